This design comes from an exercise in tuning for small area on the open sky130 flow, not from production work. Only simulation tests tie the RTL to the original design; equivalence was not proved. The runs stand in the order in which they began. Some may have run side by side, so a run need not build on the results above it, and the first need not be the original design. The series may have gaps, and a smaller design here may also do less where the tests do not look. Power is estimated from default activity; no workload was simulated.

[design/flow/design.v]
`timescale 1ns / 1ps
module aiso(clk, rst, rst_s);
   input  clk, rst;
	output rst_s;
   reg    qMeta, qOk;
   always @ (posedge clk or posedge rst)
      if (rst)	{qMeta, qOk} <= {1'b0, 1'b0};
         else	{qMeta, qOk} <= {1'b1, qMeta};
	assign rst_s = ~qOk;
endmodule
`timescale 1ns / 1ps
module vga(clk_100MHz, rst, hsync, vsync, video, pixel_tick, pixel_x, pixel_y);
    input        clk_100MHz, rst;
   output        hsync, vsync, video, pixel_tick;
   output  [9:0] pixel_x, pixel_y;
     wire        clk_100MHz, rst, hsync, vsync, video, pixel_tick;
     wire  [9:0] pixel_x, pixel_y;
   localparam HD = 640,  
              HF = 48,   
              HB = 16,   
              HR = 96,   
              VD = 480,  
              VF = 10,   
              VB = 33,   
              VR = 2;    
   reg [9:0] h_count_reg, h_count_next;
   reg [9:0] v_count_reg, v_count_next;
   reg       v_sync_reg, h_sync_reg;
   reg       v_sync_next, h_sync_next;
   wire      h_end, v_end, tick;
   always @ (posedge clk_100MHz or posedge rst)
      if (rst) 
         begin
            v_count_reg <= 0;
            h_count_reg <= 0;
            v_sync_reg <= 1'b0;
            h_sync_reg <= 1'b0;
         end
      else 
         begin
            v_count_reg <= v_count_next;
            h_count_reg <= h_count_next;
            v_sync_reg <= ~v_sync_next;
            h_sync_reg <= ~h_sync_next;
         end
   reg    [1:0] count, n_count;
   always @ (posedge clk_100MHz or posedge rst)
      if (rst) count <= 2'b0;
         else count <= n_count;
   assign tick = (count == 3);
   always @ (*)
      n_count = (tick) ? 2'b0 : count + 2'b1;
   assign h_end = (h_count_reg == (HD + HF + HB + HR - 1));
   assign v_end = (v_count_reg == (VD + VF + VB + VR - 1));
   always @ (*)
      if (tick)
         if (h_end)
            h_count_next = 0;
         else
            h_count_next = h_count_reg + 10'b1;
      else
         h_count_next = h_count_reg;   
   always @ (*)
      if (tick & h_end)
         if (v_end)
            v_count_next = 0;
         else
            v_count_next = v_count_reg + 10'b1;
      else
         v_count_next = v_count_reg;
   always @ (*)
      h_sync_next = (h_count_reg >= (HD + HB) && 
                     h_count_reg <= (HD + HB + HR - 1));
   always @ (*)
      v_sync_next = (v_count_reg >= (VD + VF) && 
                     v_count_reg <= (VD + VF + VR - 1));    
   assign video = (h_count_reg < HD) && (v_count_reg < VD);
   assign hsync = h_sync_reg;
   assign vsync = v_sync_reg;
   assign pixel_x = h_count_reg;
   assign pixel_y = v_count_reg;
   assign pixel_tick = tick;
endmodule
`timescale 1ns / 1ps
module vga_animate(clk, rst, video, sw, pixel_x, pixel_y, rgb);
	input        clk, rst, video;
   input  [1:0] sw;
	input  [9:0] pixel_x, pixel_y;
	output [11:0] rgb;
   wire   [9:0] pixel_x, pixel_y;
   reg    [11:0] rgb;
	wire         ball, paddle, wall;
	wire   [11:0] c_ball, c_paddle, c_wall;
   wire refr_tick;
   assign refr_tick = (pixel_y == 481) && (pixel_x == 0);
   wire   [9:0] ball_left, ball_right, ball_top, ball_bottom, ball_default;
   assign ball_left = ball_x_reg;
   assign ball_top = ball_y_reg;
   assign ball_right = ball_left + 3'b111;
   assign ball_bottom = ball_top + 3'b111;
   reg    [9:0] ball_x_reg, ball_y_reg;
   wire         gameover;
   assign gameover = (ball_right >= 639);
   wire   [9:0] ball_x_next, ball_y_next;
	assign ball = (pixel_x >= ball_left) && (pixel_x <= ball_right) &&
					  (pixel_y >= ball_top) && (pixel_y <= ball_bottom);
   assign ball_x_next = (refr_tick) ? ball_x_reg + x_delta_reg : ball_x_reg;
   assign ball_y_next = (refr_tick) ? ball_y_reg + y_delta_reg : ball_y_reg;
   always @ (*)
   begin
      x_delta_next = x_delta_reg;
      y_delta_next = y_delta_reg;
      if(ball_top < 1)
         y_delta_next = 2;
      else if(ball_bottom > (480 - 1))
         y_delta_next = -2;
      else if((32 <= ball_right) && (ball_right <= 35) &&
              (wall_top <= ball_bottom) && (ball_top <= wall_bottom))
         x_delta_next = 2;
      else if((600 <= ball_right) && (ball_right <= 603) &&
              (paddle_top <= ball_bottom) && (ball_top <= paddle_bottom))
         x_delta_next = -2;
   end
   reg    [9:0] x_delta_reg, x_delta_next;
   reg    [9:0] y_delta_reg, y_delta_next;
   assign c_ball = 12'b1000_1000_1000;
   wire   [9:0] paddle_top, paddle_bottom;
   assign paddle_top = paddle_reg;
   assign paddle_bottom = paddle_top + 7'b1000111;
   reg    [9:0] paddle_reg, paddle_next;   
	assign paddle = (pixel_x >= 600) && (pixel_x <= 603) &&
						 (pixel_y >= paddle_top) && (pixel_y <= paddle_bottom);
   always @ (*)
   begin
      paddle_next = paddle_reg;
      if(refr_tick)
         if(sw[1] & (paddle_bottom < 475))
            paddle_next = paddle_reg + 3'b100;
         else if(sw[0] & (paddle_top > 3'b100))
            paddle_next = paddle_reg - 3'b100;
   end
	assign c_paddle = 12'b0000_1001_0011; 
   wire   [9:0] wall_top, wall_bottom;
   assign wall_top = wall_reg;
   assign wall_bottom = wall_top + 7'b1000111;
   reg   [9:0] wall_reg, wall_next;
	assign wall = (pixel_x >= 32) && (pixel_x <= 35) &&
                 (pixel_y >= wall_top) && (pixel_y <= wall_bottom);
   always @ (*)
   begin
      wall_next = wall_reg;
      if(refr_tick)
         if((ball_bottom >= wall_bottom) &  (wall_bottom < 475))
            wall_next = wall_reg + 3'b100;
         else if((ball_top <= wall_top) & (wall_top > 3'b100))
            wall_next = wall_reg - 3'b100;
   end
	assign c_wall   = 12'b1111_1000_1100;   
   always @ (posedge clk or posedge rst)
      if(rst)
         begin
            paddle_reg <= 0;
            wall_reg <= 0;
            ball_x_reg <= 36;
            ball_y_reg <= 0;
            x_delta_reg <= 10'h004;
            y_delta_reg <= 10'h004;
         end
      else if(gameover)
         begin
            paddle_reg <= paddle_next;
            wall_reg <= wall_next;
            ball_x_reg <= 36;
            ball_y_reg <= 0;
            x_delta_reg <= x_delta_next;
            y_delta_reg <= y_delta_next;
         end      
      else
         begin
            paddle_reg <= paddle_next;
            wall_reg <= wall_next;
            ball_x_reg <= ball_x_next;
            ball_y_reg <= ball_y_next;
            x_delta_reg <= x_delta_next;
            y_delta_reg <= y_delta_next;
         end
	always @ (*)
      if (~video)
         rgb = 12'b0000_0000_0000;  
      else
         if (ball)
            rgb = c_ball;
         else if (paddle)
            rgb = c_paddle;
         else if (wall)
            rgb = c_wall;
         else
            rgb = 12'b1111_0111_0111;  
endmodule
`timescale 1ns / 1ps
module top_level(clk_100MHz, rst, sw, hsync, vsync, rgb);
    input         clk_100MHz, rst;
    input  [1:0]  sw;
   output         hsync, vsync;
   output  [11:0] rgb;
     wire         pixel_tick, rst_s, video;
     wire  [9:0]  pixel_x, pixel_y;
     wire  [11:0]  rgb_next;
     reg   [11:0]  rgb_reg;
   aiso
      AISO(.clk(clk_100MHz),  
           .rst(rst),         
           .rst_s(rst_s));    
   vga
      VGA(.clk_100MHz(clk_100MHz),  
          .rst(rst_s),              
          .hsync(hsync),            
          .vsync(vsync),            
          .video(video),            
          .pixel_tick(pixel_tick),  
          .pixel_x(pixel_x),        
          .pixel_y(pixel_y));       
   vga_animate
      PX_ANIMATE(.clk(clk_100MHz),   
                 .rst(rst_s),        
                 .video(video),      
                 .sw(sw),            
                 .pixel_x(pixel_x),  
                 .pixel_y(pixel_y),  
                 .rgb(rgb_next));    
   always@(posedge clk_100MHz)
      if (rst_s)
         rgb_reg <= 12'b0; 
      else if (pixel_tick)
         rgb_reg <= rgb_next;
   assign rgb = rgb_reg;
endmodule
[design/flow/run.sh]
#!/bin/bash
# synth_recipe.tcl (not shown) runs the flow's synth.tcl, then flattens the netlist and writes it again
# the make line also repeats each setting of config.mk as NAME=value (left out here)
make -C /OpenROAD-flow-scripts/flow DESIGN_CONFIG=/design/flow/config.mk WORK_HOME=/design/flow/orfs CLKGATE_MAP_FILE= SYNTH_SCRIPT=/design/flow/synth_recipe.tcl finish
[design/flow/config.mk]
export PLATFORM = sky130hd
export DESIGN_NAME = top_level
export DESIGN_NICKNAME = top_level
export VERILOG_FILES = /design/flow/design.v
export SDC_FILE = /design/flow/constraint.sdc
export NUM_CORES = 4
export LEC_CHECK = 0
export CAP_MARGIN = 20
export CORE_MARGIN = 2
export CORE_UTILIZATION = 40
export SLEW_MARGIN = 20
[design/flow/constraint.sdc]
create_clock -name core_clock -period 10.0 [get_ports {clk_100MHz}]
set_input_delay 2.0000 -clock core_clock [delete_from_list [all_inputs] [get_ports {clk_100MHz}]]
set_output_delay 2.0000 -clock core_clock [all_outputs]
set_load 0.01 [all_outputs]
==> flow_metrics.tcl, run 1 <==
set metrics [dict create \
    die_h_um 141 \
    cpPeakStageDelay_ns 0.55 \
    fin_cells 1121 \
    min_to "AISO.qOk" \
    htree_num_levels 3 \
    final_cell_area_sq_mm 0.00813 \
    dieArea_sq_mm 0.0198 \
    dp_hpwl_mm 15.1 \
    ys_seq_elements 72 \
    ys_top_cells_by_area "dfrtp_1, ha_1, xnor2_1" \
    holdCritPathClass "flop to flop" \
    io_buffers 17 \
    grt_pass1_wl_mm 33.1 \
    reg2reg_to "PX_ANIMATE.wall_reg[6]" \
    nets 1011 \
    r2r_cells 14 \
    clk_pin_slew_ns 0.06 \
    synthCells 889 \
    outcome "complete, no violations" \
    place_inst 1105 \
    yosysWarnings 4 \
    avgSynthCellArea_sq_um 8.42 \
    critPathArrivalTime_ns 4.59 \
    drive_gt1_share_pct 4.74 \
    netlist_top_cells_count "ha_1, nand2_1, a21oi_1" \
    coreArea_sq_mm 0.0185 \
    worst_ir_drop_vdd_v 0.0000615 \
    drt-initial-drc-count 542 \
    grt_setup_unrepaired "false" \
    synth_edf_count 0 \
    hp-start "AISO.qMeta" \
    synth_seq_area_share_pct 23.7 \
    gp_congestion 0.979 \
    tns_ns 0 \
    cts_sinks 72 \
    fin_crit_sh_pct 43.6 \
    drtPass1Iterations 5 \
    cts_tree "built" \
    diodes 0 \
    slew_viol_final 0 \
    drv_cap 0 \
    power_density_mw_per_mm2 84.1 \
    synth_ff_type "dfrtp_1" \
    hold_depth 0 \
    routed-via-count 6462 \
    crit_start "PX_ANIMATE.ball_y_reg[2]" \
    crit_fanout 10 \
    grt_max_degree 74 \
    grt_antenna_before_repair 0 \
    fmax_ghz 0.229 \
    root_buffer "clkbuf_16" \
    cts_resized 0 \
    crit_type "flop to flop" \
    netlist.area_leader.share_pct 20.7 \
    ant_nets 0 \
    synth_top_area_cell "dfrtp_1" \
    cp.required_ns 10.23 \
    r2r_start "PX_ANIMATE.ball_y_reg[2]" \
    drt-total-wl_mm 20.4 \
    startpoint_type "flop" \
    period_minus_slack_ns 4.36 \
    die_x_um 141 \
    leakagePower_nw 3.53 \
    endpoint_kind "flop" \
    worst_pin_slew_ns 1.00 \
    relSlewSlack_pct 32.9 \
    synthesis.nets 1018 \
    via_per_inst 5.76 \
    skew_ns 0.00769 \
    cts.path.max_buffers 2 \
    place_area_sq_mm 0.00781 \
    ios 18 \
    path_delay_family "simple AND/OR/NAND/NOR gates" \
    crit_chain "inv_1 -> ha_1 -> nand3b_1 -> nor3_1 -> xnor2_1 -> ha_1 -> nor2_1 -> or4_1 -> o311ai_0 -> a221oi_1 -> a211oi_1 -> nand2_1 -> a221oi_1 -> mux2i_1" \
    cts_hold_buf 0 \
    routedWlPerCell_um 18.2 \
    numCtsBuffers 9 \
    r2r_slack_ns 5.64 \
    grt_usage_pct 21.1 \
    grt_pass1_vias 6100 \
    path_buf_inv 1 \
    initial_utilization_pct 40.4 \
    grt_overflow 0 \
    num_rows 50 \
    slowest_stage "a211oi_1" \
    nFillCells 1846 \
    synth-async-reset-ratio_pct 91.7 \
    cts_setup_buffers 0 \
    yosysUniqueCellTypes 74 \
    drc 0 \
    area_delta_synth_final_pct 8.59 \
    finalHoldViolCount 0 \
    setup_violations 0 \
    insertion_delay_ns 0.35 \
    yosysMostFrequentCell "ha_1" \
    syn_area_sq_mm 0.00749 \
]
==> worst reg2reg max path: cells and delay by family (launching register included) <==
kind	cells	cell delay (ns)
xor+xnor	1	0.15
compound gates	4	1.13
mux	1	0.11
buf+inv	1	0.16
simple gates	5	1.53
fa+ha+maj	2	0.64
flops	1	0.53
==> through the flow <==
step	util, %	hold slack (ns)	setup slack (ns)	power (mW)
final	43.9	0.359	5.64	0.684
after global routing	43.9	0.373	5.31	0.707
after CTS	43.9	0.368	5.72	0.692
after detailed placement	42.2	0.353	5.78	0.331
after global placement	42.2	0.334	5.84	0.331
after floorplan	-	0.331	6.23	0.321
==> layout by cell type (no fill, tap or decap), drive strengths merged, types with 5 or more instances in the layout <==
master / synthesis / final
maj3: 8 / 8
nor3b: 5 / 5
ha: 123 / 123
a21oi: 68 / 68
o2111ai: 5 / 5
or4: 9 / 9
o21a: 10 / 10
a2111oi: 5 / 5
a21o: 12 / 12
nand2b: 10 / 10
nand4: 16 / 16
a211oi: 8 / 8
nand3b: 5 / 5
xor2: 11 / 11
xnor2: 63 / 63
nor2b: 19 / 19
clkbuf: 25 / 10
nor2: 47 / 47
or3: 6 / 6
nand3: 35 / 35
o211ai: 8 / 8
mux2i: 7 / 7
nand2: 71 / 71
inv: 64 / 65
nor3: 27 / 27
nor4: 12 / 12
o41ai: 5 / 5
dfrtp: 62 / 62
o31ai: 7 / 7
clkdlybuf4s50: 0 / 17
o21ai: 54 / 54
dfxtp: 6 / 6
==> cell type report <==
cell class,count,area (sq um),share of cell area [%]
sequential,72,1780,21.9
clock inverter,6,91.3,1.12
inverter,65,244,3.00
clock buffer,10,229,2.82
timing repair buffer,19,185,2.28
multi-input combinational,715,5310,65.3
tap,234,293,3.60
==> power breakdown <==
part | internal [mW] | switching [mW]
Clock | 0.220 | 0.139
Combinational | 0.0114 | 0.0120
Sequential | 0.293 | 0.00870
Total | 0.524 | 0.159
==> layer usage <==
| metal | GRT usage [%] | vias to the layer above | wire length (um) |
|---|---|---|---|
| met5 | 0 | - | 0 |
| met4 | 5.32 | 0 | 303 |
| met3 | 4.96 | 25 | 1200 |
| met2 | 32.3 | 202 | 8980 |
| met1 | 30.2 | 3029 | 9910 |
| li1 | - | 3206 | - |
==> cell families (layout without fill, tap and decap cells) <==
group / Yosys count / count (layout) / synth area share (%)
buffers and inverters: 102 / 100 / 5.51
adders and majority gates: 133 / 133 / 22.2
AOI/OAI and AO/OA: 220 / 220 / 18.9
DFF: 72 / 72 / 23.7
muxes: 8 / 8 / 1.09
and+or+nand+nor: 276 / 276 / 18.9
xor gates and xnor gates: 77 / 77 / 9.56
other: 1 / 1 / 0.0501
==> worst max-delay path by stage <==
| stage | endpoint | slack [ns] | cells past startpoint |
|---|---|---|---|
| 6_report | PX_ANIMATE.wall_reg[6] | 5.64 | 14 |
| 5_1_grt | PX_ANIMATE.wall_reg[6] | 5.31 | 14 |
| 4_1_cts | PX_ANIMATE.wall_reg[6] | 5.72 | 14 |
| 3_5_place_dp | PX_ANIMATE.wall_reg[6] | 5.78 | 14 |
| 3_3_place_gp | PX_ANIMATE.wall_reg[6] | 5.84 | 14 |
| 2_1_floorplan | PX_ANIMATE.wall_reg[6] | 6.23 | 15 |
==> inputs of run 2 (changes only) <==
==> design/flow/design.v (replaced) <==
`timescale 1ns / 1ps
module aiso(clk, rst, rst_s);
   input  clk, rst;
	output rst_s;
   reg    qMeta, qOk;
   always @ (posedge clk or posedge rst)
      if (rst)	{qMeta, qOk} <= {1'b0, 1'b0};
         else	{qMeta, qOk} <= {1'b1, qMeta};
	assign rst_s = ~qOk;
endmodule
`timescale 1ns / 1ps
module vga(clk_100MHz, rst, hsync, vsync, hc, vc, h_cell, v_cell);
   input        clk_100MHz, rst;
   output       hsync, vsync;
   output [9:0] hc, vc;
   output       h_cell, v_cell;
   reg [1:0] count;
   reg [9:0] hc, vc;
   reg       hsync, vsync;
   function [9:0] inc10(input [9:0] x, input cin);
      integer i; reg c;
      begin
         c = cin;
         for (i = 0; i < 10; i = i + 1) begin
            inc10[i] = x[i] ^ c;
            c = c & x[i];
         end
      end
   endfunction
   wire tick = count[1] & count[0];
   wire h_end = hc[9] & hc[8] & hc[4] & hc[3] & hc[2] & hc[1] & hc[0];    
   wire v_end = vc[9] & vc[3] & vc[2];                                    
   wire h_wrap = tick & h_end;
   wire v_wrap = h_wrap & v_end;
   wire [9:0] hc_inc = inc10(hc, tick);
   wire [9:0] vc_inc = inc10(vc, h_wrap);
   always @(posedge clk_100MHz) begin
      count <= rst ? 2'd0 : {count[1] ^ count[0], ~count[0]};
      hc <= (rst | h_wrap) ? 10'd0 : hc_inc;
      vc <= (rst | v_wrap) ? 10'd0 : vc_inc;
   end
   wire h_sync = hc[9] & ~hc[8] & hc[7] & (hc[6] | hc[5] | hc[4]) &
                 ~(hc[6] & hc[5] & hc[4]);
   wire v_sync = ~vc[9] & vc[8] & vc[7] & vc[6] & vc[5] & ~vc[4] & vc[3] &
                 ~vc[2] & vc[1];
   always @(posedge clk_100MHz or posedge rst)
      if (rst) begin
         hsync <= 1'b0;
         vsync <= 1'b0;
      end else begin
         hsync <= ~h_sync;
         vsync <= ~v_sync;
      end
   assign h_cell = tick & hc[2] & hc[1] & hc[0];
   assign v_cell = h_wrap & vc[2] & vc[1] & vc[0];
endmodule
`timescale 1ns / 1ps
module vga_animate(clk, rst, sw, hc, vc, h_cell, v_cell, rgb);
   input         clk, rst;
   input  [1:0]  sw;
   input  [9:0]  hc, vc;
   input         h_cell, v_cell;
   output [11:0] rgb;
   reg [8:0] X, Y;
   reg [6:0] P, W;
   reg       xfast, xneg, yneg;
   reg       mx, my;
   function [7:0] sub7(input [6:0] x, input [6:0] y);
      integer i; reg c;
      begin
         c = 1'b0;
         for (i = 0; i < 7; i = i + 1) begin
            sub7[i] = x[i] ^ y[i] ^ c;
            c = (~x[i] & y[i]) | (~(x[i] ^ y[i]) & c);
         end
         sub7[7] = c;
      end
   endfunction
   function [8:0] step9(input [8:0] x, input en, input down);
      integer i; reg c;
      begin
         c = en;
         for (i = 0; i < 9; i = i + 1) begin
            step9[i] = x[i] ^ c;
            c = c & (x[i] ^ down);
         end
      end
   endfunction
   function [6:0] step7(input [6:0] x, input en, input down);
      integer i; reg c;
      begin
         c = en;
         for (i = 0; i < 7; i = i + 1) begin
            step7[i] = x[i] ^ c;
            c = c & (x[i] ^ down);
         end
      end
   endfunction
   function in18(input [7:0] d);
      in18 = ~d[7] & ~d[6] & ~d[5] & ~(d[4] & (d[3] | d[2] | d[1]));
   endfunction
   wire h_zero = ~|hc;
   wire refr = h_zero & vc[8] & vc[7] & vc[6] & vc[5] & ~vc[4] & ~vc[3] &
               ~vc[2] & ~vc[1] & vc[0];
   wire video = ~h_zero & (~hc[9] | (~hc[8] & (~hc[7] | ~|hc[6:0]))) &
                ~vc[9] & ~(vc[8] & vc[7] & vc[6] & vc[5]);
   wire gameover = X[8] & X[5] & X[4] & X[3] & X[2] & ~X[1] & ~X[0];
   wire ywrap = Y[8];                  
   wire at_top = ~|Y[7:0];
   wire at_bottom = ~ywrap & Y[7] & Y[6] & Y[5] & ~Y[4] & Y[3] & Y[2] &
                    (Y[1] | Y[0]);
   wire [6:0] qa = video ? vc[8:2] : Y[7:1];
   wire [6:0] qb = (video & ~hc[9]) ? W : P;
   wire [7:0] qo = sub7(qa, qb);
   wire in_q = in18(qo);
   wire [7:0] kw = sub7(Y[7:1], W);
   wire kw_ov = (kw[7] & (&kw[6:1]) & (kw[0] | Y[0])) | in18(kw);
   wire kp_ov = (qo[7] & (&qo[6:1]) & (qo[0] | Y[0])) | in_q;
   wire x_wall = ~X[8] & ~X[7] & ~X[6] & ~X[5] & ~X[4] & X[3] & X[2] & (X[1] ^ X[0]);  
   wire x_pad  = X[8] & ~X[7] & ~X[6] & X[5] & ~X[4] & X[3] & ~X[2] & (X[1] ^ X[0]);   
   wire hit_wall = ~ywrap & x_wall & kw_ov;
   wire hit_pad  = ~video & ~ywrap & x_pad & kp_ov;
   wire w_bot = W[6] & W[5] & ~W[4] & ~W[3] & W[2] & ~W[1] & W[0];        
   wire p_bot = P[6] & P[5] & ~P[4] & ~P[3] & P[2] & ~P[1] & P[0];
   wire w_down = refr & ~ywrap & ~kw[7] & (kw[6] | kw[5] | kw[4]) & ~w_bot;
   wire w_up   = refr & ~ywrap & (kw[7] | (~Y[0] & ~|kw[6:0])) & |W[6:1];
   wire p_down = refr & sw[1] & ~p_bot;
   wire p_up   = refr & sw[0] & |P[6:1];
   reg [8:0] x_nxt;
   reg       xc;
   integer   i;
   always @(*) begin
      x_nxt[0] = X[0] ^ (refr & ~xfast);
      xc = refr & (xfast | (X[0] ^ xneg));
      for (i = 1; i < 9; i = i + 1) begin
         x_nxt[i] = X[i] ^ xc;
         xc = xc & (X[i] ^ xneg);
      end
   end
   wire [8:0] y_nxt = step9(Y, refr, yneg);
   wire [6:0] p_nxt = step7(P, p_down | p_up, ~p_down);
   wire [6:0] w_nxt = step7(W, w_down | w_up, ~w_down);
   always @(posedge clk) begin
      X <= (rst | gameover) ? 9'd18 : x_nxt;
      Y <= (rst | gameover) ? 9'd0 : y_nxt;
      P <= rst ? 7'd0 : p_nxt;
      W <= rst ? 7'd0 : w_nxt;
   end
   always @(posedge clk)
      if (rst) begin
         xfast <= 1'b1;
         xneg <= 1'b0;
         yneg <= 1'b0;
      end else begin
         if (at_top) yneg <= 1'b0;
         else if (at_bottom) yneg <= 1'b1;
         else if (hit_wall) begin xfast <= 1'b0; xneg <= 1'b0; end
         else if (hit_pad) begin xfast <= 1'b0; xneg <= 1'b1; end
      end
   wire ex = ~|(hc[9:3] ^ X[8:2]);
   wire ey = ~|(vc[9:3] ^ {1'b0, Y[7:2]});
   always @(posedge clk) begin
      if (rst) mx <= 1'b0; else if (h_cell) mx <= ex;
      if (rst) my <= 1'b0; else if (v_cell) my <= ey;
   end
   wire ltx = (~hc[2] & X[1]) | (~(hc[2] ^ X[1]) & ((~hc[1] & X[0]) | (~(hc[1] ^ X[0]) & ~hc[0])));
   wire lty = (~vc[2] & Y[1]) | (~(vc[2] ^ Y[1]) & ~vc[1] & Y[0]);
   wire bx_on = ltx ? mx : ex;
   wire by_on = lty ? my : ey;
   wire ball = bx_on & by_on;
   wire h_lo = |hc[2:0] & (~hc[2] | ~|hc[1:0]);
   wire paddle = hc[9] & ~hc[8] & ~hc[7] & hc[6] & ~hc[5] & hc[4] & hc[3] & h_lo & in_q;
   wire wall = ~hc[9] & ~hc[8] & ~hc[7] & ~hc[6] & hc[5] & ~hc[4] & ~hc[3] & h_lo & in_q;
   assign rgb = ~video ? 12'h000 :
                ball   ? 12'h888 :
                paddle ? 12'h093 :
                wall   ? 12'hF8C : 12'hF77;
endmodule
`timescale 1ns / 1ps
module top_level(clk_100MHz, rst, sw, hsync, vsync, rgb);
   input         clk_100MHz, rst;
   input  [1:0]  sw;
   output        hsync, vsync;
   output [11:0] rgb;
   wire          rst_s, h_cell, v_cell;
   wire   [9:0]  hc, vc;
   aiso AISO(.clk(clk_100MHz), .rst(rst), .rst_s(rst_s));
   vga VGA(.clk_100MHz(clk_100MHz), .rst(rst_s), .hsync(hsync),
           .vsync(vsync), .hc(hc), .vc(vc), .h_cell(h_cell), .v_cell(v_cell));
   vga_animate PX_ANIMATE(.clk(clk_100MHz), .rst(rst_s), .sw(sw),
                          .hc(hc), .vc(vc), .h_cell(h_cell),
                          .v_cell(v_cell), .rgb(rgb));
endmodule
--- a/design/flow/config.mk
+++ b/design/flow/config.mk
@@ -5,7 +5,9 @@
 export SDC_FILE = /design/flow/constraint.sdc
 export NUM_CORES = 4
 export LEC_CHECK = 0
+export ABC_AREA = 1
+export ABC_CLOCK_PERIOD_IN_PS = 10000
 export CAP_MARGIN = 20
 export CORE_MARGIN = 2
-export CORE_UTILIZATION = 40
+export CORE_UTILIZATION = 55
 export SLEW_MARGIN = 20
==> run 2 against run 1 <==
  * Clock power is 39% lower
  * Clock skew is 0.0036 ns higher
  * Die area is 57% lower
  * Cell count is 35% lower
  * Hold slack worse by 0.051 ns
  * Combinational power is 69% higher
  * Total power is 25% lower
  * Register-to-register slack worse by 0.74 ns
  * Non-clock buffer count is 2 lower
  * Sequential power is 16% lower
  * Final area is 42% lower
  * Clock-buffer cell count stayed put
  * Critical path type is now flop to primary output
  * Highest routed layer unchanged
==> flow_metrics.tcl, run 2 <==
set metrics [dict create \
    grt_setup_unrepaired "false" \
    critPathArrivalTime_ns 5.81 \
    finalHoldViolCount 0 \
    final_common_cell "nand2_1" \
    coreArea_sq_mm 0.00765 \
    cp.required_ns 8.00 \
    cts_setup_buffers 0 \
    yosysMostFrequentCell "nand2_1" \
    routedWlPerCell_um 13.5 \
    initial_utilization_pct 56.2 \
    drtPass1Iterations 7 \
    outcome "complete, no violations" \
    fmax_ghz 0.128 \
    syn_area_sq_mm 0.00430 \
    endpoint_kind "primary output" \
    htree_num_levels 3 \
    ios 18 \
    drt-total-wl_mm 9.91 \
    drv_cap 0 \
    avgSynthCellArea_sq_um 7.02 \
    cts.path.max_buffers 2 \
    cpPeakStageDelay_ns 0.56 \
    drc 0 \
    dp_hpwl_mm 7.85 \
    die_x_um 92.4 \
    final_core_util_pct 61.4 \
    grt_overflow 0 \
    insertion_delay_ns 0.34 \
    skew_ns 0.0113 \
    grt_usage_pct 24.2 \
    synth_edf_count 0 \
    synthMuxAreaShare_pct 0 \
    synth_ff_type "dfxtp_1" \
    critPathMostFrequentCell "inv_1" \
    worst_ir_drop_vdd_v 0.0000887 \
    setup_violations 0 \
    gp_congestion 0.909 \
    fin_crit_sh_pct 78.1 \
    drt-initial-drc-count 190 \
    power_density_mw_per_mm2 109 \
    synth_top_area_cell "dfxtp_1" \
    crit_fanout 21 \
    relSlewSlack_pct 50.7 \
    worst_pin_slew_ns 0.739 \
    path_buf_inv 8 \
    grt_max_degree 22 \
    synth_xor_area_share_pct 3.67 \
    num_rows 32 \
    ant_nets 0 \
    synth_top_family_by_area "simple AND/OR/NAND/NOR gates" \
    synth_simple_gate_area_share_pct 32.0 \
    synthCells 613 \
    synth-async-reset-ratio_pct 6.35 \
    grt_pass1_vias 3512 \
    slew_viol_final 0 \
    synthesis.nets 653 \
    routed-via-count 3834 \
    diodes 0 \
    cts_resized 0 \
    die_h_um 92.4 \
    synth_seq_area_share_pct 29.8 \
    ys_top_cells_by_area "dfxtp_1, nand2_1, inv_1" \
    holdCritPathClass "flop to asynchronous set/reset pin" \
    netlist_top_cells_count "nand2_1, inv_1, nor2_1" \
    grt_pass1_wl_mm 16.4 \
    netlist.area_leader.share_pct 27.5 \
    numCtsBuffers 9 \
    dieArea_sq_mm 0.00854 \
    via_per_inst 5.22 \
    grt_antenna_before_repair 0 \
    period_minus_slack_ns 7.81 \
    nets 667 \
    yosysWarnings 3 \
    cts_hold_buf 0 \
    cts_tree "built" \
    root_buffer "clkbuf_8" \
    ys_seq_elements 63 \
    synth_compound_area_share_pct 11.2 \
    clk_pin_slew_ns 0.08 \
    synth-adder-area-share_pct 12.6 \
    startpoint_type "flop" \
    drive_gt1_share_pct 8.54 \
    path_delay_family "adder cells" \
    layout_common_cells "nand2_1, inv_1, nor2_1" \
    yosysUniqueCellTypes 43 \
    io_buffers 17 \
    slowest_stage "clkdlybuf4s50_1" \
    area_delta_synth_final_pct 9.25 \
    cts_sinks 63 \
    leakagePower_nw 2.09 \
    tns_ns 0 \
    crit_type "flop to primary output" \
]
run 2: cell count changes in the layout (fill, tap and decap cells not counted), sizes merged, moves of 29 or more:
cell and change:
dfrtp -58, ha -99, nand2 +48, dfxtp +53
inv +31, a21oi -29, nor2 +38, xnor2 -57
run 2: worst register-to-register path, delay by kind of cell (launching register included):
family                   cells  cell delay (ns)
adder cells (fa/ha/maj)      7             2.18
AND/OR/NAND/NOR             10             1.40
AO/OA/AOI/OAI                4             0.63
buffers and inverters        6             0.39
flip-flops                   1             0.37
run 2: routing by layer:
layer	part of all wire, %	global-route usage, %
met2	49	42.5
met1	48	31.8
met5	0	0
met4	0.71	5.97
met3	2.4	2.77
run 2: layout make-up:
cell class,count,area [sq um]
clock buffer,10,128
clock inverter,6,61.3
fill,724,2950
inverter,98,370
multi-input combinational,438,2560
sequential,63,1280
tap,102,128
timing repair buffer,17,170
run 2: cells by family (layout without fill, tap and decap cells):
family	Yosys count	after routing
simple gates	294	294
xor+xnor	18	18
flops	63	63
fa+ha+maj	36	36
buf+inv	112	131
other cells	1	1
compound gates	89	89
run 2: path summary, 6_finish.rpt:
kind	from	endpoint	slack [ns]	cells after the start
max in group asynchronous	rst	AISO.qOk	8.09	2
min in group core_clock	AISO.qMeta	AISO.qOk	0.37	0
setup / recovery	VGA.hc[4]	rgb[7]	2.19	25
setup reg to reg	VGA.hc[4]	PX_ANIMATE.xneg	4.90	27
hold / removal	AISO.qOk	VGA.vsync	0.31	0
hold reg to reg	AISO.qOk	VGA.vsync	0.31	0
run 2: stage by stage:
step                cells  hold WS [ns]  setup WS [ns]  total power, mW  instance area [sq um]
floorplan             613        0.0194           3.48            0.289                   4300
global placement      718         0.334           2.72            0.299                   4510
detailed placement    718         0.315           2.58            0.300                   4510
CTS                   734         0.325           2.21            0.514                   4700
global route          734         0.360           1.68            0.533                   4700
finish                734         0.308           2.19            0.511                   4700
run 2: power by group:
part,internal (mW),total [mW],switching (mW)
combinational,0.0160,0.0395,0.0235
clock,0.114,0.217,0.102
sequential,0.252,0.254,0.00210
==> inputs of run 3 (changes only) <==
--- a/design/flow/config.mk
+++ b/design/flow/config.mk
@@ -10,4 +10,6 @@
 export CAP_MARGIN = 20
 export CORE_MARGIN = 2
 export CORE_UTILIZATION = 55
+export CTS_BUF_LIST = sky130_fd_sc_hd__clkbuf_4
+export CTS_CLUSTER_SIZE = 30
 export SLEW_MARGIN = 20
==> run 3 against run 2 <==
  * Still clean
  * Non-clock buffer count unchanged
  * Via count increased by 0.47%
  * Synthesized cell count unchanged
  * Worst setup slack got worse by 0.076 ns
  * Final area decreased by 1.1%
  * Critical endpoint unchanged
  * Highest routed layer unchanged
==> flow_metrics.tcl, run 3 <==
set metrics [dict create \
    r2r_cells 27 \
    yosysUniqueCellTypes 43 \
    synth_seq_area_share_pct 29.8 \
    synthesis.nets 653 \
    initial_utilization_pct 56.2 \
    drt-total-wl_mm 9.94 \
    cts_tree "built" \
    via_per_inst 5.25 \
    power_density_mw_per_mm2 101 \
    synth_top_area_cell "dfxtp_1" \
    cts.path.max_buffers 2 \
    yosysMostFrequentCell "nand2_1" \
    crit_fanout 21 \
    period_minus_slack_ns 7.88 \
    grt_antenna_before_repair 0 \
    hold_slack_ns 0.314 \
    avgSynthCellArea_sq_um 7.02 \
    synth_simple_gate_area_share_pct 32.0 \
    drc 0 \
    final_common_cell "nand2_1" \
    drive_gt1_share_pct 8.70 \
    insertion_delay_ns 0.40 \
    r2r_slack_ns 4.90 \
    die_h_um 92.4 \
    synth_compound_area_share_pct 11.2 \
    routed-via-count 3852 \
    nFillCells 728 \
    fmax_ghz 0.127 \
    synth_ff_type "dfxtp_1" \
    ios 18 \
    synth-adder-area-share_pct 12.6 \
    netlist.area_leader.share_pct 27.5 \
    grt_max_degree 22 \
    coreArea_sq_mm 0.00765 \
    ys_top_cells_by_area "dfxtp_1, nand2_1, inv_1" \
    multiInputGateArea_sq_mm 0.00256 \
    fin_crit_sh_pct 78.8 \
    ys_seq_elements 63 \
    drv_cap 0 \
    holdCritPathClass "flop to asynchronous set/reset pin" \
    grt_overflow 0 \
    numCtsBuffers 9 \
    nets 667 \
    routedWlPerCell_um 13.5 \
    outcome "complete, no violations" \
    worst_ir_drop_vdd_v 0.0000795 \
    grt_setup_unrepaired "false" \
    seq_area_sq_mm 0.00128 \
    cts_resized 0 \
    crit_type "flop to primary output" \
    grt_pass1_vias 3513 \
    yosysWarnings 3 \
    grt_pass1_wl_mm 16.4 \
    synthMuxAreaShare_pct 0 \
    die_x_um 92.4 \
    cp.required_ns 8.00 \
    cts_sinks 63 \
    layout_common_cells "nand2_1, inv_1, nor2_1" \
    syn_area_sq_mm 0.00430 \
    cts_setup_buffers 0 \
    startpoint_type "flop" \
    dp_slack_ns 2.58 \
    root_buffer "clkbuf_4" \
    drtPass1Iterations 5 \
    tns_ns 0 \
    endpoint_kind "primary output" \
    finalHoldViolCount 0 \
    slew_viol_final 0 \
    diodes 0 \
    synth_edf_count 0 \
    htree_num_levels 3 \
    relSlewSlack_pct 50.2 \
    synthCells 613 \
    worst_slack_ns 2.12 \
    final_core_util_pct 60.7 \
    worst_pin_slew_ns 0.747 \
    synth-async-reset-ratio_pct 6.35 \
    grt_usage_pct 24.2 \
    synth_xor_area_share_pct 3.67 \
    finalPower_uw 468 \
    num_rows 32 \
    gp_congestion 0.909 \
    io_buffers 17 \
    skew_ns 0.0139 \
    area_delta_synth_final_pct 8.03 \
    clk_pin_slew_ns 0.11 \
    dp_hpwl_mm 7.85 \
    netlist_top_cells_count "nand2_1, inv_1, nor2_1" \
    setup_violations 0 \
    dieArea_sq_mm 0.00854 \
    ant_nets 0 \
    cts_hold_buf 0 \
    synth_top_family_by_area "simple AND/OR/NAND/NOR gates" \
    drt-initial-drc-count 230 \
    critPathArrivalTime_ns 5.88 \
    leakagePower_nw 2.07 \
]
run 3: metrics by stage:
step / std cells / area, sq um
after floorplan: 613 / 4300
after global placement: 718 / 4510
after detailed placement: 718 / 4510
after CTS: 734 / 4650
after global routing: 734 / 4650
final: 734 / 4650
run 3: per-layer routing:
metal | part of all wire (%) | routed length (um) | vias to the layer above | global-route usage (%)
met1 | 47 | 4670 | 1747 | 31.8
met4 | 1.4 | 140 | 0 | 5.97
met2 | 48 | 4790 | 83 | 42.4
met5 | 0 | 0 | - | 0
met3 | 3.4 | 341 | 22 | 3.01
li1 | - | - | 2000 | -
run 3: worst paths after layout:
kind / from / to
worst max register to register: VGA.hc[4] / PX_ANIMATE.xneg
max in group asynchronous: rst / AISO.qOk
worst min register to register: AISO.qOk / VGA.vsync
worst max-delay path: VGA.hc[4] / rgb[7]
min in group core_clock: AISO.qMeta / AISO.qOk
worst min-delay path: AISO.qOk / VGA.vsync
run 3: final cells by class:
cell class              count  area share (%)
multi-input cells         438            55.1
flip-flops and latches     63            27.6
inverters                  98            7.97
repair buffers             17            3.66
well taps                 102            2.75
clock buffers              10            1.62
clock inverters             6            1.32
run 3: cells by family after synthesis:
family / after synthesis
and+or+nand+nor: 294
buffers and inverters: 112
AOI/OAI and AO/OA: 89
DFF: 63
adders and majority gates: 36
xor gates and xnor gates: 18
other: 1
run 3: critical path: stages (launching register included):
cell and delay, ns:
dfxtp_1 0.38, nor2_2 0.16, inv_1 0.07, or2_1 0.22, o211ai_1 0.22, nand2_1 0.38, nand2_1 0.15, o21ai_0 0.11
ha_1 0.24, inv_1 0.07, fa_1 0.16, inv_1 0.06, fa_1 0.38, fa_1 0.39, fa_1 0.36, inv_1 0.07
fa_1 0.16, inv_1 0.05, fa_1 0.50, nand3_1 0.08, a21oi_1 0.16, inv_1 0.08, nor3_1 0.23, inv_1 0.08
a31oi_1 0.17, clkdlybuf4s50_1 0.57
run 3: report_power, final:
group	internal [mW]	switching [mW]	total (mW)
clock	0.0782	0.0959	0.174
sequential	0.252	0.00211	0.255
combinational	0.0160	0.0237	0.0397
==> inputs of run 4 (changes only) <==
--- a/design/flow/config.mk
+++ b/design/flow/config.mk
@@ -10,6 +10,7 @@
 export CAP_MARGIN = 20
 export CORE_MARGIN = 2
 export CORE_UTILIZATION = 55
-export CTS_BUF_LIST = sky130_fd_sc_hd__clkbuf_4
-export CTS_CLUSTER_SIZE = 30
+export CTS_BUF_LIST = sky130_fd_sc_hd__clkbuf_8
+export CTS_CLUSTER_DIAMETER = 200
+export CTS_CLUSTER_SIZE = 64
 export SLEW_MARGIN = 20
==> run 4 against run 3 <==
  * Cell count unchanged
  * Combinational power about the same
  * Still clean
  * Hold slack got worse by 0.0067 ns
  * Worst setup slack improved by 0.076 ns
  * Clock-buffer cell count decreased by 1
  * Largest power group unchanged
  * Non-clock buffer count unchanged
  * Via count decreased by 0.47%
  * Highest routed layer unchanged
  * Synthesized cell count unchanged
  * Register-to-register slack about the same
  * Critical path type unchanged
  * Sequential share of layout area decreased by 0.31 points
  * Sequential power about the same
==> flow_metrics.tcl, run 4 <==
set metrics [dict create \
    worst_ir_drop_vdd_v 0.0000887 \
    insertion_delay_ns 0.34 \
    switching_power_uw 128 \
    worst_pin_slew_ns 0.739 \
    routed-via-count 3834 \
    drc 0 \
    setup_violations 0 \
    drtPass1Iterations 5 \
    power_density_mw_per_mm2 108 \
    critPathArrivalTime_ns 5.81 \
    tns_ns 0 \
    num_rows 32 \
    path_delay_family "adder cells" \
    avgSynthCellArea_sq_um 7.02 \
    die_x_um 92.4 \
    leakagePower_nw 2.10 \
    htree_num_levels 3 \
    slew_viol_final 0 \
    combPwrFrac_pct 7.7 \
    place_inst 718 \
    synth_simple_gate_area_share_pct 32.0 \
    ios 18 \
    dieArea_sq_mm 0.00854 \
    cts_setup_buffers 0 \
    cpPeakStageDelay_ns 0.56 \
    path_buf_inv 8 \
    dp_slack_ns 2.58 \
    finalHoldViolCount 0 \
    cts_resized 0 \
    p_sw_share_pct 25.1 \
    synthCells 613 \
    netlist_top_cells_count "nand2_1, inv_1, nor2_1" \
    grt_antenna_before_repair 0 \
    grt_pass1_wl_mm 16.4 \
    slowest_stage "clkdlybuf4s50_1" \
    synth_xor_area_share_pct 3.67 \
    crit_fanout 21 \
    endpoint_kind "primary output" \
    grt_busiest_layer "met2" \
    synth_compound_area_share_pct 11.2 \
    drv_cap 0 \
    cts_tree "built" \
    fmax_ghz 0.128 \
    grt_overflow 0 \
    period_minus_slack_ns 7.81 \
    final_core_util_pct 61.4 \
    nets 667 \
    area_delta_synth_final_pct 9.25 \
    cts_sinks 63 \
    drt-total-wl_mm 9.91 \
    initial_utilization_pct 56.2 \
    grt_setup_unrepaired "false" \
    grtUsageMet2_pct 42.5 \
    diodes 0 \
    startpoint_type "flop" \
    fin_cells 734 \
    cts_hold_buf 0 \
    clk_pin_slew_ns 0.08 \
    crit_type "flop to primary output" \
    numCtsBuffers 9 \
    netlist.area_leader.share_pct 27.5 \
    yosysWarnings 3 \
    worst_slack_ns 2.19 \
    ys_seq_elements 63 \
    layout_common_cells "nand2_1, inv_1, nor2_1" \
    synth_seq_area_share_pct 29.8 \
    seqPwrFrac_pct 49.9 \
    met3_usage_pct 2.77 \
    syn_area_sq_mm 0.00430 \
    grt_max_degree 22 \
    synth-adder-area-share_pct 12.6 \
    ant_nets 0 \
    drt-initial-drc-count 190 \
    yosysUniqueCellTypes 43 \
    synth_top_area_cell "dfxtp_1" \
    via_per_inst 5.22 \
    coreArea_sq_mm 0.00765 \
    die_h_um 92.4 \
    routedWlPerCell_um 13.5 \
    synth_top_family_by_area "simple AND/OR/NAND/NOR gates" \
    skew_ns 0.0113 \
    r2r_start "VGA.hc[4]" \
    root_buffer "clkbuf_8" \
    synth_ff_type "dfxtp_1" \
    ys_top_cells_by_area "dfxtp_1, nand2_1, inv_1" \
    cp.required_ns 8.00 \
    holdCritPathClass "flop to asynchronous set/reset pin" \
    clockPowerShare_pct 42.3 \
    fin_crit_sh_pct 78.1 \
    grt_usage_pct 24.2 \
    crit_start "VGA.hc[4]" \
    outcome "complete, no violations" \
    io_buffers 17 \
    finalPower_uw 510 \
    final_common_cell "nand2_1" \
    cts.path.max_buffers 2 \
    drive_gt1_share_pct 8.54 \
    synth_edf_count 0 \
    met1_usage_pct 31.8 \
    gp_congestion 0.909 \
    relSlewSlack_pct 50.7 \
    grt_pass1_vias 3512 \
    yosysMostFrequentCell "nand2_1" \
    synthesis.nets 653 \
    dp_hpwl_mm 7.85 \
    synthMuxAreaShare_pct 0 \
    synth-async-reset-ratio_pct 6.35 \
    p_int_uw 382 \
    critPathMostFrequentCell "inv_1" \
]
[run 4: cell counts after synthesis]
Identical to the previous run, type by type.
[run 4: cell type report]
cell class | instances | area (sq um)
Clock buffer | 9 | 124
Fill cell | 724 | 2950
Tap cell | 102 | 128
Clock inverter | 7 | 65.1
Sequential cell | 63 | 1280
Multi-Input combinational cell | 438 | 2560
Timing Repair Buffer | 17 | 170
Inverter | 98 | 370
[run 4: metrics by stage]
step	area (sq um)	hold slack, ns
floorplan	4300	0.0194
global placement	4510	0.334
detailed placement	4510	0.315
CTS	4700	0.325
global route	4700	0.360
finish	4700	0.308
[run 4: logic make-up after synthesis]
family	count (synthesis)
flops	63
fa+ha+maj	36
xor+xnor	18
other cells	1
buf+inv	112
simple gates	294
compound gates	89
[run 4: metal layers]
layer / share of wire, % / vias to the layer above / wire length [um]
li1: - / 2001 / -
met1: 48 / 1767 / 4740
met2: 49 / 59 / 4860
met3: 2.4 / 7 / 239
met4: 0.71 / 0 / 70
met5: 0 / - / 0
[run 4: path summary, 6_finish.rpt]
kind / endpoint / slack, ns / cells after the start
max in group asynchronous: AISO.qOk / 8.09 / 2
setup / recovery: rgb[7] / 2.19 / 25
hold reg to reg: VGA.vsync / 0.31 / 0
min in group core_clock: AISO.qOk / 0.37 / 0
setup reg to reg: PX_ANIMATE.xneg / 4.90 / 27
hold / removal: VGA.vsync / 0.31 / 0
[run 4: power groups by stage]
stage	Sequential (mW)	Combinational (mW)	Clock [mW]
6_report	0.254	0.0395	0.216
5_1_grt	0.255	0.0450	0.232
4_1_cts	0.255	0.0396	0.219
3_5_place_dp	0.260	0.0394	0
3_3_place_gp	0.260	0.0384	0
2_1_floorplan	0.259	0.0303	0
==> inputs of run 5 (changes only) <==
--- a/design/flow/design.v
+++ b/design/flow/design.v
@@ -27,7 +27,7 @@
          end
       end
    endfunction
-   wire tick = count[1] & count[0];
+   wire tick = count[1] & ~count[0];    
    wire h_end = hc[9] & hc[8] & hc[4] & hc[3] & hc[2] & hc[1] & hc[0];    
    wire v_end = vc[9] & vc[3] & vc[2];                                    
    wire h_wrap = tick & h_end;
@@ -35,7 +35,7 @@
    wire [9:0] hc_inc = inc10(hc, tick);
    wire [9:0] vc_inc = inc10(vc, h_wrap);
    always @(posedge clk_100MHz) begin
-      count <= rst ? 2'd0 : {count[1] ^ count[0], ~count[0]};
+      count <= rst ? 2'd0 : {count[0], ~count[1]};
       hc <= (rst | h_wrap) ? 10'd0 : hc_inc;
       vc <= (rst | v_wrap) ? 10'd0 : vc_inc;
    end
@@ -61,7 +61,8 @@
    input  [9:0]  hc, vc;
    input         h_cell, v_cell;
    output [11:0] rgb;
-   reg [8:0] X, Y;
+   reg [8:0] X;
+   reg [7:0] Y;
    reg [6:0] P, W;
    reg       xfast, xneg, yneg;
    reg       mx, my;
@@ -82,6 +83,16 @@
          c = en;
          for (i = 0; i < 9; i = i + 1) begin
             step9[i] = x[i] ^ c;
+            c = c & (x[i] ^ down);
+         end
+      end
+   endfunction
+   function [7:0] step8(input [7:0] x, input en, input down);
+      integer i; reg c;
+      begin
+         c = en;
+         for (i = 0; i < 8; i = i + 1) begin
+            step8[i] = x[i] ^ c;
             c = c & (x[i] ^ down);
          end
       end
@@ -105,9 +116,9 @@
    wire video = ~h_zero & (~hc[9] | (~hc[8] & (~hc[7] | ~|hc[6:0]))) &
                 ~vc[9] & ~(vc[8] & vc[7] & vc[6] & vc[5]);
    wire gameover = X[8] & X[5] & X[4] & X[3] & X[2] & ~X[1] & ~X[0];
-   wire ywrap = Y[8];                  
+   wire ywrap = &Y;                    
    wire at_top = ~|Y[7:0];
-   wire at_bottom = ~ywrap & Y[7] & Y[6] & Y[5] & ~Y[4] & Y[3] & Y[2] &
+   wire at_bottom = Y[7] & Y[6] & Y[5] & ~Y[4] & Y[3] & Y[2] &
                     (Y[1] | Y[0]);
    wire [6:0] qa = video ? vc[8:2] : Y[7:1];
    wire [6:0] qb = (video & ~hc[9]) ? W : P;
@@ -137,12 +148,12 @@
          xc = xc & (X[i] ^ xneg);
       end
    end
-   wire [8:0] y_nxt = step9(Y, refr, yneg);
+   wire [7:0] y_nxt = step8(Y, refr, yneg);
    wire [6:0] p_nxt = step7(P, p_down | p_up, ~p_down);
    wire [6:0] w_nxt = step7(W, w_down | w_up, ~w_down);
    always @(posedge clk) begin
       X <= (rst | gameover) ? 9'd18 : x_nxt;
-      Y <= (rst | gameover) ? 9'd0 : y_nxt;
+      Y <= (rst | gameover) ? 8'd0 : y_nxt;
       P <= rst ? 7'd0 : p_nxt;
       W <= rst ? 7'd0 : w_nxt;
    end
==> design/flow/flow/run.sh (new file) <==
#!/bin/bash
# Layout flow: the standard ORFS flow (standard.sh), unchanged except
# that the input and output port buffers use the smallest buffer cell,
# sky130_fd_sc_hd__buf_1, instead of the default clkdlybuf4s50_1.
# make's full output goes to flow_make.log in this folder; ORFS keeps each
# step's own log under orfs/logs/.
set -euo pipefail
bash standard.sh finish "BUFFER_PORTS_ARGS=-buffer_cell sky130_fd_sc_hd__buf_1" > flow_make.log 2>&1
==> design/flow/standard.sh (new file) <==
#!/bin/bash
# synth_recipe.tcl (not shown) runs the flow's synth.tcl, then flattens the netlist and writes it again
# the make line also repeats each setting of config.mk as NAME=value (left out here)
make -C /OpenROAD-flow-scripts/flow DESIGN_CONFIG=/design/flow/config.mk WORK_HOME=/design/flow/orfs CLKGATE_MAP_FILE= SYNTH_SCRIPT=/design/flow/synth_recipe.tcl "${@:-finish}"
--- a/design/flow/config.mk
+++ b/design/flow/config.mk
@@ -10,7 +10,5 @@
 export CAP_MARGIN = 20
 export CORE_MARGIN = 2
 export CORE_UTILIZATION = 55
-export CTS_BUF_LIST = sky130_fd_sc_hd__clkbuf_8
-export CTS_CLUSTER_DIAMETER = 200
-export CTS_CLUSTER_SIZE = 64
+export CTS_BUF_LIST = sky130_fd_sc_hd__clkbuf_4
 export SLEW_MARGIN = 20
removed: design/flow/run.sh
==> run 5 against run 4 <==
  * Still clean
  * Via count decreased by 1.7%
  * Combinational power fell by 19%
  * Utilization fell by 1.4 points
  * First-iteration DRC count down 6.8%
  * Register-to-register slack improved by 0.21 ns
  * Die area fell by 2.2%
  * Critical path depth rose by 2
  * Clock skew up 0.0054 ns
  * Maximum frequency rose by 7.5%
  * Sequential share of layout area increased by 1.4 points
==> flow_metrics.tcl, run 5 <==
set metrics [dict create \
    synth_seq_area_share_pct 30.0 \
    synthMuxAreaShare_pct 0 \
    synth-async-reset-ratio_pct 6.45 \
    io_buffers 17 \
    cts.path.max_buffers 2 \
    synth_xor_area_share_pct 3.34 \
    grt_usage_pct 25.0 \
    grt_setup_unrepaired "false" \
    routedWlPerCell_um 13.2 \
    synth_top_family_by_area "simple AND/OR/NAND/NOR gates" \
    tns_ns 0 \
    cts_tree "built" \
    yosysWarnings 3 \
    synth_top_area_cell "dfxtp_1" \
    die_h_um 91.4 \
    yosysMostFrequentCell "nand2_1" \
    synthesis.nets 648 \
    drt-total-wl_mm 9.56 \
    outcome "complete, no violations" \
    ant_nets 0 \
    grt_busiest_layer "met2" \
    drv_cap 0 \
    final_cell_area_sq_mm 0.00440 \
    finalHoldViolCount 0 \
    root_buffer "clkbuf_4" \
    die_x_um 91.4 \
    holdCritPathClass "flop to asynchronous set/reset pin" \
    gp_congestion 0.859 \
    critPathArrivalTime_ns 5.26 \
    area_delta_synth_final_pct 4.73 \
    synth_compound_area_share_pct 12.9 \
    diodes 0 \
    cts_resized 0 \
    grt_pass1_vias 3718 \
    cts_hold_buf 0 \
    drive_gt1_share_pct 6.25 \
    grt_overflow 0 \
    skew_ns 0.0167 \
    place_area_sq_mm 0.00430 \
    synth_edf_count 0 \
    ys_top_cells_by_area "dfxtp_1, nand2_1, inv_1" \
    worst_ir_drop_vdd_v 0.0000638 \
    synthCells 609 \
    cp.required_ns 8.00 \
    dieArea_sq_mm 0.00835 \
    drc 0 \
    setup_violations 0 \
    worst_pin_slew_ns 0.785 \
    slowest_stage "fa_1" \
    coreArea_sq_mm 0.00733 \
    cpPeakStageDelay_ns 0.51 \
    fin_crit_sh_pct 72.6 \
    cts_sinks 62 \
    grt_max_degree 22 \
    grtUsageMet2_pct 44.6 \
    endpoint_kind "primary output" \
    met1_usage_pct 29.5 \
    synth_ff_type "dfxtp_1" \
    synth-adder-area-share_pct 12.6 \
    clk_pin_slew_ns 0.11 \
    ios 18 \
    yosysUniqueCellTypes 42 \
    initial_utilization_pct 57.3 \
    netlist.area_leader.share_pct 27.6 \
    hold_slack_ns 0.307 \
    period_minus_slack_ns 7.26 \
    cts_setup_buffers 0 \
    via_per_inst 5.21 \
    syn_area_sq_mm 0.00420 \
    power_density_mw_per_mm2 97.7 \
    synth_simple_gate_area_share_pct 29.6 \
    netlist_top_cells_count "nand2_1, inv_1, nor2_1" \
    nets 659 \
    routed-via-count 3767 \
    insertion_delay_ns 0.41 \
    fmax_ghz 0.138 \
    htree_num_levels 3 \
    grt_antenna_before_repair 0 \
    leakagePower_nw 1.89 \
    slew_viol_final 0 \
    relSlewSlack_pct 47.6 \
    numCtsBuffers 9 \
    crit_type "flop to primary output" \
    num_rows 31 \
    crit_fanout 14 \
    avgSynthCellArea_sq_um 6.90 \
    drtPass1Iterations 5 \
    critPathMostFrequentCell "inv_1" \
    grt_pass1_wl_mm 16.9 \
    layout_common_cells "nand2_1, inv_1, nor2_1" \
    dp_hpwl_mm 7.33 \
    ys_seq_elements 62 \
    drt-initial-drc-count 177 \
    final_common_cell "nand2_1" \
    met3_usage_pct 3.73 \
    startpoint_type "flop" \
]
-- run 5: changes by cell type after synthesis, sizes merged, moves of 3 or more --
| cell | before | now |
|---|---|---|
| a21oi | 39 | 45 |
| buf | 12 | 9 |
| clkbuf | 2 | 9 |
| inv | 96 | 101 |
| nand3 | 46 | 37 |
| nor2 | 85 | 81 |
| nor3b | 3 | 0 |
-- run 5: routing by layer --
| metal | share of wire (%) | vias to the layer above |
|---|---|---|
| li1 | - | 1976 |
| met1 | 44 | 1696 |
| met2 | 49 | 76 |
| met3 | 3.7 | 19 |
| met4 | 2.6 | 0 |
| met5 | 0 | - |
-- run 5: path summary, 6_finish.rpt --
check	startpoint	end	slack, ns	cells past startpoint
max in group asynchronous	rst	AISO.qOk	8.48	2
max	VGA.hc[0]	rgb[7]	2.74	27
min reg2reg	AISO.qOk	VGA.hsync	0.31	0
max reg2reg	VGA.hc[0]	PX_ANIMATE.xneg	5.11	26
min in group core_clock	AISO.qMeta	AISO.qOk	0.41	0
min	AISO.qOk	VGA.hsync	0.31	0
-- run 5: logic make-up (layout without fill, tap and decap cells) --
kind of cell | after synthesis | after routing
AOI/OAI and AO/OA | 99 | 99
adders and majority gates | 35 | 35
DFF | 62 | 62
other | 1 | 1
buffers and inverters | 120 | 135
xor gates and xnor gates | 16 | 16
and+or+nand+nor | 276 | 276
-- run 5: power by group --
part	total [mW]	leakage, nW	switching [mW]	internal [mW]
clock network	0.148	0.0646	0.0909	0.0568
logic	0.0320	1.32	0.0217	0.0103
registers	0.250	0.509	0.00220	0.248
-- run 5: area by class of cell --
class | count | area, sq um
Timing Repair Buffer | 18 | 71.3
Fill cell | 713 | 2930
Multi-Input combinational cell | 427 | 2460
Clock buffer | 12 | 90.1
Tap cell | 99 | 124
Clock inverter | 3 | 13.8
Sequential cell | 62 | 1260
Inverter | 102 | 384
-- run 5: critical path: cells and delay by family, from the launching register on --
kind                       cells  cell delay (ns)
buffers and inverters          8             0.62
AOI/OAI and AO/OA              2             0.28
DFF                            1             0.35
adders and majority gates      7             2.15
and+or+nand+nor               10             1.45
-- run 5: per-stage QoR --
stage	worst slack [ns]	power (mW)	std cells	util, %
5_1_grt	2.28	0.451	723	60.0
4_1_cts	2.73	0.435	723	60.0
3_5_place_dp	3.20	0.288	708	58.6
6_report	2.74	0.430	723	60.0
2_1_floorplan	3.47	0.281	609	-
3_3_place_gp	3.39	0.287	708	58.6
==> inputs of run 6 (changes only) <==
==> design/flow/flow/run.sh (replaced) <==
#!/bin/bash
# Layout flow: the standard ORFS flow (standard.sh), with two changes:
#  - synthesis runs synth.tcl here, which is synth_recipe.tcl with only ABC's
#    mapping call replaced (area scripts in abc/, the smallest result kept),
#    and without ORFS's adder extraction (ADDER_MAP_FILE empty);
#  - the input and output port buffers use sky130_fd_sc_hd__buf_1;
#  - clock tree synthesis uses clkbuf_4 and inserts no dummy loads.
# make's full output goes to flow_make.log in this folder; each ORFS step
# keeps its own log under orfs/logs/.
set -euo pipefail
here=$(cd "$(dirname "$0")" && pwd)
export MY_ABC_DIR="$here/abc"
export FLOW_SYNTH_TCL="$PWD/synth_recipe.tcl"
bash standard.sh finish "SYNTH_SCRIPT=$here/synth.tcl" "ADDER_MAP_FILE=" \
  "BUFFER_PORTS_ARGS=-buffer_cell sky130_fd_sc_hd__buf_1" \
  "CTS_ARGS=-sink_clustering_enable -repair_clock_nets -buf_list sky130_fd_sc_hd__clkbuf_4 -dont_use_dummy_load" \
  > flow_make.log 2>&1
==> design/flow/flow/abc/a0.abc (new file) <==
strash
dch -f
amap
topo
==> design/flow/flow/abc/a1.abc (new file) <==
strash
dch -f
amap -F 20 -A 40
topo
==> design/flow/flow/abc/b1.abc (new file) <==
strash
&get -n
&deepsyn -T 20 -S 1
&put
dch -f
amap
topo
==> design/flow/flow/abc/b2.abc (new file) <==
strash
&get -n
&deepsyn -T 20 -S 2
&put
dch -f
amap
topo
==> design/flow/flow/abc/b3.abc (new file) <==
strash
&get -n
&deepsyn -T 20 -S 3
&put
dch -f
amap
topo
==> design/flow/flow/abc/b4.abc (new file) <==
strash
&get -n
&deepsyn -T 20 -S 4
&put
dch -f
amap
topo
==> design/flow/flow/abc/c5.abc (new file) <==
strash
&get -n
&deepsyn -T 20 -S 5
&put
dch -f
amap -F 20 -A 40
topo
==> design/flow/flow/abc/c6.abc (new file) <==
strash
&get -n
&deepsyn -T 20 -S 6
&put
dch -f
amap -F 20 -A 40
topo
==> design/flow/flow/synth.tcl (new file) <==
# Synthesis: the standard synthesis script (synth_recipe.tcl, which runs
# ORFS's synth.tcl with -nofsm -noshare, then flattens and renames), with
# only ABC's technology-mapping call changed: the combinational logic is
# mapped for area with several deep-synthesis seeds, and the smallest
# result is kept. Registers are mapped before this call and are unchanged.
proc abc {args} {
  set i [lsearch -exact $args -script]
  set lib [lindex $args [expr { [lsearch -exact $args -liberty] + 1 }]]
  set best -1
  yosys design -save abc_in
  foreach script [lsort [glob $::env(MY_ABC_DIR)/*.abc]] {
    yosys design -load abc_in
    yosys abc {*}[lreplace $args $i [expr { $i + 1 }] -script $script]
    yosys tee -q -o $::env(RESULTS_DIR)/abc_try.txt stat -liberty $lib
    set f [open $::env(RESULTS_DIR)/abc_try.txt]
    set txt [read $f]
    close $f
    regexp {Chip area for module '[^']*': ([0-9.]+)} $txt -> area
    puts "abc script [file tail $script]: area $area"
    if { $best < 0 || $area < $best } {
      set best $area
      yosys design -save abc_best
    }
  }
  yosys design -load abc_best
  puts "abc: kept area $best"
}
source $::env(FLOW_SYNTH_TCL)
==> run 6 against run 5 <==
  * Via count shrank 1.6%
  * Maximum frequency shrank 13%
  * Flip-flop and latch count is the same
  * Synthesized area shrank 16%
  * Routed wire length shrank 2.2%
  * Die area shrank 15%
  * Combinational power shrank 7.5%
  * Sequential share of layout area grew 5.3 points
  * Clock power shrank 17%
  * Final area shrank 16%
  * Synthesized cell count shrank 17%
  * Utilization shrank 0.87 points
  * Critical endpoint unchanged
==> flow_metrics.tcl, run 6 <==
set metrics [dict create \
    htree_num_levels 3 \
    synth_top_family_by_area "compound AO/OA/AOI/OAI gates" \
    slew_viol_final 0 \
    worst_ir_drop_vdd_v 0.0000678 \
    synthMuxAreaShare_pct 0 \
    slowest_stage "a31oi_1" \
    synthesis.nets 508 \
    yosysUniqueCellTypes 32 \
    finalHoldViolCount 0 \
    cts_sinks 62 \
    finalPower_uw 402 \
    drv_cap 0 \
    synth-adder-area-share_pct 0 \
    synth-async-reset-ratio_pct 6.45 \
    r2r_cells 28 \
    startpoint_type "flop" \
    synth_compound_area_share_pct 29.5 \
    tns_ns 0 \
    ios 18 \
    synthCells 504 \
    p_sw_share_pct 25.4 \
    ys_seq_elements 62 \
    drc 0 \
    nFillCells 634 \
    drt-total-wl_mm 9.35 \
    layout_common_cells "nor2_1, clkinv_1, dfxtp_1" \
    critPathArrivalTime_ns 6.33 \
    netlist_top_cells_count "nor2_1, clkinv_1, dfxtp_1" \
    power_density_mw_per_mm2 108 \
    cts_resized 0 \
    cts_tree "built" \
    gp_congestion 0.926 \
    diodes 0 \
    grt_pass1_wl_mm 15.5 \
    seqPwrFrac_pct 62.1 \
    coreArea_sq_mm 0.00628 \
    outcome "complete, no violations" \
    grt_setup_unrepaired "false" \
    yosysWarnings 3 \
    final_cell_area_sq_mm 0.00371 \
    r2r_slack_ns 3.96 \
    synth_seq_area_share_pct 35.8 \
    crit_fanout 12 \
    synth_xor_area_share_pct 0 \
    grt_pass1_vias 3249 \
    drt-initial-drc-count 328 \
    avgSynthCellArea_sq_um 6.99 \
    critPathMostFrequentCell "nand2_1" \
    ant_nets 0 \
    crit_start "VGA.hc[9]" \
    setup_violations 0 \
    clk_pin_slew_ns 0.10 \
    grt_usage_pct 27.1 \
    fmax_ghz 0.120 \
    routed-via-count 3707 \
    netlist.area_leader.share_pct 33.0 \
    die_x_um 84.0 \
    grt_max_degree 22 \
    cts_setup_buffers 0 \
    routedWlPerCell_um 15.5 \
    numCtsBuffers 9 \
    final_common_cell "nor2_1" \
    reg2reg_to "PX_ANIMATE.xneg" \
    area_delta_synth_final_pct 5.40 \
    drive_gt1_share_pct 1.90 \
    worst_pin_slew_ns 0.849 \
    dieArea_sq_mm 0.00706 \
    grt_overflow 0 \
    relSlewSlack_pct 42.8 \
    dp_hpwl_mm 7.13 \
    insertion_delay_ns 0.42 \
    initial_utilization_pct 56.1 \
    io_buffers 17 \
    leakagePower_nw 1.20 \
    synth_ff_type "dfxtp_1" \
    synth_simple_gate_area_share_pct 25.7 \
    clockPowerShare_pct 30.6 \
    place_area_sq_mm 0.00365 \
    root_buffer "clkbuf_4" \
    grt_antenna_before_repair 0 \
    syn_area_sq_mm 0.00352 \
    endpoint_kind "primary output" \
    crit_type "flop to primary output" \
    cts.path.max_buffers 2 \
    synth_top_area_cell "dfxtp_1" \
    switching_power_uw 102 \
    die_h_um 84.0 \
    final_core_util_pct 59.2 \
    nets 531 \
    r2r_start "VGA.hc[9]" \
    cp.required_ns 8.00 \
    drtPass1Iterations 5 \
    skew_ns 0.0222 \
    cpPeakStageDelay_ns 0.64 \
    combPwrFrac_pct 7.4 \
    cts_hold_buf 0 \
    synth_edf_count 0 \
    period_minus_slack_ns 8.33 \
    p_int_uw 299 \
    via_per_inst 6.16 \
    yosysMostFrequentCell "nor2_1" \
    ys_top_cells_by_area "dfxtp_1, nor2_1, clkinv_1" \
    holdCritPathClass "flop to asynchronous set/reset pin" \
    fin_crit_sh_pct 83.3 \
    num_rows 29 \
]
[run 6: power groups by stage]
stage | registers (mW) | logic, mW | clock network [mW]
after floorplan | 0.255 | 0.0237 | 0
after global placement | 0.255 | 0.0286 | 0
after detailed placement | 0.255 | 0.0292 | 0
after CTS | 0.249 | 0.0293 | 0.124
after global routing | 0.250 | 0.0327 | 0.134
final | 0.249 | 0.0296 | 0.123
[run 6: worst max path at each step]
stage / cells after the start / endpoint
2_1_floorplan: 28 / rgb[1]
4_1_cts: 29 / rgb[7]
3_5_place_dp: 29 / rgb[7]
5_1_grt: 29 / rgb[7]
6_report: 29 / rgb[7]
3_3_place_gp: 29 / rgb[7]
[run 6: area by class of cell]
class                   instances  area [sq um]  area share, %
well taps                      77          96.3           2.59
clock buffers                   9          67.6           1.82
repair buffers                 18          71.3           1.92
multi-input cells             365          1950           52.5
flip-flops and latches         62          1260           34.0
inverters                      71           267           7.18
[run 6: critical path: cells and delay by family (launching register included)]
| family | cells | cell delay, ns |
|---|---|---|
| buffers and inverters | 4 | 1.16 |
| and+or+nand+nor | 18 | 2.63 |
| AOI/OAI and AO/OA | 7 | 1.69 |
| DFF | 1 | 0.43 |
[run 6: cells by family (layout without fill, tap and decap cells)]
logic type      Yosys count  after routing
buf+inv                  77             98
compound gates          157            157
other cells               1              1
flops                    62             62
simple gates            207            207
[run 6: layer usage]
layer,part of all wire (%),vias to the layer above,global-route usage [%]
li1,-,1883,-
met4,2.2,0,9.38
met3,7.0,22,5.74
met5,0,-,0
met2,42,146,40.1
met1,49,1656,39.1
[run 6: through the flow]
step           setup WS (ns)  std cells  hold WS [ns]
3_3_place_gp            2.67        593         0.150
4_1_cts                 1.82        602         0.165
3_5_place_dp            2.26        593         0.152
6_report                1.67        602         0.152
5_1_grt                 1.07        602         0.163
2_1_floorplan           3.37        504        0.0662
==> inputs of run 7 (changes only) <==
--- a/design/flow/flow/run.sh
+++ b/design/flow/flow/run.sh
@@ -1,5 +1,5 @@
 #!/bin/bash
-# Layout flow: the standard ORFS flow (standard.sh), with two changes:
+# Layout flow: the standard ORFS flow (standard.sh), with three changes:
 #  - synthesis runs synth.tcl here, which is synth_recipe.tcl with only ABC's
 #    mapping call replaced (area scripts in abc/, the smallest result kept),
 #    and without ORFS's adder extraction (ADDER_MAP_FILE empty);
==> run 7 against run 6 <==
  * Maximum frequency stayed put
  * Clock skew did not move
  * Sequential power hardly changed
  * First-iteration DRC count unchanged
==> flow_metrics.tcl, run 7 <==
set metrics [dict create \
    outcome "complete, no violations" \
    via_per_inst 6.16 \
    yosysWarnings 3 \
    coreArea_sq_mm 0.00628 \
    io_buffers 17 \
    grt_setup_unrepaired "false" \
    gp_congestion 0.926 \
    ys_top_cells_by_area "dfxtp_1, nor2_1, clkinv_1" \
    slew_viol_final 0 \
    drc 0 \
    routed-via-count 3707 \
    tns_ns 0 \
    cts_setup_buffers 0 \
    grt_pass1_wl_mm 15.5 \
    crit_fanout 12 \
    synth_seq_area_share_pct 35.8 \
    yosysMostFrequentCell "nor2_1" \
    ys_seq_elements 62 \
    cp.required_ns 8.00 \
    netlist_top_cells_count "nor2_1, clkinv_1, dfxtp_1" \
    synthesis.nets 508 \
    numCtsBuffers 9 \
    path_delay_family "simple AND/OR/NAND/NOR gates" \
    cts_hold_buf 0 \
    leakagePower_nw 1.20 \
    endpoint_kind "primary output" \
    startpoint_type "flop" \
    drt-total-wl_mm 9.35 \
    power_density_mw_per_mm2 108 \
    insertion_delay_ns 0.42 \
    fin_crit_sh_pct 83.3 \
    critPathArrivalTime_ns 6.33 \
    crit_type "flop to primary output" \
    netlist.area_leader.share_pct 33.0 \
    dieArea_sq_mm 0.00706 \
    synth-async-reset-ratio_pct 6.45 \
    die_h_um 84.0 \
    avgSynthCellArea_sq_um 6.99 \
    root_buffer "clkbuf_4" \
    synth_ff_type "dfxtp_1" \
    cts_sinks 62 \
    finalHoldViolCount 0 \
    num_rows 29 \
    diodes 0 \
    worst_pin_slew_ns 0.849 \
    worst_ir_drop_vdd_v 0.0000678 \
    htree_num_levels 3 \
    die_x_um 84.0 \
    critPathMostFrequentCell "nand2_1" \
    path_buf_inv 4 \
    grt_usage_pct 27.1 \
    drive_gt1_share_pct 1.90 \
    grt_max_degree 22 \
    fmax_ghz 0.120 \
    cts.path.max_buffers 2 \
    cpPeakStageDelay_ns 0.64 \
    final_common_cell "nor2_1" \
    cts_resized 0 \
    clk_pin_slew_ns 0.10 \
    drtPass1Iterations 5 \
    synth_edf_count 0 \
    grt_overflow 0 \
    finalPower_uw 402 \
    initial_utilization_pct 56.1 \
    nets 531 \
    layout_common_cells "nor2_1, clkinv_1, dfxtp_1" \
    area_delta_synth_final_pct 5.40 \
    ant_nets 0 \
    yosysUniqueCellTypes 32 \
    grt_antenna_before_repair 0 \
    drv_cap 0 \
    synthCells 504 \
    dp_hpwl_mm 7.13 \
    synth_top_area_cell "dfxtp_1" \
    relSlewSlack_pct 42.8 \
    routedWlPerCell_um 15.5 \
    period_minus_slack_ns 8.33 \
    slowest_stage "a31oi_1" \
    cts_tree "built" \
    drt-initial-drc-count 328 \
    ios 18 \
    setup_violations 0 \
    syn_area_sq_mm 0.00352 \
    skew_ns 0.0222 \
    grt_pass1_vias 3249 \
    holdCritPathClass "flop to asynchronous set/reset pin" \
]
-- run 7: cell counts after synthesis --
No cell type changed its count.
-- run 7: path summary, 6_finish.rpt --
path	from	to	slack [ns]	cells past startpoint
setup / recovery	VGA.hc[9]	rgb[7]	1.67	29
hold / removal	AISO.qOk	VGA.hsync	0.15	0
setup reg to reg	VGA.hc[9]	PX_ANIMATE.xneg	3.96	28
hold reg to reg	AISO.qOk	VGA.hsync	0.15	0
max in group asynchronous	rst	AISO.qMeta	8.53	2
min in group core_clock	AISO.qMeta	AISO.qOk	0.37	0
-- run 7: cell type report --
type	count	area, sq um
repair buffers	18	71.3
fillers	634	2560
clock buffers	9	67.6
flip-flops and latches	62	1260
multi-input cells	365	1950
inverters	71	267
well taps	77	96.3
-- run 7: per-stage QoR --
stage | setup WS [ns] | util (%) | cell area [sq um] | std cells | hold slack, ns
floorplan | 3.37 | - | 3520 | 504 | 0.0662
global placement | 2.67 | 58.1 | 3650 | 593 | 0.150
detailed placement | 2.26 | 58.1 | 3650 | 593 | 0.152
CTS | 1.82 | 59.2 | 3710 | 602 | 0.165
global route | 1.07 | 59.2 | 3710 | 602 | 0.163
finish | 1.67 | 59.2 | 3710 | 602 | 0.152
-- run 7: metal layers --
metal | up-vias | part of all wire (%) | GRT usage [%] | routed length [um]
li1 | 1883 | - | - | -
met1 | 1656 | 49 | 39.1 | 4540
met2 | 146 | 42 | 40.1 | 3940
met3 | 22 | 7.0 | 5.74 | 658
met4 | 0 | 2.2 | 9.38 | 206
met5 | - | 0 | 0 | 0
-- run 7: cells by family (layout without fill, tap and decap cells) --
family,count (synthesis),in the layout,share of synthesized area [%]
AND/OR/NAND/NOR,207,207,25.7
AO/OA/AOI/OAI,157,157,29.5
flip-flops,62,62,35.8
other,1,1,0.106
buffers and inverters,77,98,8.84
-- run 7: power breakdown --
part / internal, mW / switching, mW / leakage [nW] / total (mW)
Sequential: 0.248 / 0.00117 / 0.509 / 0.249
Clock: 0.0417 / 0.0810 / 0.0414 / 0.123
Combinational: 0.00963 / 0.0200 / 0.651 / 0.0296
Total: 0.299 / 0.102 / 1.20 / 0.402
==> inputs of run 8 (changes only) <==
--- a/design/flow/flow/run.sh
+++ b/design/flow/flow/run.sh
@@ -13,5 +13,5 @@
 export FLOW_SYNTH_TCL="$PWD/synth_recipe.tcl"
 bash standard.sh finish "SYNTH_SCRIPT=$here/synth.tcl" "ADDER_MAP_FILE=" \
   "BUFFER_PORTS_ARGS=-buffer_cell sky130_fd_sc_hd__buf_1" \
-  "CTS_ARGS=-sink_clustering_enable -repair_clock_nets -buf_list sky130_fd_sc_hd__clkbuf_4 -dont_use_dummy_load" \
+  "CTS_ARGS=-sink_clustering_enable -repair_clock_nets -buf_list sky130_fd_sc_hd__clkbuf_16 -dont_use_dummy_load -sink_clustering_size 64 -sink_clustering_max_diameter 500" \
   > flow_make.log 2>&1
==> run 8 against run 7 <==
  * Highest routed layer unchanged
  * Critical path type unchanged
  * Utilization is 2.5 points higher
  * Synthesized cell count is the same
  * Still clean on timing, DRC and antenna
  * Clock-buffer cell count stayed put
  * Largest power group is now the clock network
  * Die area stayed put
==> flow_metrics.tcl, run 8 <==
set metrics [dict create \
    worst_pin_slew_ns 0.839 \
    grt_max_degree 22 \
    die_x_um 84.0 \
    nFillCells 603 \
    place_inst 593 \
    insertion_delay_ns 0.33 \
    diodes 0 \
    area_delta_synth_final_pct 9.87 \
    relSlewSlack_pct 43.5 \
    ant_nets 0 \
    synth_top_area_cell "dfxtp_1" \
    fmax_ghz 0.121 \
    cts_setup_buffers 0 \
    routedWlPerCell_um 15.8 \
    ios 18 \
    synthCells 504 \
    grt_usage_pct 27.7 \
    slew_viol_final 0 \
    path_delay_family "simple AND/OR/NAND/NOR gates" \
    cts_resized 0 \
    holdCritPathClass "flop to asynchronous set/reset pin" \
    clk_pin_slew_ns 0.05 \
    grt_overflow 0 \
    critPathArrivalTime_ns 6.26 \
    grt_antenna_before_repair 0 \
    routed-via-count 3734 \
    synth_edf_count 0 \
    cpPeakStageDelay_ns 0.63 \
    num_rows 29 \
    worst_ir_drop_vdd_v 0.0000887 \
    gp_congestion 0.926 \
    crit_type "flop to primary output" \
    cts_tree "built" \
    critPathMostFrequentCell "nand2_1" \
    io_buffers 17 \
    drv_cap 0 \
    drive_gt1_share_pct 1.90 \
    setup_violations 0 \
    drtPass1Iterations 7 \
    netlist.area_leader.share_pct 33.0 \
    yosysWarnings 3 \
    endpoint_kind "primary output" \
    die_h_um 84.0 \
    grt_setup_unrepaired "false" \
    place_area_sq_mm 0.00365 \
    outcome "complete, no violations" \
    ys_top_cells_by_area "dfxtp_1, nor2_1, clkinv_1" \
    synth-async-reset-ratio_pct 6.45 \
    final_common_cell "nor2_1" \
    period_minus_slack_ns 8.26 \
    htree_num_levels 3 \
    finalHoldViolCount 0 \
    tns_ns 0 \
    multiInputGateArea_sq_mm 0.00195 \
    final_cell_area_sq_mm 0.00387 \
    numCtsBuffers 9 \
    nets 531 \
    syn_area_sq_mm 0.00352 \
    synth_seq_area_share_pct 35.8 \
    via_per_inst 6.20 \
    root_buffer "clkbuf_16" \
    grt_pass1_vias 3268 \
    cts.path.max_buffers 2 \
    synthesis.nets 508 \
    power_density_mw_per_mm2 138 \
    seq_area_sq_mm 0.00126 \
    drt-total-wl_mm 9.49 \
    startpoint_type "flop" \
    cts_sinks 62 \
    yosysMostFrequentCell "nor2_1" \
    leakagePower_nw 1.27 \
    netlist_top_cells_count "nor2_1, clkinv_1, dfxtp_1" \
    coreArea_sq_mm 0.00628 \
    cp.required_ns 8.00 \
    dieArea_sq_mm 0.00706 \
    ys_seq_elements 62 \
    synth_ff_type "dfxtp_1" \
    initial_utilization_pct 56.1 \
    path_buf_inv 4 \
    dp_hpwl_mm 7.13 \
    drt-initial-drc-count 288 \
    yosysUniqueCellTypes 32 \
    cts_hold_buf 0 \
    skew_ns 0.00992 \
    slowest_stage "a31oi_1" \
    crit_fanout 12 \
    drc 0 \
    avgSynthCellArea_sq_um 6.99 \
    fin_cells 602 \
    layout_common_cells "nor2_1, clkinv_1, dfxtp_1" \
    fin_crit_sh_pct 82.6 \
    grt_pass1_wl_mm 15.7 \
]
-- run 8: layer usage --
layer	wire length (um)	GRT usage, %	share of wire [%]
met2	4030	41.1	42
met3	668	6.13	7.0
met4	235	8.80	2.5
met5	0	0	0
met1	4550	39.9	48
-- run 8: stage by stage --
step | total power, mW | utilization (%) | hold WS [ns] | setup slack [ns]
after floorplan | 0.278 | - | 0.0662 | 3.37
after global placement | 0.284 | 58.1 | 0.150 | 2.67
after detailed placement | 0.284 | 58.1 | 0.152 | 2.26
after CTS | 0.534 | 61.7 | 0.163 | 1.89
after global routing | 0.549 | 61.7 | 0.164 | 1.13
final | 0.533 | 61.7 | 0.150 | 1.74
-- run 8: cell families (layout without fill, tap and decap cells) --
group	Yosys count	after routing	synth area share, %
AO/OA/AOI/OAI	157	157	29.5
buffers and inverters	77	98	8.84
flip-flops	62	62	35.8
other	1	1	0.106
AND/OR/NAND/NOR	207	207	25.7
-- run 8: final cells by class --
| type | instances | share of cell area [%] |
|---|---|---|
| Clock buffer | 9 | 5.82 |
| Inverter | 71 | 6.88 |
| Timing Repair Buffer | 18 | 1.84 |
| Tap cell | 77 | 2.49 |
| Multi-Input combinational cell | 365 | 50.4 |
| Sequential cell | 62 | 32.6 |
-- run 8: worst register-to-register path: cells and delay by family, from the launching register on --
family,cells,cell delay (ns)
simple gates,17,2.84
flops,1,0.42
compound gates,8,1.73
buf+inv,3,1.00
-- run 8: worst paths after layout --
path	start	endpoint	slack (ns)	cells past startpoint
worst min register to register	AISO.qOk	VGA.hsync	0.15	0
worst max register to register	VGA.hc[9]	PX_ANIMATE.xneg	3.94	28
min in group core_clock	AISO.qMeta	AISO.qOk	0.36	0
max in group asynchronous	rst	AISO.qMeta	8.42	2
worst min-delay path	AISO.qOk	VGA.hsync	0.15	0
worst max-delay path	VGA.hc[9]	rgb[7]	1.74	29
-- run 8: report_power, final --
part	total [mW]	internal, mW	leakage [nW]	switching (mW)
logic	0.0297	0.00963	0.651	0.0200
clock network	0.253	0.157	0.111	0.0962
registers	0.250	0.249	0.509	0.00119
total	0.533	0.416	1.27	0.117
==> inputs of run 9 (changes only) <==
--- a/design/flow/flow/run.sh
+++ b/design/flow/flow/run.sh
@@ -13,5 +13,5 @@
 export FLOW_SYNTH_TCL="$PWD/synth_recipe.tcl"
 bash standard.sh finish "SYNTH_SCRIPT=$here/synth.tcl" "ADDER_MAP_FILE=" \
   "BUFFER_PORTS_ARGS=-buffer_cell sky130_fd_sc_hd__buf_1" \
-  "CTS_ARGS=-sink_clustering_enable -repair_clock_nets -buf_list sky130_fd_sc_hd__clkbuf_16 -dont_use_dummy_load -sink_clustering_size 64 -sink_clustering_max_diameter 500" \
+  "CTS_ARGS=-repair_clock_nets -buf_list sky130_fd_sc_hd__clkbuf_8 -dont_use_dummy_load" \
   > flow_make.log 2>&1
==> run 9 against run 8 <==
  * Still clean
  * Cell count unchanged
  * Routed wire length down 1.5%
  * Flip-flop and latch count unchanged
  * Die area unchanged
  * Highest routed layer unchanged
==> flow_metrics.tcl, run 9 <==
set metrics [dict create \
    outcome "complete, no violations" \
    numCtsBuffers 9 \
    synth-adder-area-share_pct 0 \
    dieArea_sq_mm 0.00706 \
    worst_slack_ns 1.77 \
    synthMuxAreaShare_pct 0 \
    dp_hpwl_mm 7.13 \
    area_delta_synth_final_pct 7.00 \
    synth_seq_area_share_pct 35.8 \
    ys_top_cells_by_area "dfxtp_1, nor2_1, clkinv_1" \
    grt_usage_pct 27.1 \
    grt_overflow 0 \
    place_area_sq_mm 0.00365 \
    synth_top_area_cell "dfxtp_1" \
    crit_start "VGA.hc[9]" \
    hold_slack_ns 0.144 \
    num_rows 29 \
    dp_slack_ns 2.26 \
    skew_ns 0.0118 \
    cp.required_ns 8.00 \
    cts_hold_buf 0 \
    grt_pass1_vias 3248 \
    setup_violations 0 \
    nets 531 \
    place_inst 593 \
    syn_area_sq_mm 0.00352 \
    yosysMostFrequentCell "nor2_1" \
    endpoint_kind "primary output" \
    io_buffers 17 \
    diodes 0 \
    fin_crit_sh_pct 82.3 \
    synth_compound_area_share_pct 29.5 \
    finalHoldViolCount 0 \
    cts_setup_buffers 0 \
    synth-async-reset-ratio_pct 6.45 \
    power_density_mw_per_mm2 118 \
    critPathArrivalTime_ns 6.23 \
    drc 0 \
    worst_pin_slew_ns 0.821 \
    avgSynthCellArea_sq_um 6.99 \
    root_buffer "clkbuf_8" \
    drtPass1Iterations 5 \
    relSlewSlack_pct 44.7 \
    grt_antenna_before_repair 0 \
    cts_resized 0 \
    coreArea_sq_mm 0.00628 \
    holdCritPathClass "flop to asynchronous set/reset pin" \
    drive_gt1_share_pct 1.90 \
    synthesis.nets 508 \
    grt_max_degree 22 \
    p_sw_share_pct 23.9 \
    synth_top_family_by_area "compound AO/OA/AOI/OAI gates" \
    drv_cap 0 \
    finalPower_uw 444 \
    drt-total-wl_mm 9.35 \
    gp_congestion 0.926 \
    clockPowerShare_pct 37.2 \
    fin_cells 602 \
    clk_pin_slew_ns 0.07 \
    seqPwrFrac_pct 56.2 \
    ios 18 \
    via_per_inst 6.13 \
    routed-via-count 3690 \
    crit_fanout 12 \
    cts.path.max_buffers 2 \
    tns_ns 0 \
    layout_common_cells "nor2_1, clkinv_1, dfxtp_1" \
    netlist.area_leader.share_pct 33.0 \
    insertion_delay_ns 0.34 \
    worst_ir_drop_vdd_v 0.0000752 \
    crit_type "flop to primary output" \
    final_cell_area_sq_mm 0.00377 \
    htree_num_levels 3 \
    drt-initial-drc-count 292 \
    netlist_top_cells_count "nor2_1, clkinv_1, dfxtp_1" \
    r2r_start "VGA.hc[9]" \
    slew_viol_final 0 \
    ant_nets 0 \
    leakagePower_nw 1.22 \
    p_int_uw 338 \
    final_common_cell "nor2_1" \
    cts_tree "built" \
    die_x_um 84.0 \
    synth_xor_area_share_pct 0 \
    grt_setup_unrepaired "false" \
    die_h_um 84.0 \
    final_core_util_pct 60.1 \
    period_minus_slack_ns 8.23 \
    initial_utilization_pct 56.1 \
    slowest_stage "a31oi_1" \
    fmax_ghz 0.121 \
    ys_seq_elements 62 \
    synth_simple_gate_area_share_pct 25.7 \
    cpPeakStageDelay_ns 0.62 \
    startpoint_type "flop" \
    synth_edf_count 0 \
    yosysWarnings 3 \
    combPwrFrac_pct 6.7 \
    synthCells 504 \
    grt_pass1_wl_mm 15.5 \
    routedWlPerCell_um 15.5 \
    synth_ff_type "dfxtp_1" \
    critPathMostFrequentCell "nand2_1" \
    switching_power_uw 106 \
    cts_sinks 62 \
    yosysUniqueCellTypes 32 \
]
-- run 9: worst max-delay path, delay by kind of cell (launching register included) --
kind | cells | cell delay (ns)
buffers and inverters | 4 | 1.15
AND/OR/NAND/NOR | 18 | 2.66
flip-flops | 1 | 0.42
AO/OA/AOI/OAI | 7 | 1.66
-- run 9: cells by family after synthesis --
| family | Yosys count |
|---|---|
| buffers and inverters | 77 |
| other | 1 |
| AOI/OAI and AO/OA | 157 |
| DFF | 62 |
| and+or+nand+nor | 207 |
-- run 9: final timing paths --
path                                   endpoint  slack (ns)  cells after the start
worst min register to register        VGA.hsync        0.14                      0
worst min-delay path                  VGA.hsync        0.14                      0
max in group asynchronous            AISO.qMeta        8.44                      2
worst max-delay path                     rgb[7]        1.77                     29
min in group core_clock                AISO.qOk        0.36                      0
worst max register to register  PX_ANIMATE.xneg        3.99                     28
-- run 9: metal layers --
metal	global-route usage, %	vias up	routed length [um]	part of all wire [%]
li1	-	1878	-	-
met1	39.4	1654	4550	49
met2	40.5	137	3970	42
met3	6.03	21	672	7.2
met4	7.62	0	157	1.7
met5	0	-	0	0
-- run 9: final cells by class --
cell class	instances	area [sq um]
Tap cell	77	96.3
Fill cell	620	2510
Timing Repair Buffer	18	71.3
Inverter	71	267
Sequential cell	62	1260
Multi-Input combinational cell	365	1950
Clock buffer	9	124
-- run 9: power groups by stage --
stage	sequential, mW	clock, mW	combinational [mW]
after floorplan	0.255	0	0.0237
after global placement	0.255	0	0.0286
after detailed placement	0.255	0	0.0292
after CTS	0.250	0.167	0.0293
after global routing	0.250	0.178	0.0327
final	0.250	0.165	0.0297
==> inputs of run 10 (changes only) <==
--- a/design/flow/design.v
+++ b/design/flow/design.v
@@ -125,7 +125,7 @@
    wire [7:0] qo = sub7(qa, qb);
    wire in_q = in18(qo);
    wire [7:0] kw = sub7(Y[7:1], W);
-   wire kw_ov = (kw[7] & (&kw[6:1]) & (kw[0] | Y[0])) | in18(kw);
+   wire kw_ov = (kw[7] & (&kw[6:1]) & (kw[0] | Y[0])) | (~kw[7] & ~(kw[4] & kw[1]));
    wire kp_ov = (qo[7] & (&qo[6:1]) & (qo[0] | Y[0])) | in_q;
    wire x_wall = ~X[8] & ~X[7] & ~X[6] & ~X[5] & ~X[4] & X[3] & X[2] & (X[1] ^ X[0]);  
    wire x_pad  = X[8] & ~X[7] & ~X[6] & X[5] & ~X[4] & X[3] & ~X[2] & (X[1] ^ X[0]);   
@@ -133,7 +133,7 @@
    wire hit_pad  = ~video & ~ywrap & x_pad & kp_ov;
    wire w_bot = W[6] & W[5] & ~W[4] & ~W[3] & W[2] & ~W[1] & W[0];        
    wire p_bot = P[6] & P[5] & ~P[4] & ~P[3] & P[2] & ~P[1] & P[0];
-   wire w_down = refr & ~ywrap & ~kw[7] & (kw[6] | kw[5] | kw[4]) & ~w_bot;
+   wire w_down = refr & ~ywrap & ~kw[7] & kw[4] & ~w_bot;
    wire w_up   = refr & ~ywrap & (kw[7] | (~Y[0] & ~|kw[6:0])) & |W[6:1];
    wire p_down = refr & sw[1] & ~p_bot;
    wire p_up   = refr & sw[0] & |P[6:1];
--- a/design/flow/flow/run.sh
+++ b/design/flow/flow/run.sh
@@ -13,5 +13,5 @@
 export FLOW_SYNTH_TCL="$PWD/synth_recipe.tcl"
 bash standard.sh finish "SYNTH_SCRIPT=$here/synth.tcl" "ADDER_MAP_FILE=" \
   "BUFFER_PORTS_ARGS=-buffer_cell sky130_fd_sc_hd__buf_1" \
-  "CTS_ARGS=-repair_clock_nets -buf_list sky130_fd_sc_hd__clkbuf_8 -dont_use_dummy_load" \
+  "CTS_ARGS=-sink_clustering_enable -repair_clock_nets -buf_list sky130_fd_sc_hd__clkbuf_4 -dont_use_dummy_load" \
   > flow_make.log 2>&1
==> design/flow/flow/abc/b5.abc (new file) <==
strash
&get -n
&deepsyn -T 20 -S 5
&put
dch -f
amap
topo
==> design/flow/flow/abc/b6.abc (new file) <==
strash
&get -n
&deepsyn -T 20 -S 6
&put
dch -f
amap
topo
==> design/flow/flow/abc/c1.abc (new file) <==
strash
&get -n
&deepsyn -T 20 -S 1
&put
dch -f
amap -F 20 -A 40
topo
==> design/flow/flow/abc/c2.abc (new file) <==
strash
&get -n
&deepsyn -T 20 -S 2
&put
dch -f
amap -F 20 -A 40
topo
==> design/flow/flow/abc/c3.abc (new file) <==
strash
&get -n
&deepsyn -T 20 -S 3
&put
dch -f
amap -F 20 -A 40
topo
==> design/flow/flow/abc/c4.abc (new file) <==
strash
&get -n
&deepsyn -T 20 -S 4
&put
dch -f
amap -F 20 -A 40
topo
==> design/flow/flow/abc/c7.abc (new file) <==
strash
&get -n
&deepsyn -T 20 -S 7
&put
dch -f
amap -F 20 -A 40
topo
==> design/flow/flow/abc/c8.abc (new file) <==
strash
&get -n
&deepsyn -T 20 -S 8
&put
dch -f
amap -F 20 -A 40
topo
==> run 10 against run 9 <==
  * Synthesized cell count decreased by 2.6%
  * Routed wire length down 4.4%
  * Clock skew increased by 0.020 ns
  * Critical endpoint is now rgb[3]
  * Highest routed layer unchanged
==> flow_metrics.tcl, run 10 <==
set metrics [dict create \
    routed-via-count 3679 \
    dp_slack_ns 3.08 \
    fmax_ghz 0.134 \
    cts_hold_buf 0 \
    slew_viol_final 0 \
    ys_seq_elements 62 \
    relSlewSlack_pct 40.5 \
    synth_xor_area_share_pct 0.251 \
    cts_tree "built" \
    endpoint_kind "primary output" \
    crit_type "flop to primary output" \
    setup_violations 0 \
    power_density_mw_per_mm2 110 \
    worst_slack_ns 2.55 \
    outcome "complete, no violations" \
    syn_area_sq_mm 0.00348 \
    ant_nets 0 \
    synthCells 491 \
    worst_ir_drop_vdd_v 0.0000810 \
    synthesis.nets 495 \
    synth-adder-area-share_pct 0 \
    yosysUniqueCellTypes 40 \
    place_area_sq_mm 0.00361 \
    cts_sinks 62 \
    htree_num_levels 3 \
    drt-initial-drc-count 301 \
    drc 0 \
    grt_pass1_wl_mm 15.1 \
    grt_antenna_before_repair 0 \
    netlist_top_cells_count "nor2_1, clkinv_1, dfxtp_1" \
    die_x_um 83.6 \
    yosysMostFrequentCell "nor2_1" \
    initial_utilization_pct 57.8 \
    drtPass1Iterations 5 \
    routedWlPerCell_um 15.2 \
    num_rows 28 \
    period_minus_slack_ns 7.45 \
    critPathArrivalTime_ns 5.45 \
    holdCritPathClass "flop to asynchronous set/reset pin" \
    via_per_inst 6.26 \
    path_buf_inv 2 \
    synth_top_area_cell "dfxtp_1" \
    area_delta_synth_final_pct 5.60 \
    startpoint_type "flop" \
    final_cell_area_sq_mm 0.00368 \
    yosysWarnings 3 \
    numCtsBuffers 9 \
    finalHoldViolCount 0 \
    place_inst 579 \
    cp.required_ns 8.00 \
    leakagePower_nw 1.19 \
    io_buffers 17 \
    slowest_stage "nor2_1" \
    cts_setup_buffers 0 \
    cts_resized 0 \
    nets 519 \
    synthMuxAreaShare_pct 0 \
    synth_edf_count 0 \
    ys_top_cells_by_area "dfxtp_1, nor2_1, clkinv_1" \
    netlist.area_leader.share_pct 33.3 \
    synth_compound_area_share_pct 31.6 \
    tns_ns 0 \
    cpPeakStageDelay_ns 0.56 \
    synth_ff_type "dfxtp_1" \
    skew_ns 0.0314 \
    drv_cap 0 \
    grt_pass1_vias 3168 \
    crit_fanout 12 \
    final_common_cell "nor2_1" \
    cts.path.max_buffers 2 \
    grt_setup_unrepaired "false" \
    crit_chain "nor2_1 -> nand2_1 -> nor4_1 -> o2111ai_1 -> nor2_1 -> clkinv_1 -> o22ai_1 -> nand2_1 -> o21a_1 -> nand2_1 -> nand2_1 -> nand2_1 -> nand2_1 -> o21ai_0 -> nand2_1 -> nand2_1 -> o21a_1 -> nand3b_1 -> a311oi_1 -> o211ai_1 -> nor4_1 -> nor2_1 -> nor2_1 -> buf_1" \
    diodes 0 \
    synth-async-reset-ratio_pct 6.45 \
    grt_max_degree 21 \
    path_delay_family "simple AND/OR/NAND/NOR gates" \
    finalPower_uw 404 \
    dp_hpwl_mm 6.77 \
    gp_congestion 0.921 \
    dieArea_sq_mm 0.00699 \
    avgSynthCellArea_sq_um 7.10 \
    grt_usage_pct 26.2 \
    die_h_um 83.6 \
    insertion_delay_ns 0.42 \
    coreArea_sq_mm 0.00603 \
    drive_gt1_share_pct 2.14 \
    drt-total-wl_mm 8.94 \
    clk_pin_slew_ns 0.11 \
    root_buffer "clkbuf_4" \
    grt_overflow 0 \
    worst_pin_slew_ns 0.891 \
    ios 18 \
    fin_crit_sh_pct 74.5 \
    synth_simple_gate_area_share_pct 23.2 \
    synth_top_family_by_area "compound AO/OA/AOI/OAI gates" \
    synth_seq_area_share_pct 36.2 \
    layout_common_cells "nor2_1, clkinv_1, dfxtp_1" \
    critPathMostFrequentCell "nand2_1" \
    fin_cells 588 \
]
run 10: worst paths after layout:
kind / startpoint / endpoint / slack (ns) / cells after the start
worst min register to register: AISO.qOk / VGA.vsync / 0.18 / 0
worst max-delay path: VGA.hc[1] / rgb[3] / 2.55 / 24
max in group asynchronous: rst / AISO.qMeta / 8.54 / 2
min in group core_clock: AISO.qMeta / AISO.qOk / 0.37 / 0
worst min-delay path: AISO.qOk / VGA.vsync / 0.18 / 0
worst max register to register: VGA.hc[1] / PX_ANIMATE.xfast / 5.35 / 22
run 10: through the flow:
step	util [%]	hold slack, ns
4_1_cts	61.1	0.189
3_3_place_gp	59.9	0.184
2_1_floorplan	-	0.0890
5_1_grt	61.1	0.200
6_report	61.1	0.177
3_5_place_dp	59.9	0.179
run 10: cell type report:
type                            count  area [sq um]
Fill cell                         583          2350
Tap cell                           75          93.8
Timing Repair Buffer               19          78.8
Sequential cell                    62          1260
Inverter                           68           255
Clock buffer                        9          67.6
Multi-Input combinational cell    355          1920
run 10: logic make-up after synthesis:
| group | Yosys count |
|---|---|
| and+or+nand+nor | 190 |
| AOI/OAI and AO/OA | 163 |
| buffers and inverters | 74 |
| DFF | 62 |
| xor gates and xnor gates | 1 |
| other | 1 |
run 10: per-layer routing:
metal / GRT usage, % / vias to the layer above / share of wire [%]
li1: - / 1853 / -
met1: 35.8 / 1657 / 47
met2: 41.2 / 154 / 45
met3: 5.74 / 15 / 6.7
met4: 8.65 / 0 / 1.3
met5: 0 / - / 0
run 10: power breakdown:
group          switching (mW)  internal [mW]
logic                  0.0225         0.0113
clock network          0.0795         0.0418
registers             0.00125          0.248
==> inputs of run 11 (changes only) <==
removed: design/flow/flow/abc/b1.abc
removed: design/flow/flow/abc/b2.abc
removed: design/flow/flow/abc/b3.abc
removed: design/flow/flow/abc/b4.abc
removed: design/flow/flow/abc/b5.abc
removed: design/flow/flow/abc/b6.abc
removed: design/flow/flow/abc/c1.abc
removed: design/flow/flow/abc/c2.abc
removed: design/flow/flow/abc/c3.abc
removed: design/flow/flow/abc/c4.abc
removed: design/flow/flow/abc/c5.abc
removed: design/flow/flow/abc/c6.abc
removed: design/flow/flow/abc/c7.abc
removed: design/flow/flow/abc/c8.abc
==> run 11 against run 10 <==
  * Combinational power is 3% higher
  * Critical path depth decreased by 1
  * Maximum frequency rose by 5.5%
  * Global-route usage is 1.5 points higher
  * Sequential share of layout area down 1.0 points
  * Clock power up 3%
  * Hold slack lost 0.0026 ns
  * Via count increased by 2.4%
  * Utilization is 1.0 points lower
  * Total power up 1.1%
  * Largest cell class unchanged
==> flow_metrics.tcl, run 11 <==
set metrics [dict create \
    outcome "complete, no violations" \
    grt_overflow 0 \
    skew_ns 0.0326 \
    grt_busiest_layer "met2" \
    crit_fanout 15 \
    area_delta_synth_final_pct 5.94 \
    drt-total-wl_mm 9.84 \
    grtUsageMet2_pct 45.8 \
    critPathArrivalTime_ns 5.06 \
    diodes 0 \
    worst_pin_slew_ns 0.666 \
    numCtsBuffers 9 \
    num_rows 29 \
    grt_max_degree 21 \
    drtPass1Iterations 5 \
    root_buffer "clkbuf_4" \
    cts_hold_buf 0 \
    coreArea_sq_mm 0.00631 \
    synth_top_area_cell "dfxtp_1" \
    yosysWarnings 3 \
    fmax_ghz 0.142 \
    endpoint_kind "primary output" \
    cts_sinks 62 \
    drv_cap 0 \
    synth_edf_count 0 \
    cp.required_ns 8.00 \
    slew_viol_final 0 \
    synth_seq_area_share_pct 35.2 \
    period_minus_slack_ns 7.06 \
    cts_tree "built" \
    cts.path.max_buffers 2 \
    yosysMostFrequentCell "nor2_1" \
    crit_start "VGA.hc[6]" \
    ys_seq_elements 62 \
    met3_usage_pct 6.39 \
    yosysUniqueCellTypes 37 \
    cts_setup_buffers 0 \
    layout_common_cells "nor2_1, clkinv_1, dfxtp_1" \
    drive_gt1_share_pct 2.45 \
    routedWlPerCell_um 16.2 \
    final_core_util_pct 60.1 \
    seq_area_sq_mm 0.00126 \
    ys_top_cells_by_area "dfxtp_1, nor2_1, clkinv_1" \
    grt_pass1_wl_mm 15.8 \
    ant_nets 0 \
    io_buffers 17 \
    startpoint_type "flop" \
    cts_resized 0 \
    final_common_cell "nor2_1" \
    clk_pin_slew_ns 0.12 \
    drt-initial-drc-count 328 \
    synthesis.nets 511 \
    die_h_um 84.7 \
    routed-via-count 3768 \
    power_density_mw_per_mm2 108 \
    nets 537 \
    nFillCells 595 \
    netlist.area_leader.share_pct 32.4 \
    worst_ir_drop_vdd_v 0.0000825 \
    multiInputGateArea_sq_mm 0.00199 \
    relSlewSlack_pct 55.4 \
    leakagePower_nw 1.28 \
    synth-async-reset-ratio_pct 6.45 \
    drc 0 \
    fin_crit_sh_pct 70.6 \
    grt_setup_unrepaired "false" \
    finalHoldViolCount 0 \
    synth_ff_type "dfxtp_1" \
    dp_hpwl_mm 7.39 \
    gp_congestion 0.922 \
    r2r_start "VGA.hc[6]" \
    htree_num_levels 3 \
    met1_usage_pct 35.3 \
    crit_type "flop to primary output" \
    grt_antenna_before_repair 0 \
    setup_violations 0 \
    finalPower_uw 409 \
    grt_pass1_vias 3325 \
    die_x_um 84.7 \
    synthCells 507 \
    ios 18 \
    via_per_inst 6.20 \
    dieArea_sq_mm 0.00717 \
    holdCritPathClass "flop to asynchronous set/reset pin" \
    avgSynthCellArea_sq_um 7.06 \
    grt_usage_pct 27.8 \
    tns_ns 0 \
    initial_utilization_pct 56.7 \
    netlist_top_cells_count "nor2_1, clkinv_1, dfxtp_1" \
    insertion_delay_ns 0.42 \
    syn_area_sq_mm 0.00358 \
]
==> run 11: final cells by class <==
| type | instances | share of cell area [%] |
|---|---|---|
| sequential | 62 | 33.3 |
| clock buffer | 9 | 1.78 |
| multi-input combinational | 364 | 52.5 |
| inverter | 75 | 7.42 |
| timing repair buffer | 21 | 2.47 |
| tap | 77 | 2.54 |
==> run 11: power by group <==
group / internal (mW) / switching, mW / total [mW]
logic: 0.0108 / 0.0238 / 0.0346
registers: 0.248 / 0.00130 / 0.249
clock network: 0.0418 / 0.0829 / 0.125
total: 0.301 / 0.108 / 0.409
==> run 11: kinds of logic after synthesis <==
family	after synthesis	share of synthesized area, %
flip-flops	62	35.2
other	1	0.105
AND/OR/NAND/NOR	190	23.9
buffers and inverters	81	9.12
AO/OA/AOI/OAI	173	31.6
==> run 11: worst paths after layout <==
kind,endpoint,slack (ns),cells past startpoint
worst max-delay path,rgb[3],2.94,23
worst min register to register,VGA.vsync,0.17,0
max in group asynchronous,AISO.qOk,8.55,2
worst max register to register,PX_ANIMATE.xneg,4.71,26
min in group core_clock,AISO.qOk,0.37,0
worst min-delay path,VGA.vsync,0.17,0
==> run 11: metal layers <==
layer | routed length (um) | part of all wire (%) | up-vias
li1 | - | - | 1933
met1 | 4320 | 44 | 1664
met2 | 4620 | 47 | 137
met3 | 552 | 5.6 | 34
met4 | 352 | 3.6 | 0
met5 | 0 | 0 | -
==> run 11: worst max-delay path, cell delays in order (launching register included) <==
cell and delay, ns:
dfxtp_1 0.36, nor3_1 0.29, nand4_1 0.18, a21oi_1 0.19
o2111ai_1 0.11, buf_4 0.21, nor2_1 0.39, clkinv_1 0.29
o22ai_1 0.25, a21oi_1 0.12, a21o_1 0.22, a21o_1 0.16
nand2_1 0.06, o21ai_0 0.13, a21oi_1 0.20, nor2_1 0.08
nor2_1 0.16, nor2_1 0.07, a21oi_1 0.17, nand3_1 0.15
nor4_1 0.54, nor2_1 0.08, nor2_1 0.10, buf_1 0.16
==> run 11: through the flow <==
step	cells	hold slack, ns	setup slack, ns	cell area, sq um
finish	608	0.174	2.94	3790
global placement	599	0.164	3.64	3720
floorplan	507	0.0778	3.67	3580
detailed placement	599	0.165	3.45	3720
global route	608	0.210	2.46	3790
CTS	608	0.176	2.97	3790
==> inputs of run 12 (changes only) <==
--- a/design/flow/flow/run.sh
+++ b/design/flow/flow/run.sh
@@ -13,5 +13,5 @@
 export FLOW_SYNTH_TCL="$PWD/synth_recipe.tcl"
 bash standard.sh finish "SYNTH_SCRIPT=$here/synth.tcl" "ADDER_MAP_FILE=" \
   "BUFFER_PORTS_ARGS=-buffer_cell sky130_fd_sc_hd__buf_1" \
-  "CTS_ARGS=-sink_clustering_enable -repair_clock_nets -buf_list sky130_fd_sc_hd__clkbuf_4 -dont_use_dummy_load" \
+  "CTS_ARGS=-sink_clustering_enable -repair_clock_nets -buf_list sky130_fd_sc_hd__clkbuf_4 -dont_use_dummy_load -sink_clustering_size 15 -sink_clustering_max_diameter 200" \
   > flow_make.log 2>&1
==> run 12 against run 11 <==
  * Worst setup slack is the same
  * Synthesized area is the same
  * Global-route usage is the same
  * Total power is the same
  * Hold slack is the same
  * Sequential power is essentially flat
  * Clock skew is the same
  * Utilization is the same
  * Final area is the same
  * Routed wire length is the same
  * Flip-flop and latch count is the same
  * Largest power group unchanged
==> flow_metrics.tcl, run 12 <==
set metrics [dict create \
    fin_crit_sh_pct 70.6 \
    synth_seq_area_share_pct 35.2 \
    htree_num_levels 3 \
    synth_top_area_cell "dfxtp_1" \
    grt_usage_pct 27.8 \
    outcome "complete, no violations" \
    routedWlPerCell_um 16.2 \
    root_buffer "clkbuf_4" \
    cts_sinks 62 \
    grt_antenna_before_repair 0 \
    cts_resized 0 \
    die_h_um 84.7 \
    leakagePower_nw 1.28 \
    skew_ns 0.0326 \
    crit_fanout 15 \
    netlist_top_cells_count "nor2_1, clkinv_1, dfxtp_1" \
    ant_nets 0 \
    drt-total-wl_mm 9.84 \
    yosysWarnings 3 \
    fmax_ghz 0.142 \
    area_delta_synth_final_pct 5.94 \
    die_x_um 84.7 \
    startpoint_type "flop" \
    cts_setup_buffers 0 \
    routed-via-count 3768 \
    cp.required_ns 8.00 \
    netlist.area_leader.share_pct 32.4 \
    io_buffers 17 \
    cts_hold_buf 0 \
    worst_ir_drop_vdd_v 0.0000825 \
    cts_tree "built" \
    grt_pass1_vias 3325 \
    holdCritPathClass "flop to asynchronous set/reset pin" \
    diodes 0 \
    ios 18 \
    via_per_inst 6.20 \
    endpoint_kind "primary output" \
    dieArea_sq_mm 0.00717 \
    grt_max_degree 21 \
    avgSynthCellArea_sq_um 7.06 \
    finalHoldViolCount 0 \
    insertion_delay_ns 0.42 \
    synthesis.nets 511 \
    period_minus_slack_ns 7.06 \
    synth-async-reset-ratio_pct 6.45 \
    drt-initial-drc-count 328 \
    worst_pin_slew_ns 0.666 \
    grt_pass1_wl_mm 15.8 \
    hold_slack_ns 0.174 \
    gp_congestion 0.922 \
    coreArea_sq_mm 0.00631 \
    relSlewSlack_pct 55.4 \
    final_common_cell "nor2_1" \
    tns_ns 0 \
    crit_type "flop to primary output" \
    dp_hpwl_mm 7.39 \
    cts.path.max_buffers 2 \
    drtPass1Iterations 5 \
    nets 537 \
    yosysMostFrequentCell "nor2_1" \
    synthCells 507 \
    syn_area_sq_mm 0.00358 \
    yosysUniqueCellTypes 37 \
    grt_setup_unrepaired "false" \
    ys_seq_elements 62 \
    synth_edf_count 0 \
    ys_top_cells_by_area "dfxtp_1, nor2_1, clkinv_1" \
    slew_viol_final 0 \
    drive_gt1_share_pct 2.45 \
    numCtsBuffers 9 \
    critPathArrivalTime_ns 5.06 \
    grt_overflow 0 \
    clk_pin_slew_ns 0.12 \
    power_density_mw_per_mm2 108 \
    num_rows 29 \
    drc 0 \
    synth_ff_type "dfxtp_1" \
    layout_common_cells "nor2_1, clkinv_1, dfxtp_1" \
    setup_violations 0 \
    nFillCells 595 \
    initial_utilization_pct 56.7 \
    drv_cap 0 \
]
## run 12: metal layers
metal  global-route usage (%)  vias to the layer above  part of all wire (%)
li1                         -                     1933                     -
met1                     35.3                     1664                    44
met2                     45.8                      137                    47
met3                     6.39                       34                   5.6
met4                     10.8                        0                   3.6
met5                        0                        -                     0
## run 12: worst paths after layout
kind	start	to	slack, ns	depth (start not counted)
setup / recovery	VGA.hc[6]	rgb[3]	2.94	23
hold / removal	AISO.qOk	VGA.vsync	0.17	0
setup reg to reg	VGA.hc[6]	PX_ANIMATE.xneg	4.71	26
hold reg to reg	AISO.qOk	VGA.vsync	0.17	0
max in group asynchronous	rst	AISO.qOk	8.55	2
min in group core_clock	AISO.qMeta	AISO.qOk	0.37	0
## run 12: stage by stage
step / worst slack [ns] / util, % / area [sq um] / std cells / total power [mW]
floorplan: 3.67 / - / 3580 / 507 / 0.282
global placement: 3.64 / 59.0 / 3720 / 599 / 0.288
detailed placement: 3.45 / 59.0 / 3720 / 599 / 0.289
CTS: 2.97 / 60.1 / 3790 / 608 / 0.411
global route: 2.46 / 60.1 / 3790 / 608 / 0.423
finish: 2.94 / 60.1 / 3790 / 608 / 0.409
## run 12: kinds of logic (layout without fill, tap and decap cells)
group,Yosys count,in the layout,synth area share [%]
AND/OR/NAND/NOR,190,190,23.9
AO/OA/AOI/OAI,173,173,31.6
buffers and inverters,81,105,9.12
flip-flops,62,62,35.2
other,1,1,0.105
## run 12: power by group
part / switching (mW) / internal (mW)
Sequential: 0.00130 / 0.248
Clock: 0.0829 / 0.0418
Combinational: 0.0238 / 0.0108
Total: 0.108 / 0.301
## run 12: area by class of cell
cell class              count  area, sq um  area share [%]
clock buffers               9         67.6            1.78
flip-flops and latches     62         1260            33.3
multi-input cells         364         1990            52.5
well taps                  77         96.3            2.54
repair buffers             21         93.8            2.47
inverters                  75          282            7.42
## run 12: worst max-delay path, cell delays in order (launching register included)
cell       delay, ns
dfxtp_1         0.36
nor3_1          0.29
nand4_1         0.18
a21oi_1         0.19
o2111ai_1       0.11
buf_4           0.21
nor2_1          0.39
clkinv_1        0.29
o22ai_1         0.25
a21oi_1         0.12
a21o_1          0.22
a21o_1          0.16
nand2_1         0.06
o21ai_0         0.13
a21oi_1         0.20
nor2_1          0.08
nor2_1          0.16
nor2_1          0.07
a21oi_1         0.17
nand3_1         0.15
nor4_1          0.54
nor2_1          0.08
nor2_1          0.10
buf_1           0.16
==> inputs of run 13 (changes only) <==
--- a/design/flow/flow/run.sh
+++ b/design/flow/flow/run.sh
@@ -13,5 +13,5 @@
 export FLOW_SYNTH_TCL="$PWD/synth_recipe.tcl"
 bash standard.sh finish "SYNTH_SCRIPT=$here/synth.tcl" "ADDER_MAP_FILE=" \
   "BUFFER_PORTS_ARGS=-buffer_cell sky130_fd_sc_hd__buf_1" \
-  "CTS_ARGS=-sink_clustering_enable -repair_clock_nets -buf_list sky130_fd_sc_hd__clkbuf_4 -dont_use_dummy_load -sink_clustering_size 15 -sink_clustering_max_diameter 200" \
+  "CTS_ARGS=-repair_clock_nets -buf_list sky130_fd_sc_hd__clkbuf_4 -dont_use_dummy_load" \
   > flow_make.log 2>&1
==> run 13 against run 12 <==
  * Cell count unchanged
  * Highest routed layer unchanged
  * Sequential power is essentially flat
  * Via count unchanged
  * Critical path depth unchanged
  * Largest cell class unchanged
  * Combinational power barely moved
  * Utilization unchanged
  * Worst setup slack unchanged
  * Global-route usage unchanged
  * First-iteration DRC count did not move
  * Clock power about the same
  * Maximum frequency is the same
  * Non-clock buffer count unchanged
==> flow_metrics.tcl, run 13 <==
set metrics [dict create \
    outcome "complete, no violations" \
    synth-async-reset-ratio_pct 6.45 \
    finalHoldViolCount 0 \
    synth_edf_count 0 \
    synthCells 507 \
    area_delta_synth_final_pct 5.94 \
    fin_crit_sh_pct 70.6 \
    grt_usage_pct 27.8 \
    cts_sinks 62 \
    ant_nets 0 \
    gp_congestion 0.922 \
    initial_utilization_pct 56.7 \
    relSlewSlack_pct 55.4 \
    yosysMostFrequentCell "nor2_1" \
    drt-total-wl_mm 9.84 \
    coreArea_sq_mm 0.00631 \
    root_buffer "clkbuf_4" \
    yosysWarnings 3 \
    syn_area_sq_mm 0.00358 \
    leakagePower_nw 1.28 \
    grt_max_degree 21 \
    synth_ff_type "dfxtp_1" \
    layout_common_cells "nor2_1, clkinv_1, dfxtp_1" \
    drt-initial-drc-count 328 \
    nFillCells 595 \
    drv_cap 0 \
    insertion_delay_ns 0.42 \
    startpoint_type "flop" \
    slew_viol_final 0 \
    ys_seq_elements 62 \
    dieArea_sq_mm 0.00717 \
    crit_fanout 15 \
    netlist_top_cells_count "nor2_1, clkinv_1, dfxtp_1" \
    ios 18 \
    holdCritPathClass "flop to asynchronous set/reset pin" \
    cp.required_ns 8.00 \
    synthesis.nets 511 \
    dp_hpwl_mm 7.39 \
    critPathArrivalTime_ns 5.06 \
    grt_antenna_before_repair 0 \
    drc 0 \
    synth_top_area_cell "dfxtp_1" \
    fin_cells 608 \
    clk_pin_slew_ns 0.12 \
    grt_pass1_wl_mm 15.8 \
    netlist.area_leader.share_pct 32.4 \
    die_x_um 84.7 \
    r2r_cells 26 \
    worst_pin_slew_ns 0.666 \
    drtPass1Iterations 5 \
    die_h_um 84.7 \
    ys_top_cells_by_area "dfxtp_1, nor2_1, clkinv_1" \
    cts_hold_buf 0 \
    avgSynthCellArea_sq_um 7.06 \
    htree_num_levels 3 \
    synth_seq_area_share_pct 35.2 \
    endpoint_kind "primary output" \
    cts.path.max_buffers 2 \
    crit_type "flop to primary output" \
    numCtsBuffers 9 \
    grt_pass1_vias 3325 \
    skew_ns 0.0326 \
    final_common_cell "nor2_1" \
    cts_resized 0 \
    nets 537 \
    routedWlPerCell_um 16.2 \
    via_per_inst 6.20 \
    setup_violations 0 \
    diodes 0 \
    tns_ns 0 \
    power_density_mw_per_mm2 108 \
    grt_setup_unrepaired "false" \
    io_buffers 17 \
    grt_overflow 0 \
    cts_tree "built" \
    worst_ir_drop_vdd_v 0.0000825 \
    num_rows 29 \
    drive_gt1_share_pct 2.45 \
    fmax_ghz 0.142 \
    place_inst 599 \
    yosysUniqueCellTypes 37 \
    cts_setup_buffers 0 \
    period_minus_slack_ns 7.06 \
    routed-via-count 3768 \
]
run 13: path summary, 6_finish.rpt:
path / start / endpoint / slack [ns]
max: VGA.hc[6] / rgb[3] / 2.94
max reg2reg: VGA.hc[6] / PX_ANIMATE.xneg / 4.71
max in group asynchronous: rst / AISO.qOk / 8.55
min: AISO.qOk / VGA.vsync / 0.17
min reg2reg: AISO.qOk / VGA.vsync / 0.17
min in group core_clock: AISO.qMeta / AISO.qOk / 0.37
run 13: metrics by stage:
step / utilization, % / instance area [sq um] / setup slack, ns / hold slack, ns / power (mW)
3_3_place_gp: 59.0 / 3720 / 3.64 / 0.164 / 0.288
6_report: 60.1 / 3790 / 2.94 / 0.174 / 0.409
3_5_place_dp: 59.0 / 3720 / 3.45 / 0.165 / 0.289
5_1_grt: 60.1 / 3790 / 2.46 / 0.210 / 0.423
4_1_cts: 60.1 / 3790 / 2.97 / 0.176 / 0.411
2_1_floorplan: - / 3580 / 3.67 / 0.0778 / 0.282
run 13: layer usage:
metal / track usage, % / routed length, um / up-vias
met5: 0 / 0 / -
li1: - / - / 1933
met3: 6.39 / 552 / 34
met2: 45.8 / 4620 / 137
met4: 10.8 / 352 / 0
met1: 35.3 / 4320 / 1664
run 13: worst max-delay path, stage by stage (launching register included):
cell and delay [ns]:
dfxtp_1 0.36, nor3_1 0.29, nand4_1 0.18, a21oi_1 0.19
o2111ai_1 0.11, buf_4 0.21, nor2_1 0.39, clkinv_1 0.29
o22ai_1 0.25, a21oi_1 0.12, a21o_1 0.22, a21o_1 0.16
nand2_1 0.06, o21ai_0 0.13, a21oi_1 0.20, nor2_1 0.08
nor2_1 0.16, nor2_1 0.07, a21oi_1 0.17, nand3_1 0.15
nor4_1 0.54, nor2_1 0.08, nor2_1 0.10, buf_1 0.16
run 13: area by class of cell:
type / count / area [sq um] / share of cell area, %
sequential: 62 / 1260 / 33.3
inverter: 75 / 282 / 7.42
tap: 77 / 96.3 / 2.54
clock buffer: 9 / 67.6 / 1.78
timing repair buffer: 21 / 93.8 / 2.47
multi-input combinational: 364 / 1990 / 52.5
run 13: cell families (layout without fill, tap and decap cells):
kind of cell	Yosys count	count (layout)	share of synthesized area, %
buffers and inverters	81	105	9.12
AOI/OAI and AO/OA	173	173	31.6
DFF	62	62	35.2
other	1	1	0.105
and+or+nand+nor	190	190	23.9
run 13: report_power, final:
group	internal, mW	leakage [nW]	total (mW)	switching [mW]
sequential	0.248	0.509	0.249	0.00130
clock	0.0418	0.0414	0.125	0.0829
combinational	0.0108	0.727	0.0346	0.0238
total	0.301	1.28	0.409	0.108
==> inputs of run 14 (changes only) <==
--- a/design/flow/flow/run.sh
+++ b/design/flow/flow/run.sh
@@ -13,5 +13,5 @@
 export FLOW_SYNTH_TCL="$PWD/synth_recipe.tcl"
 bash standard.sh finish "SYNTH_SCRIPT=$here/synth.tcl" "ADDER_MAP_FILE=" \
   "BUFFER_PORTS_ARGS=-buffer_cell sky130_fd_sc_hd__buf_1" \
-  "CTS_ARGS=-repair_clock_nets -buf_list sky130_fd_sc_hd__clkbuf_4 -dont_use_dummy_load" \
+  "CTS_ARGS=-sink_clustering_enable -repair_clock_nets -buf_list sky130_fd_sc_hd__clkbuf_4 -dont_use_dummy_load -sink_clustering_size 30 -sink_buffer_max_cap_derate 2.0" \
   > flow_make.log 2>&1
==> run 14 against run 13 <==
  * The run now fails in 4_1_cts
  * Synthesized cell count unchanged
  * Synthesized area did not move
==> flow_metrics.tcl, run 14 <==
set metrics [dict create \
    outcome "aborted with a tool error" \
    stop_stage "4_1_cts" \
    error "[ERROR CTS-0109] sink_buffer_max_cap_derate needs to be between 0 and 1.0." \
    synth_top_area_cell "dfxtp_1" \
    netlist_top_cells_count "nor2_1, clkinv_1, dfxtp_1" \
    synth-async-reset-ratio_pct 6.45 \
    num_rows 29 \
    ys_seq_elements 62 \
    avgSynthCellArea_sq_um 7.06 \
    ios 18 \
    place_area_sq_mm 0.00372 \
    dp_hpwl_mm 7.39 \
    yosysMostFrequentCell "nor2_1" \
    io_buffers 17 \
    netlist.area_leader.share_pct 32.4 \
    die_h_um 84.7 \
    place_inst 599 \
    ys_top_cells_by_area "dfxtp_1, nor2_1, clkinv_1" \
    initial_utilization_pct 56.7 \
    yosysWarnings 3 \
    syn_area_sq_mm 0.00358 \
    gp_congestion 0.922 \
    synth_seq_area_share_pct 35.2 \
    synth_ff_type "dfxtp_1" \
    synthCells 507 \
    dp_slack_ns 3.45 \
    synthesis.nets 511 \
    synth_edf_count 0 \
    yosysUniqueCellTypes 37 \
    die_x_um 84.7 \
]
[run 14: how the worst max path moves through the flow]
stage / to / cells past startpoint / start
after floorplan: rgb[6] / 23 / VGA.hc[6]
after global placement: rgb[3] / 23 / VGA.hc[6]
after detailed placement: rgb[3] / 23 / VGA.hc[6]
[run 14: power by group through the flow]
stage          clock network, mW  logic, mW  registers [mW]
2_1_floorplan                  0     0.0278           0.255
3_3_place_gp                   0     0.0332           0.255
3_5_place_dp                   0     0.0340           0.255
[run 14: logic make-up after synthesis]
family | after synthesis | share of synthesized area [%]
other | 1 | 0.105
DFF | 62 | 35.2
AOI/OAI and AO/OA | 173 | 31.6
and+or+nand+nor | 190 | 23.9
buffers and inverters | 81 | 9.12
==> inputs of run 15 (changes only) <==
--- a/design/flow/flow/run.sh
+++ b/design/flow/flow/run.sh
@@ -13,5 +13,5 @@
 export FLOW_SYNTH_TCL="$PWD/synth_recipe.tcl"
 bash standard.sh finish "SYNTH_SCRIPT=$here/synth.tcl" "ADDER_MAP_FILE=" \
   "BUFFER_PORTS_ARGS=-buffer_cell sky130_fd_sc_hd__buf_1" \
-  "CTS_ARGS=-sink_clustering_enable -repair_clock_nets -buf_list sky130_fd_sc_hd__clkbuf_4 -dont_use_dummy_load -sink_clustering_size 30 -sink_buffer_max_cap_derate 2.0" \
+  "CTS_ARGS=-sink_clustering_enable -repair_clock_nets -buf_list sky130_fd_sc_hd__clkbuf_8 -dont_use_dummy_load -sink_clustering_size 32 -sink_buffer_max_cap_derate 2.0" \
   > flow_make.log 2>&1
==> run 15 against run 14 <==
  * The flow again stops in 4_1_cts
  * Synthesized area did not move
  * Synthesized cell count did not move
==> flow_metrics.tcl, run 15 <==
set metrics [dict create \
    dp_hpwl_mm 7.39 \
    error "[ERROR CTS-0109] sink_buffer_max_cap_derate needs to be between 0 and 1.0." \
    synth_ff_type "dfxtp_1" \
    yosysWarnings 3 \
    ys_seq_elements 62 \
    synthCells 507 \
    gp_congestion 0.922 \
    netlist.area_leader.share_pct 32.4 \
    initial_utilization_pct 56.7 \
    ys_top_cells_by_area "dfxtp_1, nor2_1, clkinv_1" \
    yosysMostFrequentCell "nor2_1" \
    synth_seq_area_share_pct 35.2 \
    syn_area_sq_mm 0.00358 \
    netlist_top_cells_count "nor2_1, clkinv_1, dfxtp_1" \
    io_buffers 17 \
    yosysUniqueCellTypes 37 \
    die_x_um 84.7 \
    avgSynthCellArea_sq_um 7.06 \
    outcome "aborted with a tool error" \
    synth-async-reset-ratio_pct 6.45 \
    place_inst 599 \
    num_rows 29 \
    ios 18 \
    synth_edf_count 0 \
    stop_stage "4_1_cts" \
    synth_top_area_cell "dfxtp_1" \
    synthesis.nets 511 \
    die_h_um 84.7 \
]
-- run 15: cell counts after synthesis --
No cell type changed its count.
-- run 15: worst max path at each step --
stage	startpoint	endpoint	slack [ns]
3_3_place_gp	VGA.hc[6]	rgb[3]	3.64
3_5_place_dp	VGA.hc[6]	rgb[3]	3.45
2_1_floorplan	VGA.hc[6]	rgb[6]	3.67
-- run 15: per-stage QoR --
| stage | util [%] | setup slack (ns) | area, sq um |
|---|---|---|---|
| detailed placement | 59.0 | 3.45 | 3720 |
| global placement | 59.0 | 3.64 | 3720 |
| floorplan | - | 3.67 | 3580 |
-- run 15: cells by family after synthesis --
family	synth area share, %
other	0.105
AOI/OAI and AO/OA	31.6
buffers and inverters	9.12
DFF	35.2
and+or+nand+nor	23.9
-- run 15: power by group through the flow --
stage	registers (mW)	clock network, mW	logic [mW]
2_1_floorplan	0.255	0	0.0278
3_3_place_gp	0.255	0	0.0332
3_5_place_dp	0.255	0	0.0340
==> inputs of run 16 (changes only) <==
--- a/design/flow/flow/run.sh
+++ b/design/flow/flow/run.sh
@@ -13,5 +13,5 @@
 export FLOW_SYNTH_TCL="$PWD/synth_recipe.tcl"
 bash standard.sh finish "SYNTH_SCRIPT=$here/synth.tcl" "ADDER_MAP_FILE=" \
   "BUFFER_PORTS_ARGS=-buffer_cell sky130_fd_sc_hd__buf_1" \
-  "CTS_ARGS=-sink_clustering_enable -repair_clock_nets -buf_list sky130_fd_sc_hd__clkbuf_8 -dont_use_dummy_load -sink_clustering_size 32 -sink_buffer_max_cap_derate 2.0" \
+  "CTS_ARGS=-sink_clustering_enable -repair_clock_nets -buf_list sky130_fd_sc_hd__clkbuf_4 -dont_use_dummy_load -sink_clustering_size 30 -sink_buffer_max_cap_derate 1.0" \
   > flow_make.log 2>&1
==> run 16 against run 15 <==
  * Now clean on timing, DRC and antenna
  * Synthesized cell count stayed put
  * Synthesized area did not move
==> flow_metrics.tcl, run 16 <==
set metrics [dict create \
    cts_setup_buffers 0 \
    nets 537 \
    initial_utilization_pct 56.7 \
    synth-async-reset-ratio_pct 6.45 \
    grtUsageMet2_pct 45.8 \
    avgSynthCellArea_sq_um 7.06 \
    drc 0 \
    synth_seq_area_share_pct 35.2 \
    slowest_stage "nor4_1" \
    synth_ff_type "dfxtp_1" \
    dp_hpwl_mm 7.39 \
    drtPass1Iterations 5 \
    synthesis.nets 511 \
    worst_ir_drop_vdd_v 0.0000825 \
    ys_seq_elements 62 \
    finalHoldViolCount 0 \
    htree_num_levels 3 \
    area_delta_synth_final_pct 5.94 \
    ant_nets 0 \
    netlist_top_cells_count "nor2_1, clkinv_1, dfxtp_1" \
    die_x_um 84.7 \
    drive_gt1_share_pct 2.45 \
    final_common_cell "nor2_1" \
    path_buf_inv 3 \
    cts.path.max_buffers 2 \
    outcome "complete, no violations" \
    netlist.area_leader.share_pct 32.4 \
    yosysUniqueCellTypes 37 \
    crit_type "flop to primary output" \
    routed-via-count 3768 \
    cts_hold_buf 0 \
    coreArea_sq_mm 0.00631 \
    grt_usage_pct 27.8 \
    synth_top_area_cell "dfxtp_1" \
    drt-initial-drc-count 328 \
    nFillCells 595 \
    routedWlPerCell_um 16.2 \
    syn_area_sq_mm 0.00358 \
    critPathMostFrequentCell "nor2_1" \
    finalPower_uw 409 \
    power_density_mw_per_mm2 108 \
    io_buffers 17 \
    die_h_um 84.7 \
    numCtsBuffers 9 \
    synth_edf_count 0 \
    grt_setup_unrepaired "false" \
    path_delay_family "simple AND/OR/NAND/NOR gates" \
    skew_ns 0.0326 \
    slew_viol_final 0 \
    worst_pin_slew_ns 0.666 \
    layout_common_cells "nor2_1, clkinv_1, dfxtp_1" \
    clk_pin_slew_ns 0.12 \
    grt_max_degree 21 \
    fin_crit_sh_pct 70.6 \
    critPathArrivalTime_ns 5.06 \
    gp_congestion 0.922 \
    drv_cap 0 \
    startpoint_type "flop" \
    grt_overflow 0 \
    fmax_ghz 0.142 \
    crit_chain "nor3_1 -> nand4_1 -> a21oi_1 -> o2111ai_1 -> buf_4 -> nor2_1 -> clkinv_1 -> o22ai_1 -> a21oi_1 -> a21o_1 -> a21o_1 -> nand2_1 -> o21ai_0 -> a21oi_1 -> nor2_1 -> nor2_1 -> nor2_1 -> a21oi_1 -> nand3_1 -> nor4_1 -> nor2_1 -> nor2_1 -> buf_1" \
    dieArea_sq_mm 0.00717 \
    holdCritPathClass "flop to asynchronous set/reset pin" \
    yosysWarnings 3 \
    via_per_inst 6.20 \
    grt_pass1_wl_mm 15.8 \
    num_rows 29 \
    diodes 0 \
    yosysMostFrequentCell "nor2_1" \
    cts_resized 0 \
    cts_sinks 62 \
    tns_ns 0 \
    cp.required_ns 8.00 \
    ys_top_cells_by_area "dfxtp_1, nor2_1, clkinv_1" \
    drt-total-wl_mm 9.84 \
    cts_tree "built" \
    met3_usage_pct 6.39 \
    ios 18 \
    synthCells 507 \
    endpoint_kind "primary output" \
    setup_violations 0 \
    cpPeakStageDelay_ns 0.54 \
    grt_busiest_layer "met2" \
    crit_fanout 15 \
    period_minus_slack_ns 7.06 \
    insertion_delay_ns 0.42 \
    root_buffer "clkbuf_4" \
    leakagePower_nw 1.28 \
    met1_usage_pct 35.3 \
    grt_antenna_before_repair 0 \
    grt_pass1_vias 3325 \
    relSlewSlack_pct 55.4 \
]
==> run 16: layer usage <==
layer	share of wire [%]	wire length, um
met4	3.6	352
met1	44	4320
met2	47	4620
met5	0	0
met3	5.6	552
==> run 16: through the flow <==
step	utilization, %	hold slack (ns)	setup slack [ns]	cell area [sq um]	cells
after floorplan	-	0.0778	3.67	3580	507
final	60.1	0.174	2.94	3790	608
after global placement	59.0	0.164	3.64	3720	599
after global routing	60.1	0.210	2.46	3790	608
after detailed placement	59.0	0.165	3.45	3720	599
after CTS	60.1	0.176	2.97	3790	608
==> run 16: cell families (layout without fill, tap and decap cells) <==
kind of cell           after synthesis  count (layout)  synth area share (%)
DFF                                 62              62                  35.2
other                                1               1                 0.105
AOI/OAI and AO/OA                  173             173                  31.6
buffers and inverters               81             105                  9.12
and+or+nand+nor                    190             190                  23.9
==> run 16: cell type report <==
class                   count  area [sq um]  share of cell area [%]
well taps                  77          96.3                    2.54
inverters                  75           282                    7.42
clock buffers               9          67.6                    1.78
multi-input cells         364          1990                    52.5
flip-flops and latches     62          1260                    33.3
repair buffers             21          93.8                    2.47
==> run 16: final timing paths <==
check	start	to	slack, ns	cells past startpoint
setup / recovery	VGA.hc[6]	rgb[3]	2.94	23
hold / removal	AISO.qOk	VGA.vsync	0.17	0
setup reg to reg	VGA.hc[6]	PX_ANIMATE.xneg	4.71	26
hold reg to reg	AISO.qOk	VGA.vsync	0.17	0
max in group asynchronous	rst	AISO.qOk	8.55	2
min in group core_clock	AISO.qMeta	AISO.qOk	0.37	0
==> run 16: power breakdown <==
part | internal (mW) | switching, mW | total (mW)
Sequential | 0.248 | 0.00130 | 0.249
Combinational | 0.0108 | 0.0238 | 0.0346
Clock | 0.0418 | 0.0829 | 0.125
Total | 0.301 | 0.108 | 0.409
==> inputs of run 17 (changes only) <==
--- a/design/flow/flow/run.sh
+++ b/design/flow/flow/run.sh
@@ -13,5 +13,5 @@
 export FLOW_SYNTH_TCL="$PWD/synth_recipe.tcl"
 bash standard.sh finish "SYNTH_SCRIPT=$here/synth.tcl" "ADDER_MAP_FILE=" \
   "BUFFER_PORTS_ARGS=-buffer_cell sky130_fd_sc_hd__buf_1" \
-  "CTS_ARGS=-sink_clustering_enable -repair_clock_nets -buf_list sky130_fd_sc_hd__clkbuf_4 -dont_use_dummy_load -sink_clustering_size 30 -sink_buffer_max_cap_derate 1.0" \
+  "CTS_ARGS=-sink_clustering_enable -repair_clock_nets -buf_list sky130_fd_sc_hd__clkbuf_8 -dont_use_dummy_load -sink_clustering_size 32 -sink_buffer_max_cap_derate 1.0" \
   > flow_make.log 2>&1
==> run 17 against run 16 <==
  * Clock skew decreased by 0.0093 ns
  * Via count down 0.19%
  * First-iteration DRC count is 12% lower
  * Utilization up 0.89 points
  * Combinational power is essentially flat
  * Maximum frequency grew 0.66%
  * Synthesized cell count unchanged
  * Cell count stayed put
  * Hold slack got worse by 0.0048 ns
  * Total power increased by 11%
  * Final area rose by 1.5%
  * Die area unchanged
  * Critical path type unchanged
  * Critical endpoint is now rgb[7]
==> flow_metrics.tcl, run 17 <==
set metrics [dict create \
    layout_common_cells "nor2_1, clkinv_1, dfxtp_1" \
    cts_sinks 62 \
    nets 537 \
    startpoint_type "flop" \
    syn_area_sq_mm 0.00358 \
    htree_num_levels 3 \
    yosysUniqueCellTypes 37 \
    num_rows 29 \
    crit_chain "nor3_1 -> nand4_1 -> a21oi_1 -> o2111ai_1 -> buf_4 -> nor2_1 -> clkinv_1 -> o22ai_1 -> a21oi_1 -> a21o_1 -> a21o_1 -> nand2_1 -> o21ai_0 -> a21oi_1 -> nor2_1 -> nor2_1 -> nor2_1 -> a21oi_1 -> nand3_1 -> nor4_1 -> or2_0 -> nor2_1 -> nor2_1 -> buf_1" \
    synth_seq_area_share_pct 35.2 \
    endpoint_kind "primary output" \
    grt_setup_unrepaired "false" \
    area_delta_synth_final_pct 7.51 \
    synth_edf_count 0 \
    fin_crit_sh_pct 70.1 \
    tns_ns 0 \
    drt-initial-drc-count 288 \
    cts.path.max_buffers 2 \
    r2r_start "VGA.hc[6]" \
    root_buffer "clkbuf_8" \
    netlist_top_cells_count "nor2_1, clkinv_1, dfxtp_1" \
    netlist.area_leader.share_pct 32.4 \
    outcome "complete, no violations" \
    slew_viol_final 0 \
    nFillCells 583 \
    multiInputGateArea_sq_mm 0.00199 \
    seq_area_sq_mm 0.00126 \
    power_density_mw_per_mm2 118 \
    drv_cap 0 \
    crit_fanout 15 \
    finalHoldViolCount 0 \
    cts_setup_buffers 0 \
    worst_ir_drop_vdd_v 0.000104 \
    io_buffers 17 \
    holdCritPathClass "flop to asynchronous set/reset pin" \
    fin_cells 608 \
    initial_utilization_pct 56.7 \
    worst_pin_slew_ns 0.651 \
    diodes 0 \
    die_h_um 84.7 \
    cts_resized 0 \
    avgSynthCellArea_sq_um 7.06 \
    dieArea_sq_mm 0.00717 \
    skew_ns 0.0233 \
    period_minus_slack_ns 7.01 \
    grt_pass1_wl_mm 15.8 \
    synth_ff_type "dfxtp_1" \
    yosysWarnings 3 \
    clk_pin_slew_ns 0.08 \
    insertion_delay_ns 0.35 \
    drive_gt1_share_pct 2.45 \
    synth-async-reset-ratio_pct 6.45 \
    grt_overflow 0 \
    drc 0 \
    final_common_cell "nor2_1" \
    yosysMostFrequentCell "nor2_1" \
    leakagePower_nw 1.30 \
    ys_top_cells_by_area "dfxtp_1, nor2_1, clkinv_1" \
    cp.required_ns 8.00 \
    place_inst 599 \
    grt_max_degree 21 \
    drtPass1Iterations 6 \
    cpPeakStageDelay_ns 0.38 \
    gp_congestion 0.922 \
    dp_hpwl_mm 7.39 \
    routed-via-count 3761 \
    crit_type "flop to primary output" \
    coreArea_sq_mm 0.00631 \
    routedWlPerCell_um 16.3 \
    ys_seq_elements 62 \
    die_x_um 84.7 \
    grt_antenna_before_repair 0 \
    ios 18 \
    cts_tree "built" \
    slowest_stage "nor2_1" \
    relSlewSlack_pct 55.5 \
    via_per_inst 6.19 \
    grt_usage_pct 27.9 \
    critPathArrivalTime_ns 5.01 \
    fmax_ghz 0.143 \
    cts_hold_buf 0 \
    final_core_util_pct 61.0 \
    crit_start "VGA.hc[6]" \
    synth_top_area_cell "dfxtp_1" \
    synthCells 507 \
    ant_nets 0 \
    drt-total-wl_mm 9.90 \
    numCtsBuffers 9 \
    synthesis.nets 511 \
    setup_violations 0 \
    grt_pass1_vias 3290 \
    critPathMostFrequentCell "nor2_1" \
]
## run 17: changes by cell type in the layout (fill, tap and decap cells not counted)
| cell | change |
|---|---|
| clkbuf_4 | -9 |
| clkbuf_8 | +9 |
## run 17: through the flow
stage | setup WS, ns | cell area [sq um] | hold WS, ns | power [mW]
floorplan | 3.67 | 3580 | 0.0778 | 0.282
CTS | 3.06 | 3850 | 0.172 | 0.455
global route | 2.56 | 3850 | 0.200 | 0.467
finish | 2.99 | 3850 | 0.169 | 0.453
global placement | 3.64 | 3720 | 0.164 | 0.288
detailed placement | 3.45 | 3720 | 0.165 | 0.289
## run 17: critical path, delay by kind of cell (launching register included)
kind	cells	cell delay, ns
DFF	1	0.35
AOI/OAI and AO/OA	9	1.55
buffers and inverters	3	0.65
and+or+nand+nor	12	2.10
## run 17: where the power goes
part / switching (mW) / internal, mW
Combinational: 0.0236 / 0.0108
Sequential: 0.00130 / 0.248
Clock: 0.0892 / 0.0801
Total: 0.114 / 0.339
## run 17: final cells by class
type                    instances  share of cell area, %
repair buffers                 21                   2.44
clock buffers                   9                   3.22
flip-flops and latches         62                   32.8
inverters                      75                   7.31
multi-input cells             364                   51.8
well taps                      77                   2.50
## run 17: cell families after synthesis
group | Yosys count | synth area share (%)
buffers and inverters | 81 | 9.12
and+or+nand+nor | 190 | 23.9
other | 1 | 0.105
AOI/OAI and AO/OA | 173 | 31.6
DFF | 62 | 35.2
## run 17: worst paths after layout
kind | end | slack (ns) | cells after the start
max in group asynchronous | AISO.qOk | 8.47 | 2
worst max register to register | PX_ANIMATE.xneg | 4.63 | 26
worst min register to register | VGA.vsync | 0.17 | 0
worst min-delay path | VGA.vsync | 0.17 | 0
worst max-delay path | rgb[7] | 2.99 | 24
min in group core_clock | AISO.qOk | 0.36 | 0
## run 17: metal layers
metal	track usage (%)	up-vias	part of all wire [%]	routed length, um
met5	0	-	0	0
met4	11.3	0	2.0	200
met3	4.42	19	5.5	540
met2	47.1	134	48	4780
met1	35.6	1680	44	4370
li1	-	1928	-	-

-- separate check: timing with driven ports --
Ports are ideal in the flow. The routed layouts listed here were re-timed in OpenROAD.
Step 1 sets driving cells, clkbuf_16 on the clock port and buf_2 on the other inputs (assumed; they add their load-dependent delay and slew).
Step 2 moves the port delays by t, midway between the first and last clock arrival at a register: inputs arrive t later, outputs are due t later. That takes back most of the time a late clock gives input paths.
Three values: ideal, step 1, step 2; two values: the first two.
run	t, ns	setup slack, ns	pins driven straight from the clock port
run 1	0.393	5.636 / 5.636 / 5.636	1
run 2	0.361	2.192 / 2.164 / 2.526	1
run 3	0.422	2.115 / 2.087 / 2.509	1
run 4	0.361	2.192 / 2.165 / 2.526	1
run 5	0.435	2.739 / 2.708 / 3.143	1
run 6	0.435	1.672 / 1.643 / 2.078	1
run 7	0.435	1.672 / 1.643 / 2.078	1
run 8	0.357	1.736 / 1.701 / 2.058	1
run 9	0.364	1.769 / 1.739 / 2.103	1
run 10	0.429	2.550 / 2.521 / 2.951	1
run 11	0.429	2.941 / 2.914 / 3.344	1
run 12	0.429	2.941 / 2.914 / 3.344	1
run 13	0.429	2.941 / 2.914 / 3.344	1
run 16	0.429	2.941 / 2.914 / 3.344	1
run 17	0.372	2.988 / 2.956 / 3.328	1
After both steps every run listed still meets setup and hold.
